Context: an optimization exercise on an open-source flow, tuned for small area. The choices shown serve that exercise and are no tape-out recipe.
At most, simulation tests tie the RTL to the original design; equivalence was not proved.
Runs are listed by start time; runs that overlapped did not see each other's results, and the first one shown may already differ from the original design.
Some runs may be left out. An edit can pass the tests and still lose a function that they never use.
Only the layout flow was run in run 2; the RTL was not checked for function there.
In runs 3 to 7 the design's own scripts or RTL, not TritonCTS, make the clock network.
The clock port is modelled as an ideal driver, which makes a skipped or thinned clock tree look cheaper than it is; a real chip needs a root buffer or a tree.

File: design/flow/design.v
`timescale 1ns/1ns
module divisor_clock_m 
# (parameter CLK_FPGA = 32767)
(
    input clk, rst_n,
    input logic [7:0] velocidade,
    output logic clk_hz
);
logic [31:0] cont;
logic [31:0] clk_velocidade;
assign clk_velocidade = (60 * (CLK_FPGA + 1) - 1) / velocidade;
always_ff @(posedge clk or negedge rst_n)
begin
    if(~rst_n)
    begin
        cont <= 32'd0;
        clk_hz <= 1'b0;
    end
    else if(cont < clk_velocidade)
    begin
        cont <= cont + 1'b1;
        clk_hz <= 1'b0;
    end
    else
    begin
        cont <= 32'd0;
        clk_hz <= 1'b1;
    end
end
endmodule
module metronomo_m 
# (parameter width = 2)
(
    input clk, rst_n, en,
    output logic [width - 1:0] leds
);
logic [width - 1:0] cont;
always_ff @ (posedge clk or negedge rst_n)
begin
    if(~rst_n)
    begin
       cont <= {{(width - 1){1'b0}}, 1'b1};
    end
    else if(en)
    begin
		cont <= {cont[width - 2:0],cont[width - 1]};
    end
end
assign leds = cont;
endmodule
`timescale 1ns / 1ps
module veloc_atual_m
(
	input clk, 
	input b_decrem, 
	input b_increm, 
	input rst_n,   
	output logic [7:0] veloc       
);
logic clk_1HZ;
divisor_clock_m div(clk, rst_n, 60, clk_1HZ);
always_ff @(posedge clk or negedge rst_n)
begin
	if(!rst_n)
		veloc <= 6'b111100;     
	else if(clk_1HZ && b_decrem && !b_increm && veloc >= 5'b11110)
		veloc <= veloc - 4'b1010;	 
	else if(clk_1HZ && b_increm && !b_decrem && veloc <= 8'b11011100)
		veloc <= veloc + 4'b1010;	 
end
endmodule
`timescale 1ns/1ns
module triple_display_7_segments(value, rst, clk, disp7_dig1, disp7_dig2, disp7_dig3);
	input rst, clk;
	input [8:0] value;
	output logic [6:0] disp7_dig1, disp7_dig2, disp7_dig3;
	logic [8:0] aux_buffer;
	always_ff @(posedge clk)
		begin
			if(value >= 7'b1100100 && value < 8'b11001000) begin
				disp7_dig1 <= 7'b1111001;
				aux_buffer = value - 7'b1100100;
			end else if(value >= 8'b11001000) begin
				disp7_dig1 <= 7'b0100100;
				aux_buffer = value - 8'b11001000;
			end else begin
				disp7_dig1 <= 7'b1000000;
				aux_buffer = value;
			end
			if(aux_buffer >= 4'b1010 && aux_buffer < 5'b10100) begin
				disp7_dig2 <= 7'b1111001;
				aux_buffer = aux_buffer - 4'b1010;
			end else if(aux_buffer >= 5'b10100 && aux_buffer < 5'b11110) begin
				disp7_dig2 <= 7'b0100100;
				aux_buffer = aux_buffer - 5'b10100;
			end else if(aux_buffer >= 5'b11110 && aux_buffer < 6'b101000) begin
				disp7_dig2 <= 7'b0110000;
				aux_buffer = aux_buffer - 5'b11110;
			end else if(aux_buffer >= 6'b101000 && aux_buffer < 6'b110010) begin
				disp7_dig2 <= 7'b0011001;
				aux_buffer = aux_buffer - 6'b101000;
			end else if(aux_buffer >= 6'b110010 && aux_buffer < 6'b111100) begin
				disp7_dig2 <= 7'b0010010;
				aux_buffer = aux_buffer - 6'b110010;
			end else if(aux_buffer >= 6'b111100 && aux_buffer < 7'b1000110) begin
				disp7_dig2 <= 7'b0000010;
				aux_buffer = aux_buffer - 6'b111100;
			end else if(aux_buffer >= 7'b1000110 && aux_buffer < 7'b1010000) begin
				disp7_dig2 <= 7'b1111000;
				aux_buffer = aux_buffer - 7'b1000110;
			end else if(aux_buffer >= 7'b1010000 && aux_buffer < 7'b1011010) begin
				disp7_dig2 <= 7'b0000000;
				aux_buffer = aux_buffer - 7'b1010000;
			end else if(aux_buffer >= 7'b1011010) begin	
				disp7_dig2 <= 7'b0010000;
				aux_buffer = aux_buffer - 7'b1011010;
			end else begin
				disp7_dig2 <= 7'b1000000;
			end
			case (aux_buffer)
				4'd0: disp7_dig3 <= 7'b1000000;
				4'd1: disp7_dig3 <= 7'b1111001;
				4'd2: disp7_dig3 <= 7'b0100100;
				4'd3: disp7_dig3 <= 7'b0110000;
				4'd4: disp7_dig3 <= 7'b0011001;
				4'd5: disp7_dig3 <= 7'b0010010;
				4'd6: disp7_dig3 <= 7'b0000010;
				4'd7: disp7_dig3 <= 7'b1111000;
				4'd8: disp7_dig3 <= 7'b0000000;
				4'd9: disp7_dig3 <= 7'b0010000;
			endcase
		end
endmodule
`timescale 1ns / 1ps
module top_level
# (parameter width = 2)
(
    input clk,
    input rst_n,
    input botao1,  
    input botao2,  
    output logic [width - 1:0] LED,  
    output logic [6:0] digito1, digito2, digito3
);
wire [7:0] veloc;
wire inc, dec;
wire clk_veloc;
veloc_atual_m   vel(clk, botao1, botao2, rst_n, veloc);                   
divisor_clock_m div(clk, rst_n, veloc, clk_veloc);                  
triple_display_7_segments  displays(veloc, rst_n, clk, digito1, digito2, digito3);  
metronomo_m     met(clk, rst_n, clk_veloc, LED);                         
endmodule
File: design/flow/run.sh
#!/bin/bash
# synth_recipe.tcl (not shown) runs the flow's synth.tcl, then flattens the netlist and writes it again
# the make line also repeats each setting of config.mk as NAME=value (left out here)
make -C /OpenROAD-flow-scripts/flow DESIGN_CONFIG=/design/flow/config.mk WORK_HOME=/design/flow/orfs CLKGATE_MAP_FILE= SYNTH_SCRIPT=/design/flow/synth_recipe.tcl finish
File: design/flow/config.mk
export PLATFORM = sky130hd
export DESIGN_NAME = top_level
export DESIGN_NICKNAME = top_level
export VERILOG_FILES = /design/flow/design.v
export SDC_FILE = /design/flow/constraint.sdc
export NUM_CORES = 4
export LEC_CHECK = 0
export CAP_MARGIN = 20
export CORE_MARGIN = 2
export CORE_UTILIZATION = 40
export PLACE_DENSITY = 0.6
export SLEW_MARGIN = 20
File: design/flow/constraint.sdc
create_clock -name core_clock -period 100.0 [get_ports {clk}]
set_input_delay 20.0000 -clock core_clock [delete_from_list [all_inputs] [get_ports {clk}]]
set_output_delay 20.0000 -clock core_clock [all_outputs]
set_load 0.01 [all_outputs]
==> results of run 1 <==
-- area by class of cell --
| cell class | count | area share (%) |
|---|---|---|
| clock buffer | 9 | 0.807 |
| clock inverter | 7 | 0.247 |
| inverter | 83 | 1.13 |
| multi-input combinational | 3410 | 84.3 |
| sequential | 90 | 7.97 |
| tap | 864 | 3.87 |
| timing repair buffer | 55 | 1.70 |
-- synth_stat cells (17+ instances only) --
cell / number / area [µm²]
a211oi_1: 38 / 285
a21o_1: 156 / 1170
a21oi_1: 300 / 1500
a31oi_1: 51 / 319
and2_1: 52 / 325
and3_1: 68 / 425
and4_1: 17 / 149
buf_2: 33 / 165
clkbuf_1: 56 / 210
dfrtp_1: 70 / 1750
ha_1: 227 / 2840
inv_1: 65 / 244
mux2_2: 42 / 473
mux2i_1: 47 / 470
nand2_1: 294 / 1100
nand2b_1: 74 / 463
nand3_1: 124 / 621
nand4_1: 50 / 313
nor2_1: 350 / 1310
nor2b_1: 42 / 263
nor3_1: 151 / 756
nor4_1: 43 / 269
nor4b_1: 17 / 149
o2111ai_1: 20 / 175
o211ai_1: 50 / 375
o21a_1: 72 / 541
o21ai_0: 175 / 876
o21ai_1: 30 / 150
o21bai_1: 20 / 150
o22ai_1: 19 / 119
o31ai_1: 48 / 360
or2_2: 34 / 213
or3_1: 42 / 263
or4_1: 18 / 135
xnor2_1: 160 / 1400
xor2_1: 134 / 1170
-- worst max-delay path by stage --
stage	cells past startpoint	startpoint	end	slack, ns
5_1_grt	329	vel.veloc[2]	div.cont[5]	16.98
3_5_place_dp	323	vel.veloc[2]	div.cont[24]	25.80
2_1_floorplan	360	vel.veloc[2]	div.cont[2]	34.24
6_report	325	vel.veloc[2]	div.cont[24]	24.86
3_3_place_gp	322	vel.veloc[2]	div.cont[24]	27.85
4_1_cts	323	vel.veloc[2]	div.cont[24]	25.48
-- metal layers --
layer	global-route usage [%]	routed length [µm]	up-vias	part of all wire [%]
li1	-	-	14000	-
met2	38.0	36200	758	46
met5	0	0	-	0
met1	31.6	38700	13200	49
met4	4.23	1280	0	1.6
met3	1.07	3170	90	4.0
-- kinds of logic (layout without fill, tap and decap cells) --
kind of cell / count (synthesis) / after routing / share of synthesized area (%)
AO/OA/AOI/OAI: 1279 / 1279 / 33.9
XOR/XNOR: 296 / 296 / 9.84
adder cells (fa/ha/maj): 229 / 229 / 10.8
buffers and inverters: 203 / 154 / 3.44
flip-flops: 90 / 90 / 8.37
multiplexers: 94 / 94 / 3.81
other: 1 / 18 / 0.0141
AND/OR/NAND/NOR: 1494 / 1494 / 29.8
-- through the flow --
stage | cells | hold slack [ns]
after global placement | 4502 | 0.490
after global routing | 4518 | 0.533
after CTS | 4518 | 0.516
after floorplan | 3703 | 0.461
final | 4518 | 0.510
after detailed placement | 4502 | 0.504
==> flow_summary_export.csv, run 1 <==
group,metric,value,unit
worst_hold_path,hold_end,"div.cont[0]",
floorplan,core_area,65700,µm²
floorplan,io_pins,27,
logic_synthesis,ys_ff_latch,90,
logic_synthesis,ys.flop_type,"dfrtp_1",
clock_tree,cts_max_path_buffers,2,
logic_synthesis,ys_seq_area_share,8.37,%
setup_path,path_max_fanout,33,
worst_hold_path,hold_depth,1,
cells_and_area,drive_gt1_share,7.44,%
setup_path,arrival,75.37,ns
clock_tree,htreeDepth,3,
route,wl_per_cell,17.6,µm
setup_path,startpoint_type,"flop",
clock_tree,numCtsBuffers,9,
sta,fin_crit,75.14,ns
sta,hold_viol_final,0,
sta,worst_pin_slew,1.10,ns
route,routed_wl,79.4,mm
global_route,grt_max_degree,55,
cells_and_area,postLayoutCellArea,27900,µm²
sta,final.setup.worst_slack,24.86,ns
sta,setup_tns,0,ns
global_route,grt.total_usage,22.4,%
global_route,grt_pass1_vias,26100,
floorplan,rows,94,
cells_and_area,final_util,42.4,%
clock_tree,clk_latency,0.35,ns
placed_design,dp_worst_setup_slack,25.80,ns
logic_synthesis,avgSynthCellArea,7.21,µm²
sta,relSlewSlack,25.9,%
global_route,grt_overflow,0,
sta,setup_violations,0,
cells_and_area,nNetsFinal,3881,
sta,rsz0062_at_grt,"false",
placed_design,io_buffers,25,
cells_and_area,final_common_cell,"nor2_1",
floorplan,dieArea,68500,µm²
setup_path,r2r_slack,24.86,ns
clock_tree,postCtsSetupBuffers,0,
setup_path,slowest_delay,0.79,ns
floorplan,start_util,40.4,%
setup_path,r2r_cells,325,
setup_path,end_kind,"flop",
worst_hold_path,hold_path.startpoint,"div.cont[0]",
placed_design,globalplace.congestion,0.920,
sta,drv_slew,0,
setup_path,path_common_cell,"a21o_1",
route,viasPerCell,6.22,
clock_tree,tritoncts,"yes",
global_route,antenna_found_initial,0,
route,drtIter0Drc,2246,
status,status,"timing/DRC/antenna clean",
worst_hold_path,holdCritPathClass,"flop to flop",
setup_path,r2r_end,"div.cont[24]",
route,final_antenna_net_count,0,
cells_and_area,mostFrequentLayoutCells,"350 x nor2_1, 300 x a21oi_1, 294 x nand2_1",
sta,skew,0.00678,ns
logic_synthesis,synth_edf_count,4,
setup_path,critPathTopFamily,"compound AO/OA/AOI/OAI gates",
clock_tree,cts.clk_slew.worst_paths,0.08,ns
floorplan,die_h,262,µm
placed_design,placed_cell_area,27600,µm²
logic_synthesis,syn-cell-area,26600,µm²
cells_and_area,multi_input_area,23500,µm²
logic_synthesis,synth_cells,3686,
sta,fin_crit_sh,75.1,%
setup_path,r2r-start,"vel.veloc[2]",
route,drc_errors,0,
setup_path,required,100.22,ns
cells_and_area,area_delta_synth_final,5.02,%
logic_synthesis,synthDistinctLibCells,146,
setup_path,critPathSlowestCell,"dfstp_2",
logic_synthesis,synth_warnings,6,
clock_tree,cts_resized,0,
clock_tree,holdBufCountCts,0,
placed_design,hpwl,61.9,mm
cells_and_area,n_antenna_cell,0,
route,firstDrtPassIters,6,
clock_tree,cts-root-buf,"clkbuf_16",
setup_path,criticalPathCategory,"flop to flop",
cells_and_area,register_area,2220,µm²
logic_synthesis,async_flop_share,83.3,%
sta,max_freq,13.3,MHz
setup_path,cp.buffers_inverters,19,
cells_and_area,fillers,6839,
floorplan,die_x,262,µm
clock_tree,clock_sinks,90,
run,maxCapViolCount,0,
route,vias,28100,
global_route,grt_first_pass_wirelength,132,mm
Power of run 1 is not shown: default switching activity piles up to over one toggle a cycle in this logic, so the estimate is an artifact.
==> run 2, diff against run 1 <==
==> design/flow/design.v (replaced) <==
`timescale 1ns / 1ps
module top_level
# (parameter width = 2)
(
    input clk,
    input rst_n,
    input botao1,
    input botao2,
    output logic [width - 1:0] LED,
    output logic [6:0] digito1, digito2, digito3
);
logic [14:0] s;
logic [1:0] st;
logic [4:0] k;
logic [16:0] b;
logic led;
wire fresh = st == 2'b11;
wire z14 = s[13:0] == 14'd0;
wire sec = z14 & ~s[14] & ~fresh;
wire beat = (b == 17'd0) & ~fresh;
wire dec = sec & botao1 & ~botao2 & (k >= 5'd3);
wire inc = sec & botao2 & ~botao1 & (k <= 5'd22);
logic [16:0] lim;
always_comb
    case (k)
        5'd2:  lim = 17'd98303;
        5'd3:  lim = 17'd65535;
        5'd4:  lim = 17'd49151;
        5'd5:  lim = 17'd39321;
        5'd6:  lim = 17'd32767;
        5'd7:  lim = 17'd28086;
        5'd8:  lim = 17'd24575;
        5'd9:  lim = 17'd21845;
        5'd10: lim = 17'd19660;
        5'd11: lim = 17'd17873;
        5'd12: lim = 17'd16383;
        5'd13: lim = 17'd15123;
        5'd14: lim = 17'd14043;
        5'd15: lim = 17'd13107;
        5'd16: lim = 17'd12287;
        5'd17: lim = 17'd11565;
        5'd18: lim = 17'd10922;
        5'd19: lim = 17'd10347;
        5'd20: lim = 17'd9830;
        5'd21: lim = 17'd9362;
        5'd22: lim = 17'd8936;
        5'd23: lim = 17'd8548;
        default: lim = 17'bx;
    endcase
logic wrap;
logic [16:0] binc;
always_comb begin
    wrap = 1'b1;
    for (int i = 0; i < 17; i++)
        wrap = (b[i] == lim[i]) ? wrap : b[i];
    for (int i = 0; i < 17; i++)
        binc[i] = b[i] ^ (&(b | ~((17'd1 << i) - 17'd1)));
end
always_ff @(posedge clk or negedge rst_n)
begin
    if (~rst_n) begin
        s <= 15'd0;
        st <= 2'b11;
        k <= 5'd6;
        b <= 17'd0;
        led <= 1'b0;
    end else begin
        s <= {s[13:0], s[14] ^ s[13] ^ z14};
        st <= {dec, inc};
        if (dec) k <= k - 5'd1;
        else if (inc) k <= k + 5'd1;
        if (wrap) b <= 17'd0;
        else b <= binc;
        if (beat) led <= ~led;
    end
end
assign LED = {led, ~led};
wire [4:0] kp = st == 2'b10 ? k + 5'd1 : st == 2'b01 ? k - 5'd1 : k;
logic [3:0] t;
always_comb begin
    if (kp >= 5'd20) begin
        digito1 = 7'b0100100;
        t = kp - 5'd20;
    end else if (kp >= 5'd10) begin
        digito1 = 7'b1111001;
        t = kp - 5'd10;
    end else begin
        digito1 = 7'b1000000;
        t = kp[3:0];
    end
    case (t)
        4'd0: digito2 = 7'b1000000;
        4'd1: digito2 = 7'b1111001;
        4'd2: digito2 = 7'b0100100;
        4'd3: digito2 = 7'b0110000;
        4'd4: digito2 = 7'b0011001;
        4'd5: digito2 = 7'b0010010;
        4'd6: digito2 = 7'b0000010;
        4'd7: digito2 = 7'b1111000;
        4'd8: digito2 = 7'b0000000;
        4'd9: digito2 = 7'b0010000;
        default: digito2 = 7'bx;
    endcase
end
assign digito3 = 7'b1000000;
endmodule
--- a/design/flow/config.mk
+++ b/design/flow/config.mk
@@ -6,4 +6,5 @@
 export NUM_CORES = 4
 export LEC_CHECK = 0
+export ABC_AREA = 1
 export CAP_MARGIN = 20
 export CORE_MARGIN = 2
==> run 2 against run 1 <==
Effect of this change: clock skew grew 0.0053 ns; non-clock buffer count fell by 37; register-to-register slack gained 72 ns; count of clock-buffer cells in the layout down 4; highest routed layer unchanged; setup slack improved by 51 ns.
==> flow_summary_export.csv, run 2 <==
group,metric,value,unit
clock_tree,postCtsSetupBuffers,0,
floorplan,rows,31,
clock_tree,holdBufCountCts,0,
placed_design,io_buffers,18,
cells_and_area,nNetsFinal,440,
floorplan,die_h,91.6,µm
worst_hold_path,holdCritPathClass,"flop to flop",
floorplan,start_util,41.9,%
cells_and_area,n_antenna_cell,0,
global_route,gr-usage-met3,2.79,%
floorplan,die_x,91.6,µm
setup_path,end_kind,"output pin",
global_route,grt.total_usage,16.4,%
clock_tree,cts_max_path_buffers,2,
clock_tree,clock_sinks,40,
logic_synthesis,syn-cell-area,3070,µm²
logic_synthesis,synth_edf_count,0,
floorplan,core_area,7330,µm²
sta,relSlewSlack,40.9,%
setup_path,required,80.00,ns
floorplan,dieArea,8390,µm²
global_route,grt_first_pass_wirelength,11.3,mm
global_route,grt_busiest_layer,"met2",
logic_synthesis,ys_seq_area_share,32.8,%
setup_path,criticalPathCategory,"flop to output pin",
logic_synthesis,yosys-top-cells-count,"82 x nand2_1, 57 x inv_1, 36 x dfrtp_1",
sta,setup_violations,0,
cells_and_area,final_common_cell,"nand2_1",
route,routed_wl,6.35,mm
sta,skew,0.0121,ns
global_route,grt_pass1_vias,2411,
sta,hold_viol_final,0,
global_route,grt_max_degree,41,
sta,fin_crit,24.06,ns
sta,rsz0062_at_grt,"false",
route,wl_per_cell,12.3,µm
clock_tree,clk_latency,0.30,ns
global_route,antenna_found_initial,0,
logic_synthesis,ys.flop_type,"dfrtp_1",
cells_and_area,drive_gt1_share,16.5,%
global_route,met1_usage,21.0,%
run,maxCapViolCount,0,
logic_synthesis,synth_warnings,1,
sta,fin_crit_sh,24.1,%
cells_and_area,regMostFlops,"b",
setup_path,critPathSlowestCell,"dfrtp_1",
setup_path,cp_cell_sequence,"inv_2 > ha_1 > inv_1 > o21ai_0 > o21ai_2 > inv_1 > ha_1 > inv_1 > nand2_1 > nand2_1 > a31oi_2 > clkinv_2 > nand2_2 > xor2_2 > inv_1 > ha_1 > nor2_1 > nor2_1 > clkdlybuf4s50_1",
setup_path,startpoint_type,"flop",
route,final_antenna_net_count,0,
setup_path,path_common_cell,"inv_1",
placed_design,globalplace.congestion,0.867,
placed_design,hpwl,4.82,mm
global_route,grt_overflow,0,
logic_synthesis,ys_ff_latch,40,
logic_synthesis,avgSynthCellArea,7.64,µm²
route,vias,2485,
global_route,use_met2,27.9,%
clock_tree,cts_resized,0,
clock_tree,numCtsBuffers,5,
cells_and_area,largest_register_ffs,17,
cells_and_area,mostFrequentLayoutCells,"82 x nand2_1, 57 x inv_1, 36 x dfrtp_1",
sta,max_freq,41.6,MHz
cells_and_area,area_delta_synth_final,9.41,%
logic_synthesis,synth.area.top_cells,"dfrtp_1 29%, nand2_1 10%, ha_1 8.1%, inv_1 7.0%, nor2_1 4.2%",
setup_path,arrival,4.06,ns
logic_synthesis,synthDistinctLibCells,44,
logic_synthesis,synth_top_area_share,29.3,%
clock_tree,cts-root-buf,"clkbuf_8",
clock_tree,tritoncts,"yes",
route,viasPerCell,4.82,
setup_path,slowest_delay,0.60,ns
logic_synthesis,yosysMostFrequentCell,"nand2_1",
logic_synthesis,synth_cells,402,
route,firstDrtPassIters,5,
sta,drv_slew,0,
status,status,"timing/DRC/antenna clean",
sta,worst_pin_slew,0.887,ns
route,drc_errors,0,
logic_synthesis,async_flop_share,100,%
floorplan,io_pins,27,
logic_synthesis,synth_area_leader_cell,"dfrtp_1",
clock_tree,htreeDepth,2,
setup_path,path_max_fanout,10,
clock_tree,cts.clk_slew.worst_paths,0.09,ns
route,drtIter0Drc,101,
sta,setup_tns,0,ns
==> run 2: through the flow <==
step	setup slack, ns	utilization [%]	instance area [µm²]	hold slack (ns)	instances
2_1_floorplan	77.05	-	3090	0.346	408
3_3_place_gp	76.44	44.3	3240	0.358	508
3_5_place_dp	76.29	44.3	3240	0.353	508
4_1_cts	75.94	45.8	3360	0.374	516
5_1_grt	75.56	45.8	3360	0.391	516
6_report	75.94	45.8	3360	0.371	516
==> run 2: area by class of cell <==
| type | instances | area [µm²] |
|---|---|---|
| fillers | 762 | 3970 |
| multi-input cells | 275 | 1650 |
| flip-flops and latches | 40 | 1010 |
| inverters | 76 | 289 |
| repair buffers | 18 | 175 |
| well taps | 99 | 124 |
| clock buffers | 5 | 68.8 |
| clock inverters | 3 | 46.3 |
==> run 2: final timing paths <==
check | startpoint | endpoint | slack [ns] | cells after the start
max | k[0] | digito2[3] | 75.94 | 19
min | s[4] | s[5] | 0.37 | 0
max reg2reg | k[0] | b[11] | 97.08 | 20
min reg2reg | s[4] | s[5] | 0.37 | 0
max in group asynchronous | rst_n | s[14] | 79.63 | 1
min in group asynchronous | rst_n | b[14] | 19.81 | 1
==> run 2: critical path: cells and delay by family (launching register included) <==
family | cells | cell delay [ns]
xor gates and xnor gates | 1 | 0.21
and+or+nand+nor | 5 | 0.38
buffers and inverters | 7 | 1.16
AOI/OAI and AO/OA | 3 | 0.56
adders and majority gates | 3 | 0.85
DFF | 1 | 0.60
==> run 2: per-layer routing <==
layer	vias up	part of all wire, %	wire length, µm
met1	1144	45	2890
li1	1272	-	-
met4	0	1.7	108
met2	56	49	3110
met3	13	3.7	237
met5	-	0	0
==> run 2: logic make-up (layout without fill, tap and decap cells) <==
kind of cell,Yosys count,count (layout),synth area share [%]
AND/OR/NAND/NOR,181,181,29.3
buffers and inverters,93,102,14.2
AO/OA/AOI/OAI,49,49,10.2
flip-flops,40,40,32.8
adder cells (fa/ha/maj),20,20,8.15
XOR/XNOR,17,17,5.09
other,2,8,0.245
Power of run 2 is not shown: the default activity estimate is doubtful for this run.
==> run 3, diff against run 2 <==
--- a/design/flow/design.v
+++ b/design/flow/design.v
@@ -12,16 +12,15 @@
 logic [14:0] s;
 logic [1:0] st;
-logic [4:0] k;
-logic [16:0] b;
+logic [4:0] kd;
+logic [16:0] c;
 logic led;
 wire fresh = st == 2'b11;
 wire z14 = s[13:0] == 14'd0;
 wire sec = z14 & ~s[14] & ~fresh;
-wire beat = (b == 17'd0) & ~fresh;
-wire dec = sec & botao1 & ~botao2 & (k >= 5'd3);
-wire inc = sec & botao2 & ~botao1 & (k <= 5'd22);
+wire dec = sec & botao1 & ~botao2 & (kd >= 5'd3);
+wire inc = sec & botao2 & ~botao1 & (kd <= 5'd22);
 logic [16:0] lim;
 always_comb
-    case (k)
+    case (kd)
         5'd2:  lim = 17'd98303;
         5'd3:  lim = 17'd65535;
@@ -46,15 +45,17 @@
         5'd22: lim = 17'd8936;
         5'd23: lim = 17'd8548;
-        default: lim = 17'bx;
+        default: lim = 17'd0;
     endcase
 logic wrap;
-logic [16:0] binc;
+logic [16:0] cinc;
 always_comb begin
     wrap = 1'b1;
     for (int i = 0; i < 17; i++)
-        wrap = (b[i] == lim[i]) ? wrap : b[i];
+        wrap = (c[i] == lim[i]) ? wrap : c[i];
     for (int i = 0; i < 17; i++)
-        binc[i] = b[i] ^ (&(b | ~((17'd1 << i) - 17'd1)));
+        cinc[i] = c[i] ^ (&(c | ~((17'd1 << i) - 17'd1)));
 end
+always_ff @(posedge clk)
+    c <= (wrap | fresh | ~rst_n) ? 17'd0 : cinc;
 always_ff @(posedge clk or negedge rst_n)
 begin
@@ -62,30 +63,26 @@
         s <= 15'd0;
         st <= 2'b11;
-        k <= 5'd6;
-        b <= 17'd0;
+        kd <= 5'd6;
         led <= 1'b0;
     end else begin
         s <= {s[13:0], s[14] ^ s[13] ^ z14};
         st <= {dec, inc};
-        if (dec) k <= k - 5'd1;
-        else if (inc) k <= k + 5'd1;
-        if (wrap) b <= 17'd0;
-        else b <= binc;
-        if (beat) led <= ~led;
+        if (st == 2'b01) kd <= kd + 5'd1;
+        else if (st == 2'b10) kd <= kd - 5'd1;
+        if (wrap) led <= ~led;
     end
 end
 assign LED = {led, ~led};
-wire [4:0] kp = st == 2'b10 ? k + 5'd1 : st == 2'b01 ? k - 5'd1 : k;
 logic [3:0] t;
 always_comb begin
-    if (kp >= 5'd20) begin
+    if (kd >= 5'd20) begin
         digito1 = 7'b0100100;
-        t = kp - 5'd20;
-    end else if (kp >= 5'd10) begin
+        t = kd - 5'd20;
+    end else if (kd >= 5'd10) begin
         digito1 = 7'b1111001;
-        t = kp - 5'd10;
+        t = kd - 5'd10;
     end else begin
         digito1 = 7'b1000000;
-        t = kp[3:0];
+        t = kd[3:0];
     end
     case (t)
@@ -100,5 +97,5 @@
         4'd8: digito2 = 7'b0000000;
         4'd9: digito2 = 7'b0010000;
-        default: digito2 = 7'bx;
+        default: digito2 = 7'b0000000;
     endcase
 end
==> design/flow/flow/run.sh (new file) <==
#!/bin/bash
# Own layout flow: the standard ORFS flow (standard.sh), with
#  - synthesis: the same script (synth_recipe.tcl), but ABC maps with an
#    area-oriented script (abc_area.script here) and full adders are not
#    extracted first, so ABC sees all of the logic; registers are unchanged;
#  - port buffers: the smallest buffer cell;
#  - tie cells: not duplicated per load;
#  - clock tree: one clock buffer for all registers (own_cts.tcl).
# Each tool's output goes to a log file of its own in this folder.
set -euo pipefail
W=$(pwd)
rm -rf "$W/scripts_own"
cp -r "$FLOW_HOME/scripts" "$W/scripts_own"
cp "$W/flow/abc_area.script" "$W/scripts_own/abc_area.script"
sed -i 's|^log_cmd clock_tree_synthesis .*|source $::env(OWN_CTS_TCL)|' "$W/scripts_own/cts.tcl"
grep -q OWN_CTS_TCL "$W/scripts_own/cts.tcl"
V=(SCRIPTS_DIR="$W/scripts_own" ABC_AREA=1 ADDER_MAP_FILE=
   "BUFFER_PORTS_ARGS=-buffer_cell sky130_fd_sc_hd__buf_1"
   SKIP_REPAIR_TIE_FANOUT=1
   OWN_CTS_TCL="$W/flow/own_cts.tcl" OWN_CLK_BUF=sky130_fd_sc_hd__clkbuf_8 OWN_CLK_NBUF=2)
bash standard.sh "${V[@]}" synth > "$W/log_synth.txt" 2>&1
bash standard.sh "${V[@]}" finish > "$W/log_layout.txt" 2>&1
==> design/flow/flow/abc_area.script (new file) <==
strash
&get -n
&st
&dch
&nf -R 1000
&put
strash
&get -n
&st
&dch
&nf -R 1000
&put
topo
==> design/flow/flow/own_cts.tcl (new file) <==
# Clock tree: OWN_CLK_NBUF clock buffers of type OWN_CLK_BUF, one per group of
# registers (the groups split the registers left to right), each placed at
# the centre of its group; the clock port drives only these buffers.
set block [ord::get_db_block]
set dbu [$block getDbUnitsPerMicron]
set sinks {}
foreach it [[$block findNet clk] getITerms] {
  set bb [[$it getInst] getBBox]
  lappend sinks [list [expr {([$bb xMin] + [$bb xMax]) / 2.0 / $dbu}] \
                      [expr {([$bb yMin] + [$bb yMax]) / 2.0 / $dbu}] \
                      [[$it getInst] getName]/[[$it getMTerm] getName]]
}
set sinks [lsort -real -index 0 $sinks]
set nbuf $::env(OWN_CLK_NBUF)
set n [llength $sinks]
for {set g 0} {$g < $nbuf} {incr g} {
  set part [lrange $sinks [expr {$g * $n / $nbuf}] [expr {($g + 1) * $n / $nbuf - 1}]]
  set sx 0
  set sy 0
  set pins {}
  foreach s $part {
    set sx [expr {$sx + [lindex $s 0]}]
    set sy [expr {$sy + [lindex $s 1]}]
    lappend pins [get_pins [lindex $s 2]]
  }
  set cx [expr {$sx / [llength $part]}]
  set cy [expr {$sy / [llength $part]}]
  puts "own clock buffer $g: $::env(OWN_CLK_BUF) for [llength $part] sinks at ($cx, $cy)"
  insert_buffer -buffer_cell $::env(OWN_CLK_BUF) -net clk -load_pins $pins \
    -location [list $cx $cy] -buffer_name clkbuf_own$g -net_name clknet_own$g
}
set_propagated_clock [all_clocks]
==> design/flow/standard.sh (new file) <==
#!/bin/bash
# synth_recipe.tcl (not shown) runs the flow's synth.tcl, then flattens the netlist and writes it again
# the make line also repeats each setting of config.mk as NAME=value (left out here)
make -C /OpenROAD-flow-scripts/flow DESIGN_CONFIG=/design/flow/config.mk WORK_HOME=/design/flow/orfs CLKGATE_MAP_FILE= SYNTH_SCRIPT=/design/flow/synth_recipe.tcl "${@:-finish}"
--- a/design/flow/config.mk
+++ b/design/flow/config.mk
@@ -6,8 +6,8 @@
 export NUM_CORES = 4
 export LEC_CHECK = 0
-export ABC_AREA = 1
 export CAP_MARGIN = 20
 export CORE_MARGIN = 2
 export CORE_UTILIZATION = 40
+export CTS_BUF_LIST = sky130_fd_sc_hd__clkbuf_4 sky130_fd_sc_hd__clkbuf_8
 export PLACE_DENSITY = 0.6
 export SLEW_MARGIN = 20
removed: design/flow/run.sh
==> run 3 against run 2 <==
Effect of this change: still clean on timing, DRC and antenna; flip-flop and latch count unchanged; sequential share of layout area rose by 12 points; die area fell by 30%; fmax increased by 7.0%; utilization fell by 2.4 points; synthesized cell count decreased by 40%.
==> flow_summary_export.csv, run 3 <==
group,metric,value,unit
cells_and_area,regMostFlops,"c",
sta,skew,0.00576,ns
setup_path,arrival,2.48,ns
sta,fin_crit,22.48,ns
cells_and_area,drive_gt1_share,2.79,%
setup_path,r2r_slack,94.40,ns
sta,fin_crit_sh,22.5,%
setup_path,slowest_delay,0.78,ns
logic_synthesis,syn-cell-area,2110,µm²
setup_path,criticalPathCategory,"flop to output pin",
route,drc_errors,0,
setup_path,path_max_fanout,22,
placed_design,globalplace.congestion,0.902,
sta,setup_violations,0,
sta,setup_tns,0,ns
setup_path,cp_cell_sequence,"nor2_1 > nor2b_1 > clkinv_1 > a21oi_1 > xor2_1 > a21oi_1 > nor3_1 > buf_1",
logic_synthesis,ys_ff_latch,40,
global_route,antenna_found_initial,0,
floorplan,io_pins,27,
cells_and_area,fillers,532,
sta,final.setup.worst_slack,77.52,ns
setup_path,critPathSlowestCell,"dfstp_2",
logic_synthesis,synth_area_leader_cell,"dfrtp_1",
route,wl_per_cell,12.9,µm
setup_path,required,80.00,ns
cells_and_area,area_delta_synth_final,5.10,%
setup_path,end_kind,"output pin",
logic_synthesis,yosys-top-cells-count,"34 x nor2_1, 26 x a21oi_1, 19 x dfrtp_1",
route,dr_wl_met2,1.83,mm
logic_synthesis,synth_edf_count,0,
clock_tree,clk_latency,0.17,ns
route,top_layer,"met4",
clock_tree,cts.clk_slew.worst_paths,0.12,ns
route,m1WireLength,2.09,mm
route,wl_met3,166,µm
logic_synthesis,synth_cells,241,
status,status,"timing/DRC/antenna clean",
setup_path,path_common_cell,"a21oi_1",
logic_synthesis,async_flop_share,57.5,%
logic_synthesis,ys_seq_area_share,43.6,%
global_route,grt_first_pass_wirelength,7.22,mm
setup_path,startpoint_type,"flop",
sta,drv_slew,0,
logic_synthesis,yosysMostFrequentCell,"nor2_1",
logic_synthesis,synth_top_area_share,22.5,%
logic_synthesis,synth.area.top_cells,"dfrtp_1 23%, dfxtp_1 16%, a21oi_1 6.2%, nor2_1 6.0%, xnor2_1 5.8%",
cells_and_area,mostFrequentLayoutCells,"34 x nor2_1, 26 x a21oi_1, 19 x dfrtp_1",
clock_tree,holdBufCountCts,0,
clock_tree,cts_resized,0,
cells_and_area,n_antenna_cell,0,
floorplan,start_util,41.3,%
floorplan,core_area,5110,µm²
route,vias,1719,
floorplan,die_x,76.6,µm
route,routed_wl,4.13,mm
floorplan,dieArea,5870,µm²
global_route,grt.total_usage,14.1,%
global_route,grt_max_degree,26,
floorplan,die_h,76.6,µm
sta,hold_viol_final,0,
cells_and_area,nNetsFinal,257,
cells_and_area,final_common_cell,"nor2_1",
sta,worst_pin_slew,0.783,ns
route,firstDrtPassIters,4,
global_route,grt_pass1_vias,1521,
global_route,grt_overflow,0,
logic_synthesis,synthDistinctLibCells,40,
sta,max_freq,44.5,MHz
logic_synthesis,avgSynthCellArea,8.76,µm²
placed_design,dp_worst_setup_slack,77.73,ns
floorplan,rows,26,
logic_synthesis,synth_warnings,1,
sta,relSlewSlack,47.8,%
clock_tree,postCtsSetupBuffers,0,
route,final_antenna_net_count,0,
cells_and_area,largest_register_ffs,17,
route,viasPerCell,5.36,
run,maxCapViolCount,0,
logic_synthesis,ys.flop_type,"dfrtp_1",
placed_design,io_buffers,18,
placed_design,hpwl,2.95,mm
route,drtIter0Drc,144,
worst_hold_path,holdCritPathClass,"flop to flop",
sta,rsz0062_at_grt,"false",
[run 3: cell count changes after synthesis, moves of 10 or more]
cell	delta
dfrtp_1	-17
dfxtp_1	+17
nor3_1	+10
inv_1	-57
nor2_4	-10
nand3_1	-18
nand2_1	-67
ha_1	-20
a21oi_1	+16
inv_2	-17
[run 3: routing by layer]
| metal | up-vias | global-route usage (%) |
|---|---|---|
| met4 | 0 | 1.45 |
| met2 | 31 | 23.1 |
| met5 | - | 0 |
| met3 | 4 | 1.18 |
| met1 | 807 | 21.0 |
| li1 | 877 | - |
[run 3: layout make-up, clock buffers not listed]
class	count	area (µm²)	share of cell area (%)
multi-input combinational	185	1090	49.1
sequential	40	921	41.5
tap	70	87.6	3.95
timing repair buffer	19	75.1	3.38
inverter	5	18.8	0.846
[run 3: worst paths after layout]
check	from	to	cells after the start
min in group asynchronous	rst_n	s[5]	2
max in group asynchronous	rst_n	st[1]	2
min	s[4]	s[5]	0
max	kd[2]	digito2[0]	8
max reg2reg	kd[4]	c[2]	21
min reg2reg	s[4]	s[5]	0
[run 3: stage by stage]
step | area [µm²] | utilization, % | hold slack (ns) | instances
after floorplan | 2110 | - | 0.346 | 241
after global placement | 2190 | 42.9 | 0.349 | 319
after detailed placement | 2190 | 42.9 | 0.352 | 319
after CTS | 2220 | 43.4 | 0.384 | 321
after global routing | 2220 | 43.4 | 0.396 | 321
final | 2220 | 43.4 | 0.376 | 321
[run 3: cells by family after synthesis]
group                    Yosys count  synth area share (%)
AO/OA/AOI/OAI                     59                  17.5
XOR/XNOR                          19                  7.88
adder cells (fa/ha/maj)            5                  2.37
buffers and inverters             16                  4.80
flip-flops                        40                  43.6
other                              2                 0.356
AND/OR/NAND/NOR                  100                  23.4
[run 3: worst max-delay path, delay by kind of cell (launching register included)]
kind                      cells  cell delay (ns)
AOI/OAI and AO/OA             2             0.30
DFF                           1             0.78
buffers and inverters         2             0.30
and+or+nand+nor               3             0.57
xor gates and xnor gates      1             0.35
Power of run 3 is not shown: the default activity estimate is doubtful for this run.
==> run 4, diff against run 3 <==
--- a/design/flow/design.v
+++ b/design/flow/design.v
@@ -11,6 +11,8 @@
 );
 logic [14:0] s;
-logic [1:0] st;
-logic [4:0] kd;
+logic [1:0] stn;
+wire [1:0] st = ~stn;
+logic [4:0] kq;
+wire [4:0] kd = kq ^ 5'd6;
 logic [16:0] c;
 logic led;
@@ -62,12 +64,12 @@
     if (~rst_n) begin
         s <= 15'd0;
-        st <= 2'b11;
-        kd <= 5'd6;
+        stn <= 2'b00;
+        kq <= 5'd0;
         led <= 1'b0;
     end else begin
         s <= {s[13:0], s[14] ^ s[13] ^ z14};
-        st <= {dec, inc};
-        if (st == 2'b01) kd <= kd + 5'd1;
-        else if (st == 2'b10) kd <= kd - 5'd1;
+        stn <= ~{dec, inc};
+        if (st == 2'b01) kq <= (kd + 5'd1) ^ 5'd6;
+        else if (st == 2'b10) kq <= (kd - 5'd1) ^ 5'd6;
         if (wrap) led <= ~led;
     end
==> design/flow/flow/abc_area.script (replaced) <==
strash
&get -n
&deepsyn -T 90
&put
&get -n
&dch
&nf -R 1000
&put
strash
&get -n
&dch
&nf -R 1000
&put
topo
--- a/design/flow/config.mk
+++ b/design/flow/config.mk
@@ -9,5 +9,4 @@
 export CORE_MARGIN = 2
 export CORE_UTILIZATION = 40
-export CTS_BUF_LIST = sky130_fd_sc_hd__clkbuf_4 sky130_fd_sc_hd__clkbuf_8
 export PLACE_DENSITY = 0.6
 export SLEW_MARGIN = 20
==> run 4 against run 3 <==
Effect of this change: highest routed layer unchanged; worst hold slack improved by 0.0020 ns; cell count decreased by 7.5%; synthesized cell count decreased by 8.7%; synthesized area decreased by 5.6%; flip-flop and latch count unchanged; clock skew decreased by 0.0022 ns; register-to-register slack improved by 0.15 ns; utilization increased by 0.67 points; design area decreased by 5.5%; fmax decreased by 2.5%; routed wire length about the same; still clean on timing, DRC and antenna.
==> flow_summary_export.csv, run 4 <==
group,metric,value,unit
floorplan,core_area,4750,µm²
floorplan,rows,25,
sta,fin_crit,23.06,ns
setup_path,required,80.00,ns
setup_path,critPathTopFamily,"compound AO/OA/AOI/OAI gates",
logic_synthesis,synth_area_leader_cell,"dfrtp_1",
logic_synthesis,synth_edf_count,0,
floorplan,die_h,74.6,µm
global_route,grt.total_usage,15.0,%
setup_path,cp.buffers_inverters,1,
floorplan,dieArea,5560,µm²
cells_and_area,final_common_cell,"dfrtp_1",
cells_and_area,n_antenna_cell,0,
floorplan,io_pins,27,
setup_path,path_common_cell,"nor2b_1",
clock_tree,clk_latency,0.17,ns
logic_synthesis,synth_top_area_share,28.9,%
logic_synthesis,synth.area.top_cells,"dfrtp_1 29%, dfxtp_1 17%, xnor2_1 4.4%, buf_4 4.1%, nor2_1 4.0%",
floorplan,die_x,74.6,µm
setup_path,r2r_cells,23,
logic_synthesis,ys_seq_area_share,46.0,%
run,maxCapViolCount,0,
logic_synthesis,synthDistinctLibCells,40,
sta,setup_violations,0,
route,wl_per_cell,13.9,µm
global_route,antenna_found_initial,0,
route,final_antenna_net_count,0,
global_route,grt_pass1_vias,1377,
cells_and_area,largest_register_ffs,17,
sta,rsz0062_at_grt,"false",
sta,relSlewSlack,54.5,%
logic_synthesis,ys_ff_latch,40,
setup_path,slowest_delay,0.70,ns
route,drtIter0Drc,206,
setup_path,r2r-start,"kq[3]",
setup_path,end_kind,"output pin",
setup_path,critPathSlowestCell,"dfrtp_1",
sta,drv_slew,0,
status,status,"timing/DRC/antenna clean",
setup_path,r2r_end,"c[14]",
cells_and_area,drive_gt1_share,1.30,%
clock_tree,cts.clk_slew.worst_paths,0.12,ns
route,vias,1622,
setup_path,arrival,3.06,ns
worst_hold_path,hold_depth,0,
logic_synthesis,syn-cell-area,1990,µm²
placed_design,hpwl,3.00,mm
floorplan,start_util,41.9,%
logic_synthesis,yosys-top-cells-count,"23 x dfrtp_1, 21 x nor2_1, 17 x dfxtp_1",
sta,fin_crit_sh,23.1,%
cells_and_area,regMostFlops,"c",
sta,worst_pin_slew,0.683,ns
setup_path,startpoint_type,"flop",
setup_path,path_max_fanout,18,
placed_design,io_buffers,18,
sta,skew,0.00359,ns
logic_synthesis,synth_cells,220,
route,viasPerCell,5.46,
setup_path,r2r_slack,94.55,ns
logic_synthesis,async_flop_share,57.5,%
setup_path,cp_cell_sequence,"nor2b_1 > nor2_1 > o32ai_1 > or2_0 > o221a_1 > o21ai_0 > a21boi_0 > nor2b_1 > buf_1",
global_route,grt_first_pass_wirelength,6.73,mm
route,firstDrtPassIters,4,
logic_synthesis,synth_warnings,1,
logic_synthesis,avgSynthCellArea,9.06,µm²
logic_synthesis,ys.flop_type,"dfrtp_1",
clock_tree,postCtsSetupBuffers,0,
global_route,grt_max_degree,25,
sta,max_freq,43.4,MHz
cells_and_area,area_delta_synth_final,5.21,%
route,drc_errors,0,
sta,hold_viol_final,0,
global_route,grt_overflow,0,
setup_path,criticalPathCategory,"flop to output pin",
clock_tree,cts_resized,0,
worst_hold_path,hold_path.startpoint,"s[0]",
cells_and_area,fillers,497,
sta,setup_tns,0,ns
worst_hold_path,holdCritPathClass,"flop to flop",
logic_synthesis,yosysMostFrequentCell,"dfrtp_1",
cells_and_area,nNetsFinal,236,
cells_and_area,mostFrequentLayoutCells,"23 x dfrtp_1, 21 x nor2_1, 18 x buf_1",
route,routed_wl,4.13,mm
worst_hold_path,hold_end,"s[1]",
clock_tree,holdBufCountCts,0,
placed_design,globalplace.congestion,0.870,
run 4: cell types whose count changed after synthesis, moves of 5 or more:
cell	change
a21oi_1	-11
maj3_1	-5
nor2_1	-13
o21ai_0	+5
run 4: per-stage QoR:
stage,hold slack (ns),utilization [%],setup slack [ns],instances,cell area [µm²]
2_1_floorplan,0.346,-,77.41,220,1990
3_3_place_gp,0.354,43.5,77.22,295,2070
3_5_place_dp,0.361,43.5,77.23,295,2070
4_1_cts,0.381,44.1,76.98,297,2100
5_1_grt,0.395,44.1,76.72,297,2100
6_report,0.378,44.1,76.94,297,2100
run 4: cell type report, clock buffers not listed:
class	count	area, µm²	area share (%)
multi-input combinational	166	983	46.9
sequential	40	916	43.7
tap	67	83.8	4.00
timing repair buffer	19	75.1	3.58
inverter	3	11.3	0.537
run 4: how the worst max path moves through the flow:
stage / cells past startpoint / endpoint / start / slack [ns]
final: 9 / digito2[0] / kq[3] / 76.94
after global routing: 9 / digito2[0] / kq[3] / 76.72
after CTS: 9 / digito2[0] / kq[3] / 76.98
after detailed placement: 9 / digito2[0] / kq[3] / 77.23
after global placement: 9 / digito2[0] / kq[3] / 77.22
after floorplan: 8 / digito2[2] / kq[1] / 77.41
run 4: cell families (layout without fill, tap and decap cells):
kind of cell,after synthesis,count (layout),share of synthesized area (%)
xor+xnor,13,13,5.71
flops,40,40,46.0
other cells,2,2,0.377
buf+inv,14,24,4.71
mux,1,1,0.502
simple gates,93,93,24.2
compound gates,57,57,18.6
run 4: routing by layer:
layer | track usage (%) | wire length, µm | vias up
met5 | 0 | 0 | -
met4 | 1.39 | 25 | 0
met3 | 1.63 | 134 | 2
met2 | 21.8 | 1750 | 29
met1 | 24.5 | 2220 | 778
li1 | - | - | 813
run 4: worst reg2reg max path, delay by kind of cell (launching register included):
family | cells | cell delay (ns)
AOI/OAI and AO/OA | 16 | 3.05
and+or+nand+nor | 7 | 1.65
DFF | 1 | 0.70
Power of run 4 is not shown: the default activity estimate is doubtful for this run.
==> run 5, diff against run 4 <==
--- a/design/flow/design.v
+++ b/design/flow/design.v
@@ -10,5 +10,6 @@
     output logic [6:0] digito1, digito2, digito3
 );
-logic [14:0] s;
+logic [14:0] q;
+wire [14:0] s = q ^ 15'h2aaa;
 logic [1:0] stn;
 wire [1:0] st = ~stn;
@@ -60,13 +61,13 @@
 always_ff @(posedge clk)
     c <= (wrap | fresh | ~rst_n) ? 17'd0 : cinc;
+always_ff @(posedge clk)
+    q <= (rst_n ? {s[13:0], s[14] ^ s[13] ^ z14} : 15'd0) ^ 15'h2aaa;
 always_ff @(posedge clk or negedge rst_n)
 begin
     if (~rst_n) begin
-        s <= 15'd0;
         stn <= 2'b00;
         kq <= 5'd0;
         led <= 1'b0;
     end else begin
-        s <= {s[13:0], s[14] ^ s[13] ^ z14};
         stn <= ~{dec, inc};
         if (st == 2'b01) kq <= (kd + 5'd1) ^ 5'd6;
==> design/flow/flow/run.sh (replaced) <==
#!/bin/bash
# Own layout flow: the standard ORFS flow (standard.sh), with
#  - synthesis: the same script (synth_recipe.tcl), but ABC maps with an
#    area-oriented script (abc_area.script here, with deepsyn) and full adders
#    are not extracted first, so ABC sees all of the logic; registers are
#    unchanged. Synthesis runs once per deepsyn seed in SEEDS, and the run with
#    the smallest cell area is laid out;
#  - port buffers: the smallest buffer cell;
#  - tie cells: not duplicated per load;
#  - clock tree: OWN_CLK_NBUF clock buffers, each driving a group of registers
#    (own_cts.tcl).
# Each tool's output goes to a log file of its own in this folder.
set -euo pipefail
W=$(pwd)
SEEDS="0 1 2 3"
V=(ABC_AREA=1 ADDER_MAP_FILE=
   "BUFFER_PORTS_ARGS=-buffer_cell sky130_fd_sc_hd__buf_1"
   SKIP_REPAIR_TIE_FANOUT=1
   OWN_CTS_TCL="$W/flow/own_cts.tcl" OWN_CLK_BUF=sky130_fd_sc_hd__clkbuf_8 OWN_CLK_NBUF=2)
for i in $SEEDS; do
  d="$W/syn_$i"
  rm -rf "$d"
  mkdir -p "$d"
  cp -r "$FLOW_HOME/scripts" "$d/scripts_own"
  sed "s/@SEED@/$i/" "$W/flow/abc_area.script" > "$d/scripts_own/abc_area.script"
  sed -i 's|^log_cmd clock_tree_synthesis .*|source $::env(OWN_CTS_TCL)|' "$d/scripts_own/cts.tcl"
  grep -q OWN_CTS_TCL "$d/scripts_own/cts.tcl"
  sed "s|$W/orfs|$d/orfs|g" "$W/standard.sh" > "$d/standard.sh"
done
for i in $SEEDS; do
  d="$W/syn_$i"
  bash "$d/standard.sh" SCRIPTS_DIR="$d/scripts_own" "${V[@]}" synth > "$W/log_synth_$i.txt" 2>&1 &
done
wait
best=""
best_area=""
for i in $SEEDS; do
  f="$W/syn_$i/orfs/reports/sky130hd/top_level/base/synth_stat.txt"
  [[ -f "$W/syn_$i/orfs/results/sky130hd/top_level/base/1_synth.odb" && -f "$f" ]] || continue
  a=$(awk '/Chip area for module/ {print $NF}' "$f")
  echo "seed $i: synthesis area $a" >> "$W/log_seeds.txt"
  if [[ -z "$best" ]] || awk -v a="$a" -v b="$best_area" 'BEGIN {exit !(a < b)}'; then
    best=$i
    best_area=$a
  fi
done
echo "laid out: seed $best" >> "$W/log_seeds.txt"
rm -rf "$W/orfs"
mv "$W/syn_$best/orfs" "$W/orfs"
bash standard.sh SCRIPTS_DIR="$W/syn_$best/scripts_own" "${V[@]}" finish > "$W/log_layout.txt" 2>&1
==> design/flow/flow/abc_area.script (replaced) <==
strash
&get -n
&deepsyn -T 90 -S @SEED@
&put
&get -n
&dch
&nf -R 1000
&put
strash
&get -n
&dch
&nf -R 1000
&put
topo
==> run 5 against run 4 <==
Effect of this change: still clean; die area down 0.12%; synthesized area down 0.13%; synthesized cell count up 14%; sequential share of layout area down 3.5 points; critical endpoint unchanged.
==> flow_summary_export.csv, run 5 <==
group,metric,value,unit
route,viasPerCell,5.29,
cells_and_area,multi_input_area,1050,µm²
logic_synthesis,synthXorXnorAreaFrac,6.16,%
sta,setup_violations,0,
sta,skew,0.00449,ns
route,drc_errors,0,
setup_path,slowest_delay,0.57,ns
floorplan,io_pins,27,
clock_tree,postCtsSetupBuffers,0,
cells_and_area,regMostFlops,"c",
worst_hold_path,hold_depth,1,
setup_path,r2r-start,"kq[1]",
sta,relSlewSlack,61.3,%
logic_synthesis,synth_warnings,1,
logic_synthesis,yosysMostFrequentCell,"nor2_1",
setup_path,startpoint_type,"flop",
floorplan,die_x,74.5,µm
setup_path,required,80.00,ns
cells_and_area,area_delta_synth_final,5.22,%
logic_synthesis,synth_top_family_by_area,"simple AND/OR/NAND/NOR gates",
worst_hold_path,holdCritPathClass,"flop to flop",
route,firstDrtPassIters,7,
clock_tree,holdBufCountCts,0,
logic_synthesis,synth_adder_area_share,1.01,%
sta,final.setup.worst_slack,77.49,ns
route,drtIter0Drc,172,
placed_design,dp_worst_setup_slack,77.77,ns
logic_synthesis,ys_seq_area_share,42.2,%
floorplan,die_h,74.5,µm
logic_synthesis,avgSynthCellArea,7.96,µm²
global_route,antenna_found_initial,0,
cells_and_area,final_common_cell,"nor2_1",
placed_design,hpwl,2.96,mm
setup_path,criticalPathCategory,"flop to output pin",
logic_synthesis,synth_area_leader_cell,"dfxtp_1",
logic_synthesis,ys.flop_type,"dfxtp_1",
global_route,grt_pass1_vias,1435,
floorplan,core_area,4750,µm²
cells_and_area,register_area,841,µm²
status,status,"timing/DRC/antenna clean",
global_route,grt_max_degree,25,
sta,worst_pin_slew,0.581,ns
logic_synthesis,synth_compound_area_share,16.5,%
sta,drv_slew,0,
global_route,grt_first_pass_wirelength,6.84,mm
clock_tree,cts.clk_slew.worst_paths,0.12,ns
run,maxCapViolCount,0,
logic_synthesis,yosys-top-cells-count,"40 x nor2_1, 34 x nand2_1, 32 x dfxtp_1",
setup_path,critPathTopFamily,"simple AND/OR/NAND/NOR gates",
setup_path,cp_num_cells,10,
route,vias,1731,
setup_path,arrival,2.51,ns
sta,fin_crit_sh,22.5,%
logic_synthesis,synth_cells,250,
worst_hold_path,hold_path.startpoint,"q[12]",
floorplan,start_util,41.9,%
cells_and_area,n_antenna_cell,0,
logic_synthesis,yosys-mux-area-fraction,0,%
setup_path,r2r_end,"c[5]",
setup_path,cp_cell_sequence,"clkinv_1 > nor2_1 > nand2_1 > nand2_1 > o21a_1 > nand3b_1 > o21ai_0 > nand2_1 > o21ai_0 > buf_1",
logic_synthesis,syn-cell-area,1990,µm²
logic_synthesis,async_flop_share,20.0,%
clock_tree,cts_resized,0,
setup_path,r2r_cells,24,
sta,rsz0062_at_grt,"false",
cells_and_area,mostFrequentLayoutCells,"40 x nor2_1, 34 x nand2_1, 32 x dfxtp_1",
worst_hold_path,hold_end,"q[13]",
floorplan,dieArea,5560,µm²
setup_path,path_common_cell,"nand2_1",
setup_path,cp.buffers_inverters,2,
cells_and_area,nNetsFinal,266,
sta,fin_crit,22.51,ns
setup_path,end_kind,"output pin",
route,final_antenna_net_count,0,
global_route,grt.total_usage,14.9,%
logic_synthesis,ys_ff_latch,40,
clock_tree,clk_latency,0.17,ns
cells_and_area,fillers,495,
logic_synthesis,synth_top_area_share,32.2,%
route,wl_per_cell,12.6,µm
sta,hold_viol_final,0,
setup_path,critPathSlowestCell,"dfrtp_1",
cells_and_area,largest_register_ffs,17,
placed_design,io_buffers,18,
sta,max_freq,44.4,MHz
setup_path,r2r_slack,95.22,ns
route,routed_wl,4.11,mm
logic_synthesis,synthDistinctLibCells,37,
floorplan,rows,25,
cells_and_area,drive_gt1_share,1.15,%
logic_synthesis,synth_edf_count,0,
sta,setup_tns,0,ns
logic_synthesis,yosys.area_share.simple,28.6,%
setup_path,path_max_fanout,10,
global_route,grt_overflow,0,
placed_design,globalplace.congestion,0.867,
logic_synthesis,synth.area.top_cells,"dfxtp_1 32%, dfrtp_1 10%, nor2_1 7.5%, nand2_1 6.4%, a21oi_1 4.8%",
[run 5: cell count changes in the layout (fill, tap and decap cells not counted), sizes merged, moves of 3 or more]
| cell | previous run | this run |
|---|---|---|
| nand2b | 7 | 4 |
| nor2 | 21 | 40 |
| nand2 | 15 | 34 |
| nand3b | 4 | 1 |
| dfrtp | 23 | 8 |
| dfxtp | 17 | 32 |
| nand3 | 6 | 3 |
| a221oi | 4 | 1 |
| a21oi | 15 | 19 |
[run 5: worst max path at each step]
stage	slack (ns)	startpoint	to
after global routing	77.25	kq[4]	digito2[0]
after detailed placement	77.77	kq[4]	digito2[0]
final	77.49	kq[4]	digito2[0]
after global placement	77.93	kq[4]	digito2[0]
after floorplan	78.03	kq[1]	digito2[1]
after CTS	77.53	kq[4]	digito2[0]
[run 5: through the flow]
| stage | cells | hold WS, ns | area, µm² | util [%] |
|---|---|---|---|---|
| 5_1_grt | 327 | 0.424 | 2090 | 44.1 |
| 3_3_place_gp | 325 | 0.373 | 2070 | 43.5 |
| 6_report | 327 | 0.405 | 2090 | 44.1 |
| 3_5_place_dp | 325 | 0.378 | 2070 | 43.5 |
| 4_1_cts | 327 | 0.407 | 2090 | 44.1 |
| 2_1_floorplan | 250 | 0.359 | 1990 | - |
[run 5: layout make-up, clock buffers not listed]
type                    count  area share [%]
multi-input cells         194            50.1
well taps                  67            4.00
inverters                   5           0.896
flip-flops and latches     40            40.1
repair buffers             19            3.58
[run 5: cell families (layout without fill, tap and decap cells)]
| logic type | Yosys count | count (layout) |
|---|---|---|
| flops | 40 | 40 |
| other cells | 2 | 2 |
| simple gates | 122 | 122 |
| xor+xnor | 14 | 14 |
| compound gates | 54 | 54 |
| buf+inv | 16 | 26 |
| fa+ha+maj | 2 | 2 |
[run 5: routing by layer]
| layer | up-vias | share of wire [%] | GRT usage, % |
|---|---|---|---|
| met2 | 58 | 37 | 21.6 |
| met5 | - | 0 | 0 |
| met3 | 3 | 7.1 | 1.49 |
| met1 | 775 | 55 | 24.8 |
| met4 | 0 | 0.71 | 0.794 |
| li1 | 895 | - | - |
Power of run 5 is not shown: the default activity estimate is doubtful for this run.
==> run 6, diff against run 5 <==
==> design/flow/design.v (replaced) <==
module top_level #(parameter width = 2) (clk, rst_n, botao1, botao2, LED, digito1, digito2, digito3);
  input clk;
  wire clk;
  input rst_n;
  wire rst_n;
  input botao1;
  wire botao1;
  input botao2;
  wire botao2;
  output [1:0] LED;
  wire [1:0] LED;
  output [6:0] digito1;
  wire [6:0] digito1;
  output [6:0] digito2;
  wire [6:0] digito2;
  output [6:0] digito3;
  wire [6:0] digito3;
  wire [13:0] _0000_;
  wire _0001_;
  wire _0002_;
  wire _0003_;
  wire _0004_;
  wire _0005_;
  wire _0006_;
  wire _0007_;
  wire _0008_;
  wire _0009_;
  wire _0010_;
  wire _0011_;
  wire _0012_;
  wire _0013_;
  wire _0014_;
  wire _0015_;
  wire _0016_;
  wire _0017_;
  wire _0018_;
  wire _0019_;
  wire _0020_;
  wire _0021_;
  wire _0022_;
  wire _0023_;
  wire _0024_;
  wire _0025_;
  wire _0026_;
  wire _0027_;
  wire _0028_;
  wire _0029_;
  wire _0030_;
  wire _0031_;
  wire _0032_;
  wire _0033_;
  wire _0034_;
  wire _0035_;
  wire _0036_;
  wire _0037_;
  wire _0038_;
  wire _0039_;
  wire _0040_;
  wire _0041_;
  wire _0042_;
  wire _0043_;
  wire _0044_;
  wire _0045_;
  wire _0046_;
  wire _0047_;
  wire _0048_;
  wire _0049_;
  wire _0050_;
  wire _0051_;
  wire _0052_;
  wire _0053_;
  wire _0054_;
  wire _0055_;
  wire _0056_;
  wire _0057_;
  wire _0058_;
  wire _0059_;
  wire _0060_;
  wire _0061_;
  wire _0062_;
  wire _0063_;
  wire _0064_;
  wire _0065_;
  wire _0066_;
  wire _0067_;
  wire _0068_;
  wire _0069_;
  wire _0070_;
  wire _0071_;
  wire _0072_;
  wire _0073_;
  wire _0074_;
  wire _0075_;
  wire _0076_;
  wire _0077_;
  wire _0078_;
  wire _0079_;
  wire _0080_;
  wire _0081_;
  wire _0082_;
  wire _0083_;
  wire _0084_;
  wire _0085_;
  wire _0086_;
  wire _0087_;
  wire _0088_;
  wire _0089_;
  wire _0090_;
  wire _0091_;
  wire _0092_;
  wire _0093_;
  wire _0094_;
  wire _0095_;
  wire _0096_;
  wire _0097_;
  wire _0098_;
  wire _0099_;
  wire _0100_;
  wire _0101_;
  wire _0102_;
  wire _0103_;
  wire _0104_;
  wire _0105_;
  wire _0106_;
  wire _0107_;
  wire _0108_;
  wire _0109_;
  wire _0110_;
  wire _0111_;
  wire _0112_;
  wire _0113_;
  wire _0114_;
  wire _0115_;
  wire _0116_;
  wire _0117_;
  wire _0118_;
  wire _0119_;
  wire _0120_;
  wire _0121_;
  wire _0122_;
  wire _0123_;
  wire _0124_;
  wire _0125_;
  wire _0126_;
  wire _0127_;
  wire _0128_;
  wire _0129_;
  wire _0130_;
  wire _0131_;
  wire _0132_;
  wire _0133_;
  wire _0134_;
  wire _0135_;
  wire _0136_;
  wire _0137_;
  wire _0138_;
  wire _0139_;
  wire _0140_;
  wire _0141_;
  wire _0142_;
  wire _0143_;
  wire _0144_;
  wire _0145_;
  wire _0146_;
  wire _0147_;
  wire _0148_;
  wire _0149_;
  wire _0150_;
  wire _0151_;
  wire _0152_;
  wire _0153_;
  wire _0154_;
  wire _0155_;
  wire _0156_;
  wire _0157_;
  wire _0158_;
  wire _0159_;
  wire _0160_;
  wire _0161_;
  wire _0162_;
  wire _0163_;
  wire _0164_;
  wire _0165_;
  wire _0166_;
  wire _0167_;
  wire _0168_;
  wire _0169_;
  wire _0170_;
  wire _0171_;
  wire _0172_;
  wire _0173_;
  wire _0174_;
  wire _0175_;
  wire _0176_;
  wire _0177_;
  wire _0178_;
  wire _0179_;
  wire _0180_;
  wire _0181_;
  wire _0182_;
  wire _0183_;
  wire _0184_;
  wire _0185_;
  wire _0186_;
  wire _0187_;
  wire _0188_;
  wire _0189_;
  wire _0190_;
  wire _0191_;
  wire _0192_;
  wire _0193_;
  wire _0194_;
  wire _0195_;
  wire _0196_;
  wire _0197_;
  wire _0198_;
  wire _0199_;
  wire _0200_;
  wire _0201_;
  wire _0202_;
  wire _0203_;
  wire _0204_;
  wire _0205_;
  wire _0206_;
  wire _0207_;
  wire _0208_;
  wire _0209_;
  wire _0210_;
  wire _0211_;
  wire _0212_;
  wire _0213_;
  wire _0214_;
  wire _0215_;
  wire _0216_;
  wire _0217_;
  wire _0218_;
  wire _0219_;
  wire _0220_;
  wire _0221_;
  wire _0222_;
  wire _0223_;
  wire _0224_;
  wire _0225_;
  wire _0226_;
  wire _0227_;
  wire _0228_;
  wire _0229_;
  wire _0230_;
  wire _0231_;
  wire _0232_;
  wire _0233_;
  wire _0234_;
  wire _0235_;
  wire _0236_;
  wire _0237_;
  wire _0238_;
  wire _0239_;
  wire _0240_;
  wire _0241_;
  wire _0242_;
  wire _0243_;
  wire _0244_;
  wire _0245_;
  wire _0246_;
  wire _0247_;
  wire _0248_;
  wire _0249_;
  wire _0250_;
  wire _0251_;
  wire _0252_;
  wire _0253_;
  wire _0254_;
  wire _0255_;
  wire _0256_;
  wire _0257_;
  wire _0258_;
  wire _0259_;
  wire _0260_;
  wire _0261_;
  wire _0262_;
  wire _0263_;
  wire _0264_;
  wire _0265_;
  wire _0266_;
  wire _0267_;
  wire _0268_;
  wire _0269_;
  wire _0270_;
  wire _0271_;
  wire _0272_;
  wire _0273_;
  wire _0274_;
  wire _0275_;
  wire _0276_;
  wire _0277_;
  wire _0278_;
  wire _0279_;
  wire _0280_;
  wire _0281_;
  wire _0282_;
  wire _0283_;
  wire _0284_;
  wire _0285_;
  wire _0286_;
  wire _0287_;
  wire _0288_;
  wire _0289_;
  wire _0290_;
  wire _0291_;
  wire _0292_;
  wire _0293_;
  wire _0294_;
  wire _0295_;
  wire _0296_;
  wire _0297_;
  wire _0298_;
  wire _0299_;
  wire _0300_;
  wire _0301_;
  wire _0302_;
  wire _0303_;
  wire _0304_;
  wire _0305_;
  wire _0306_;
  wire _0307_;
  wire _0308_;
  wire _0309_;
  wire _0310_;
  wire _0311_;
  wire _0312_;
  wire _0313_;
  wire _0314_;
  wire _0315_;
  wire _0316_;
  wire _0317_;
  wire _0318_;
  wire _0319_;
  wire _0320_;
  wire _0321_;
  wire _0322_;
  wire _0323_;
  wire _0324_;
  wire _0325_;
  wire _0326_;
  wire _0327_;
  wire _0328_;
  wire _0329_;
  wire _0330_;
  wire _0331_;
  wire _0332_;
  wire _0333_;
  wire _0334_;
  wire _0335_;
  wire _0336_;
  wire _0337_;
  wire _0338_;
  wire _0339_;
  wire _0340_;
  wire _0341_;
  wire _0342_;
  wire _0343_;
  wire _0344_;
  wire _0345_;
  wire _0346_;
  wire _0347_;
  wire _0348_;
  wire _0349_;
  wire _0350_;
  wire _0351_;
  wire _0352_;
  wire _0353_;
  wire _0354_;
  wire _0355_;
  wire _0356_;
  wire _0357_;
  wire _0358_;
  wire _0359_;
  wire _0360_;
  wire _0361_;
  wire _0362_;
  wire _0363_;
  wire _0364_;
  wire _0365_;
  wire _0366_;
  wire _0367_;
  wire _0368_;
  wire _0369_;
  wire _0370_;
  wire _0371_;
  wire _0372_;
  wire _0373_;
  wire _0374_;
  wire _0375_;
  wire _0376_;
  wire _0377_;
  wire _0378_;
  wire _0379_;
  wire _0380_;
  wire _0381_;
  wire _0382_;
  wire _0383_;
  wire _0384_;
  wire _0385_;
  wire _0386_;
  wire _0387_;
  wire _0388_;
  wire _0389_;
  wire _0390_;
  wire _0391_;
  wire _0392_;
  wire _0393_;
  wire _0394_;
  wire _0395_;
  wire _0396_;
  wire _0397_;
  wire _0398_;
  wire _0399_;
  wire _0400_;
  wire _0401_;
  wire _0402_;
  wire _0403_;
  wire _0404_;
  wire _0405_;
  wire _0406_;
  wire _0407_;
  wire _0408_;
  wire _0409_;
  wire _0410_;
  wire _0411_;
  wire _0412_;
  wire _0413_;
  wire _0414_;
  wire _0415_;
  wire _0416_;
  wire _0417_;
  wire _0418_;
  wire _0419_;
  wire _0420_;
  wire _0421_;
  wire _0422_;
  wire _0423_;
  wire _0424_;
  wire _0425_;
  wire _0426_;
  wire _0427_;
  wire _0428_;
  wire _0429_;
  wire _0430_;
  wire _0431_;
  wire _0432_;
  wire _0433_;
  wire _0434_;
  wire _0435_;
  wire _0436_;
  wire _0437_;
  wire _0438_;
  wire _0439_;
  wire _0440_;
  wire _0441_;
  wire _0442_;
  wire _0443_;
  wire _0444_;
  wire _0445_;
  wire _0446_;
  wire _0447_;
  wire _0448_;
  wire _0449_;
  wire _0450_;
  wire _0451_;
  wire _0452_;
  wire _0453_;
  wire _0454_;
  wire _0455_;
  wire _0456_;
  wire _0457_;
  wire _0458_;
  wire _0459_;
  wire _0460_;
  wire _0461_;
  wire _0462_;
  wire _0463_;
  wire _0464_;
  wire _0465_;
  wire _0466_;
  wire _0467_;
  wire _0468_;
  wire _0469_;
  wire _0470_;
  wire _0471_;
  wire _0472_;
  wire _0473_;
  wire _0474_;
  wire _0475_;
  wire _0476_;
  wire _0477_;
  wire _0478_;
  wire _0479_;
  wire _0480_;
  wire _0481_;
  wire _0482_;
  wire _0483_;
  wire _0484_;
  wire _0485_;
  wire _0486_;
  wire _0487_;
  wire _0488_;
  wire _0489_;
  wire _0490_;
  wire _0491_;
  wire _0492_;
  wire _0493_;
  wire _0494_;
  wire _0495_;
  wire _0496_;
  wire _0497_;
  wire _0498_;
  wire _0499_;
  wire _0500_;
  wire _0501_;
  wire _0502_;
  wire _0503_;
  wire _0504_;
  wire _0505_;
  wire _0506_;
  wire _0507_;
  wire _0508_;
  wire _0509_;
  wire _0510_;
  wire _0511_;
  wire _0512_;
  wire _0513_;
  wire _0514_;
  wire _0515_;
  wire _0516_;
  wire _0517_;
  wire _0518_;
  wire _0519_;
  wire _0520_;
  wire _0521_;
  wire _0522_;
  wire _0523_;
  wire _0524_;
  wire _0525_;
  wire _0526_;
  wire _0527_;
  wire _0528_;
  wire _0529_;
  wire _0530_;
  wire _0531_;
  wire _0532_;
  wire _0533_;
  wire _0534_;
  wire _0535_;
  wire _0536_;
  wire _0537_;
  wire _0538_;
  wire _0539_;
  wire _0540_;
  wire _0541_;
  wire _0542_;
  wire _0543_;
  wire _0544_;
  wire _0545_;
  wire _0546_;
  wire _0547_;
  wire _0548_;
  wire _0549_;
  wire _0550_;
  wire _0551_;
  wire _0552_;
  wire _0553_;
  wire _0554_;
  wire _0555_;
  wire _0556_;
  wire _0557_;
  wire _0558_;
  wire _0559_;
  wire _0560_;
  wire _0561_;
  wire _0562_;
  wire _0563_;
  wire _0564_;
  wire _0565_;
  wire _0566_;
  wire _0567_;
  wire _0568_;
  wire _0569_;
  wire _0570_;
  wire _0571_;
  wire _0572_;
  wire _0573_;
  wire _0574_;
  wire _0575_;
  wire _0576_;
  wire _0577_;
  wire _0578_;
  wire _0579_;
  wire _0580_;
  wire _0581_;
  wire _0582_;
  wire _0583_;
  wire _0584_;
  wire _0585_;
  wire _0586_;
  wire _0587_;
  wire _0588_;
  wire _0589_;
  wire _0590_;
  wire _0591_;
  wire _0592_;
  wire _0593_;
  wire _0594_;
  wire _0595_;
  wire _0596_;
  wire _0597_;
  wire _0598_;
  wire _0599_;
  wire _0600_;
  wire _0601_;
  wire _0602_;
  wire _0603_;
  wire _0604_;
  wire _0605_;
  wire _0606_;
  wire _0607_;
  wire _0608_;
  wire _0609_;
  wire _0610_;
  wire _0611_;
  wire _0612_;
  wire _0613_;
  wire _0614_;
  wire _0615_;
  wire _0616_;
  wire _0617_;
  wire _0618_;
  wire _0619_;
  wire _0620_;
  wire _0621_;
  wire _0622_;
  wire _0623_;
  wire _0624_;
  wire _0625_;
  wire _0626_;
  wire _0627_;
  wire _0628_;
  wire _0629_;
  wire _0630_;
  wire _0631_;
  wire _0632_;
  wire _0633_;
  wire _0634_;
  wire _0635_;
  wire _0636_;
  wire _0637_;
  wire _0638_;
  wire _0639_;
  wire _0640_;
  wire _0641_;
  wire _0642_;
  wire _0643_;
  wire _0644_;
  wire _0645_;
  wire _0646_;
  wire _0647_;
  wire _0648_;
  wire _0649_;
  wire _0650_;
  wire _0651_;
  wire _0652_;
  wire _0653_;
  wire _0654_;
  wire _0655_;
  wire _0656_;
  wire _0657_;
  wire _0658_;
  wire _0659_;
  wire _0660_;
  wire _0661_;
  wire _0662_;
  wire _0663_;
  wire _0664_;
  wire _0665_;
  wire _0666_;
  wire _0667_;
  wire _0668_;
  wire _0669_;
  wire _0670_;
  wire _0671_;
  wire _0672_;
  wire _0673_;
  wire _0674_;
  wire _0675_;
  wire _0676_;
  wire _0677_;
  wire _0678_;
  wire _0679_;
  wire _0680_;
  wire _0681_;
  wire _0682_;
  wire _0683_;
  wire _0684_;
  wire _0685_;
  wire _0686_;
  wire _0687_;
  wire _0688_;
  wire _0689_;
  wire _0690_;
  wire _0691_;
  wire _0692_;
  wire _0693_;
  wire _0694_;
  wire _0695_;
  wire _0696_;
  wire _0697_;
  wire _0698_;
  wire _0699_;
  wire _0700_;
  wire _0701_;
  wire _0702_;
  wire _0703_;
  wire _0704_;
  wire _0705_;
  wire _0706_;
  wire _0707_;
  wire _0708_;
  wire _0709_;
  wire _0710_;
  wire _0711_;
  wire _0712_;
  wire _0713_;
  wire _0714_;
  wire _0715_;
  wire _0716_;
  wire _0717_;
  wire _0718_;
  wire _0719_;
  wire _0720_;
  wire _0721_;
  wire _0722_;
  wire _0723_;
  wire _0724_;
  wire _0725_;
  wire _0726_;
  wire _0727_;
  wire _0728_;
  wire _0729_;
  wire _0730_;
  wire _0731_;
  wire _0732_;
  wire _0733_;
  wire _0734_;
  wire _0735_;
  wire _0736_;
  wire _0737_;
  wire _0738_;
  wire _0739_;
  wire _0740_;
  wire _0741_;
  wire _0742_;
  wire _0743_;
  wire _0744_;
  wire _0745_;
  wire _0746_;
  wire _0747_;
  wire _0748_;
  wire _0749_;
  wire _0750_;
  wire _0751_;
  wire _0752_;
  wire _0753_;
  wire _0754_;
  wire _0755_;
  wire _0756_;
  wire _0757_;
  wire _0758_;
  wire _0759_;
  wire _0760_;
  wire _0761_;
  wire _0762_;
  wire _0763_;
  wire _0764_;
  wire _0765_;
  wire _0766_;
  wire _0767_;
  wire _0768_;
  wire _0769_;
  wire _0770_;
  wire _0771_;
  wire _0772_;
  wire _0773_;
  wire _0774_;
  wire _0775_;
  wire _0776_;
  wire _0777_;
  wire _0778_;
  wire _0779_;
  wire _0780_;
  wire _0781_;
  wire _0782_;
  wire _0783_;
  wire _0784_;
  wire _0785_;
  wire _0786_;
  wire _0787_;
  wire _0788_;
  wire _0789_;
  wire _0790_;
  wire _0791_;
  wire _0792_;
  wire _0793_;
  wire _0794_;
  wire _0795_;
  wire _0796_;
  wire _0797_;
  wire _0798_;
  wire _0799_;
  wire _0800_;
  wire _0801_;
  wire _0802_;
  wire _0803_;
  wire _0804_;
  wire _0805_;
  wire _0806_;
  wire _0807_;
  wire _0808_;
  wire _0809_;
  wire _0810_;
  wire _0811_;
  wire _0812_;
  wire _0813_;
  wire _0814_;
  wire _0815_;
  wire _0816_;
  wire _0817_;
  wire _0818_;
  wire _0819_;
  wire _0820_;
  wire _0821_;
  wire _0822_;
  wire _0823_;
  wire _0824_;
  wire _0825_;
  wire _0826_;
  wire _0827_;
  wire _0828_;
  wire _0829_;
  wire _0830_;
  wire _0831_;
  wire _0832_;
  wire _0833_;
  wire _0834_;
  wire _0835_;
  wire _0836_;
  wire _0837_;
  wire _0838_;
  wire _0839_;
  wire _0840_;
  wire _0841_;
  wire _0842_;
  wire _0843_;
  wire _0844_;
  wire _0845_;
  wire _0846_;
  wire _0847_;
  wire _0848_;
  wire _0849_;
  wire _0850_;
  wire _0851_;
  reg [16:0] c;
  wire [4:0] kd;
  wire [4:0] kq;
  reg led;
  reg [14:0] q;
  reg [1:0] stn;
  always @(posedge clk)
    c[0] <= _0145_;
  always @(posedge clk)
    c[1] <= _0144_;
  always @(posedge clk)
    c[2] <= _0142_;
  always @(posedge clk)
    c[3] <= _0140_;
  always @(posedge clk)
    c[4] <= _0138_;
  always @(posedge clk)
    c[5] <= _0136_;
  always @(posedge clk)
    c[6] <= _0134_;
  always @(posedge clk)
    c[7] <= _0124_;
  always @(posedge clk)
    c[8] <= _0121_;
  always @(posedge clk)
    c[9] <= _0119_;
  always @(posedge clk)
    c[10] <= _0116_;
  always @(posedge clk)
    c[11] <= _0114_;
  always @(posedge clk)
    c[12] <= _0112_;
  always @(posedge clk)
    c[13] <= _0109_;
  always @(posedge clk)
    c[14] <= _0097_;
  always @(posedge clk)
    c[15] <= _0169_;
  always @(posedge clk)
    c[16] <= _0167_;
  always @(posedge clk)
    q[1] <= _0000_[1];
  always @(posedge clk)
    q[3] <= _0000_[3];
  always @(posedge clk)
    q[5] <= _0000_[5];
  always @(posedge clk)
    q[7] <= _0000_[7];
  always @(posedge clk)
    q[9] <= _0000_[9];
  always @(posedge clk)
    q[11] <= _0000_[11];
  always @(posedge clk)
    q[13] <= _0000_[13];
  always @(posedge clk)
    q[0] <= _0165_;
  always @(posedge clk)
    q[2] <= _0162_;
  always @(posedge clk)
    q[4] <= _0161_;
  always @(posedge clk)
    q[6] <= _0160_;
  always @(posedge clk)
    q[8] <= _0159_;
  always @(posedge clk)
    q[10] <= _0158_;
  always @(posedge clk)
    q[12] <= _0157_;
  always @(posedge clk)
    q[14] <= _0166_;
  always @(posedge clk, negedge rst_n)
    if (!rst_n) led <= 1'h0;
    else led <= _0098_;
  always @(posedge clk)
    stn[0] <= _0156_;
  always @(posedge clk)
    stn[1] <= _0107_;
  reg \kd_reg[0] ;
  always @(posedge clk)
    \kd_reg[0]  <= _0153_;
  assign kd[0] = \kd_reg[0] ;
  reg \kq_reg[1] ;
  always @(posedge clk)
    \kq_reg[1]  <= _0151_;
  assign kq[1] = \kq_reg[1] ;
  reg \kq_reg[2] ;
  always @(posedge clk)
    \kq_reg[2]  <= _0149_;
  assign kq[2] = \kq_reg[2] ;
  reg \kd_reg[3] ;
  always @(posedge clk)
    \kd_reg[3]  <= _0147_;
  assign kd[3] = \kd_reg[3] ;
  reg \kd_reg[4] ;
  always @(posedge clk)
    \kd_reg[4]  <= _0132_;
  assign kd[4] = \kd_reg[4] ;
  assign _0003_ = _0170_ & _0171_;
  assign _0170_ = ~kq[2];
  assign _0171_ = ~kd[4];
  assign _0007_ = kd[3] & kd[4];
  assign _0001_ = _0172_ | _0173_;
  assign _0172_ = ~kq[1];
  assign _0173_ = ~kq[2];
  assign _0177_ = _0174_ & _0175_;
  assign _0008_ = _0177_ | _0176_;
  assign _0174_ = ~kq[1];
  assign _0175_ = ~kd[3];
  assign _0176_ = ~_0001_;
  assign _0002_ = ~kd[4];
  assign _0004_ = _0178_ & _0179_;
  assign _0178_ = ~kd[3];
  assign _0179_ = ~_0002_;
  assign _0183_ = _0180_ & _0181_;
  assign _0009_ = _0183_ | _0182_;
  assign _0180_ = ~_0003_;
  assign _0181_ = ~_0004_;
  assign _0182_ = ~kd[0];
  assign _0005_ = _0184_ & _0185_;
  assign _0184_ = ~kq[1];
  assign _0185_ = ~kd[3];
  assign _0006_ = _0186_ | _0187_;
  assign _0186_ = ~kd[0];
  assign _0187_ = ~_0003_;
  assign _0192_ = _0188_ & _0189_;
  assign _0193_ = _0190_ & _0191_;
  assign _0010_ = _0192_ | _0193_;
  assign _0188_ = ~_0005_;
  assign _0189_ = ~_0006_;
  assign _0190_ = ~kq[1];
  assign _0191_ = ~_0002_;
  assign _0199_ = _0194_ & _0195_;
  assign _0200_ = _0199_ & _0196_;
  assign _0201_ = _0197_ & _0198_;
  assign digito2[6] = _0200_ | _0201_;
  assign _0194_ = ~_0003_;
  assign _0195_ = ~_0007_;
  assign _0196_ = ~_0008_;
  assign _0197_ = ~_0009_;
  assign _0198_ = ~_0010_;
  assign _0018_ = _0202_ | _0203_;
  assign _0202_ = ~kd[0];
  assign _0203_ = ~digito2[6];
  assign _0013_ = _0204_ & _0205_;
  assign _0204_ = ~kd[3];
  assign _0205_ = ~kd[4];
  assign _0011_ = _0206_ & _0207_;
  assign _0206_ = ~kq[1];
  assign _0207_ = ~kq[2];
  assign _0014_ = _0001_ & _0208_;
  assign _0208_ = ~_0011_;
  assign _0012_ = kq[2] | _0209_;
  assign _0209_ = ~kd[4];
  assign digito1[2] = _0210_ & _0211_;
  assign _0210_ = ~kd[3];
  assign _0211_ = ~_0012_;
  assign _0212_ = kq[2] & _0013_;
  assign _0213_ = _0212_ | _0014_;
  assign _0015_ = _0213_ | digito1[2];
  assign _0216_ = _0214_ & _0215_;
  assign _0217_ = kq[1] & kd[3];
  assign _0016_ = _0216_ | _0217_;
  assign _0214_ = ~kq[1];
  assign _0215_ = ~kd[3];
  assign _0221_ = _0218_ & _0219_;
  assign _0017_ = _0221_ | _0220_;
  assign _0218_ = ~kq[1];
  assign _0219_ = ~kq[2];
  assign _0220_ = ~kd[4];
  assign _0225_ = _0222_ | _0223_;
  assign _0019_ = _0225_ | _0224_;
  assign _0222_ = ~_0015_;
  assign _0223_ = ~_0016_;
  assign _0224_ = ~_0017_;
  assign digito2[5] = _0226_ | _0227_;
  assign _0226_ = ~_0018_;
  assign _0227_ = ~_0019_;
  assign _0232_ = _0228_ & _0229_;
  assign _0233_ = _0230_ & _0231_;
  assign _0020_ = _0232_ | _0233_;
  assign _0228_ = ~kq[1];
  assign _0229_ = ~_0007_;
  assign _0230_ = ~_0013_;
  assign _0231_ = ~_0007_;
  assign _0022_ = _0234_ | _0235_;
  assign _0234_ = ~kd[0];
  assign _0235_ = ~_0020_;
  assign _0238_ = kq[1] & _0236_;
  assign _0239_ = _0237_ & kd[3];
  assign _0021_ = _0238_ | _0239_;
  assign _0236_ = ~kd[3];
  assign _0237_ = ~kq[1];
  assign _0023_ = _0240_ | _0241_;
  assign _0240_ = ~_0003_;
  assign _0241_ = ~_0021_;
  assign digito2[4] = _0242_ | _0243_;
  assign _0242_ = ~_0022_;
  assign _0243_ = ~_0023_;
  assign _0247_ = _0244_ & _0245_;
  assign digito2[3] = _0247_ | _0246_;
  assign _0244_ = ~kd[0];
  assign _0245_ = ~_0023_;
  assign _0246_ = ~_0018_;
  assign digito2[2] = _0248_ & _0249_;
  assign _0248_ = ~kd[0];
  assign _0249_ = ~_0019_;
  assign _0255_ = _0250_ & _0251_;
  assign _0256_ = _0255_ & _0252_;
  assign _0257_ = _0253_ & _0254_;
  assign digito2[1] = _0256_ | _0257_;
  assign _0250_ = ~kd[0];
  assign _0251_ = ~kd[3];
  assign _0252_ = ~_0015_;
  assign _0253_ = ~_0016_;
  assign _0254_ = ~_0006_;
  assign digito2[0] = digito2[3] & _0258_;
  assign _0258_ = ~_0008_;
  assign _0027_ = _0259_ & _0260_;
  assign _0259_ = ~_0003_;
  assign _0260_ = ~_0004_;
  assign _0028_ = _0261_ & _0262_;
  assign _0261_ = ~kq[2];
  assign _0262_ = ~_0002_;
  assign _0024_ = kd[3] | _0263_;
  assign _0263_ = ~kq[1];
  assign _0025_ = _0264_ | _0265_;
  assign _0264_ = ~_0002_;
  assign _0265_ = ~_0024_;
  assign _0026_ = kd[3] & _0266_;
  assign _0266_ = ~kq[2];
  assign _0029_ = _0025_ | _0026_;
  assign _0270_ = _0267_ & _0268_;
  assign digito1[6] = _0270_ | _0269_;
  assign _0267_ = ~_0027_;
  assign _0268_ = ~_0028_;
  assign _0269_ = ~_0029_;
  assign _0275_ = _0271_ & _0272_;
  assign _0276_ = _0273_ & _0274_;
  assign digito1[5] = _0275_ | _0276_;
  assign _0271_ = ~_0008_;
  assign _0272_ = ~_0025_;
  assign _0273_ = ~kd[3];
  assign _0274_ = ~_0002_;
  assign digito1[0] = _0012_ & digito1[5];
  assign _0000_[11] = _0277_ | _0278_;
  assign _0277_ = ~q[10];
  assign _0278_ = ~rst_n;
  assign _0000_[9] = _0279_ | _0280_;
  assign _0279_ = ~q[8];
  assign _0280_ = ~rst_n;
  assign _0000_[7] = _0281_ | _0282_;
  assign _0281_ = ~q[6];
  assign _0282_ = ~rst_n;
  assign _0000_[5] = _0283_ | _0284_;
  assign _0283_ = ~q[4];
  assign _0284_ = ~rst_n;
  assign _0000_[3] = _0285_ | _0286_;
  assign _0285_ = ~q[2];
  assign _0286_ = ~rst_n;
  assign _0000_[1] = _0287_ | _0288_;
  assign _0287_ = ~q[0];
  assign _0288_ = ~rst_n;
  assign LED[0] = ~led;
  assign _0000_[13] = _0289_ | _0290_;
  assign _0289_ = ~q[12];
  assign _0290_ = ~rst_n;
  assign _0086_ = ~rst_n;
  assign _0072_ = kd[4] | digito2[6];
  assign _0030_ = _0291_ | _0292_;
  assign _0291_ = ~kq[2];
  assign _0292_ = ~kd[3];
  assign _0296_ = _0293_ & _0294_;
  assign _0074_ = _0296_ | _0295_;
  assign _0293_ = ~_0006_;
  assign _0294_ = ~_0024_;
  assign _0295_ = ~_0030_;
  assign _0031_ = _0297_ & _0298_;
  assign _0297_ = ~_0028_;
  assign _0298_ = ~_0011_;
  assign _0302_ = _0299_ | _0300_;
  assign _0032_ = _0302_ | _0301_;
  assign _0299_ = ~kd[0];
  assign _0300_ = ~kq[2];
  assign _0301_ = ~kd[3];
  assign _0306_ = _0303_ & _0304_;
  assign _0068_ = _0306_ | _0305_;
  assign _0303_ = ~_0013_;
  assign _0304_ = ~_0031_;
  assign _0305_ = ~_0032_;
  assign _0035_ = _0307_ | _0308_;
  assign _0307_ = ~kq[1];
  assign _0308_ = ~_0028_;
  assign _0313_ = _0309_ & _0310_;
  assign _0314_ = _0313_ & _0311_;
  assign _0033_ = _0314_ | _0312_;
  assign _0309_ = ~kd[3];
  assign _0310_ = ~_0028_;
  assign _0311_ = ~_0011_;
  assign _0312_ = ~kd[0];
  assign _0034_ = _0315_ & _0316_;
  assign _0315_ = ~kq[1];
  assign _0316_ = ~_0013_;
  assign _0036_ = _0317_ | _0318_;
  assign _0317_ = ~_0033_;
  assign _0318_ = ~_0034_;
  assign _0044_ = _0319_ | _0320_;
  assign _0319_ = ~_0035_;
  assign _0320_ = ~_0036_;
  assign _0323_ = kd[0] & _0321_;
  assign _0324_ = _0322_ & kq[1];
  assign _0037_ = _0323_ | _0324_;
  assign _0321_ = ~kq[1];
  assign _0322_ = ~kd[0];
  assign _0328_ = _0325_ & _0326_;
  assign _0038_ = _0328_ | _0327_;
  assign _0325_ = ~_0008_;
  assign _0326_ = ~_0037_;
  assign _0327_ = ~_0032_;
  assign _0039_ = ~_0038_;
  assign _0333_ = _0329_ & _0330_;
  assign _0334_ = _0331_ & _0332_;
  assign _0050_ = _0333_ | _0334_;
  assign _0329_ = ~_0009_;
  assign _0330_ = ~_0026_;
  assign _0331_ = ~_0039_;
  assign _0332_ = ~_0026_;
  assign _0338_ = _0335_ & _0336_;
  assign _0059_ = _0338_ | _0337_;
  assign _0335_ = ~_0017_;
  assign _0336_ = ~_0037_;
  assign _0337_ = ~_0006_;
  assign _0054_ = _0339_ | _0340_;
  assign _0339_ = ~_0035_;
  assign _0340_ = ~_0033_;
  assign _0040_ = _0341_ & _0342_;
  assign _0341_ = ~_0008_;
  assign _0342_ = ~_0037_;
  assign _0046_ = _0343_ & _0344_;
  assign _0343_ = ~_0034_;
  assign _0344_ = ~_0040_;
  assign _0041_ = _0345_ | _0346_;
  assign _0345_ = ~kq[2];
  assign _0346_ = ~c[0];
  assign _0042_ = _0347_ | _0348_;
  assign _0347_ = ~kd[0];
  assign _0348_ = ~_0041_;
  assign _0043_ = c[1] | _0349_;
  assign _0349_ = ~kq[2];
  assign _0356_ = _0350_ & _0351_;
  assign _0357_ = _0352_ & _0353_;
  assign _0358_ = _0354_ & _0355_;
  assign _0359_ = _0356_ | _0357_;
  assign _0051_ = _0359_ | _0358_;
  assign _0350_ = ~kd[4];
  assign _0351_ = ~c[2];
  assign _0352_ = ~_0042_;
  assign _0353_ = ~c[2];
  assign _0354_ = ~_0043_;
  assign _0355_ = ~c[2];
  assign _0364_ = _0360_ & _0361_;
  assign _0365_ = _0362_ & _0363_;
  assign _0052_ = _0364_ | _0365_;
  assign _0360_ = ~c[0];
  assign _0361_ = ~c[1];
  assign _0362_ = ~_0031_;
  assign _0363_ = ~c[1];
  assign _0370_ = _0366_ & _0367_;
  assign _0371_ = _0368_ & _0369_;
  assign _0045_ = _0370_ | _0371_;
  assign _0366_ = ~kd[0];
  assign _0367_ = ~_0044_;
  assign _0368_ = ~kd[4];
  assign _0369_ = ~_0044_;
  assign _0047_ = _0372_ & _0373_;
  assign _0372_ = ~digito2[0];
  assign _0373_ = ~_0045_;
  assign _0048_ = _0374_ & _0375_;
  assign _0374_ = ~_0046_;
  assign _0375_ = ~_0047_;
  assign _0376_ = c[0] & c[1];
  assign _0377_ = _0028_ & c[1];
  assign _0049_ = _0376_ | _0377_;
  assign _0382_ = _0378_ & _0379_;
  assign _0383_ = _0380_ & _0381_;
  assign _0053_ = _0382_ | _0383_;
  assign _0378_ = ~_0049_;
  assign _0379_ = ~_0050_;
  assign _0380_ = ~c[2];
  assign _0381_ = ~_0048_;
  assign _0388_ = _0384_ & _0385_;
  assign _0389_ = _0386_ & _0387_;
  assign _0055_ = _0388_ | _0389_;
  assign _0384_ = ~_0052_;
  assign _0385_ = ~_0053_;
  assign _0386_ = ~_0046_;
  assign _0387_ = ~_0051_;
  assign _0393_ = _0390_ & _0391_;
  assign _0056_ = _0393_ | _0392_;
  assign _0390_ = ~c[3];
  assign _0391_ = ~_0054_;
  assign _0392_ = ~_0055_;
  assign _0402_ = _0394_ & _0395_;
  assign _0403_ = _0396_ & _0397_;
  assign _0404_ = _0398_ & _0399_;
  assign _0405_ = _0400_ & _0401_;
  assign _0406_ = _0402_ | _0403_;
  assign _0407_ = _0406_ | _0404_;
  assign _0057_ = _0407_ | _0405_;
  assign _0394_ = ~c[3];
  assign _0395_ = ~_0047_;
  assign _0396_ = ~c[3];
  assign _0397_ = ~c[4];
  assign _0398_ = ~_0054_;
  assign _0399_ = ~_0047_;
  assign _0400_ = ~_0054_;
  assign _0401_ = ~c[4];
  assign _0412_ = _0408_ & _0409_;
  assign _0413_ = _0410_ & _0411_;
  assign _0058_ = _0412_ | _0413_;
  assign _0408_ = ~_0038_;
  assign _0409_ = ~c[5];
  assign _0410_ = ~c[4];
  assign _0411_ = ~_0047_;
  assign _0418_ = _0414_ & _0415_;
  assign _0419_ = _0416_ & _0417_;
  assign _0060_ = _0418_ | _0419_;
  assign _0414_ = ~_0056_;
  assign _0415_ = ~_0058_;
  assign _0416_ = ~_0057_;
  assign _0417_ = ~_0058_;
  assign _0432_ = _0420_ & _0421_;
  assign _0433_ = _0432_ & _0422_;
  assign _0434_ = _0423_ & _0424_;
  assign _0435_ = _0434_ & _0425_;
  assign _0436_ = _0426_ & _0427_;
  assign _0437_ = _0436_ & _0428_;
  assign _0438_ = _0429_ & _0430_;
  assign _0439_ = _0438_ & _0431_;
  assign _0440_ = _0433_ | _0435_;
  assign _0441_ = _0440_ | _0437_;
  assign _0064_ = _0441_ | _0439_;
  assign _0420_ = ~c[5];
  assign _0421_ = ~_0059_;
  assign _0422_ = ~_0060_;
  assign _0423_ = ~c[5];
  assign _0424_ = ~c[6];
  assign _0425_ = ~_0060_;
  assign _0426_ = ~_0038_;
  assign _0427_ = ~_0059_;
  assign _0428_ = ~_0060_;
  assign _0429_ = ~_0038_;
  assign _0430_ = ~c[6];
  assign _0431_ = ~_0060_;
  assign _0445_ = _0442_ & _0443_;
  assign _0061_ = _0445_ | _0444_;
  assign _0442_ = ~kq[1];
  assign _0443_ = ~_0002_;
  assign _0444_ = ~_0001_;
  assign _0449_ = _0446_ & _0447_;
  assign _0062_ = _0449_ | _0448_;
  assign _0446_ = ~_0026_;
  assign _0447_ = ~_0061_;
  assign _0448_ = ~kd[0];
  assign _0453_ = _0450_ & _0451_;
  assign _0063_ = _0453_ | _0452_;
  assign _0450_ = ~kd[0];
  assign _0451_ = ~_0035_;
  assign _0452_ = ~_0062_;
  assign _0458_ = _0454_ & _0455_;
  assign _0459_ = _0456_ & _0457_;
  assign _0065_ = _0458_ | _0459_;
  assign _0454_ = ~_0063_;
  assign _0455_ = ~c[7];
  assign _0456_ = ~c[6];
  assign _0457_ = ~_0059_;
  assign _0468_ = _0460_ & _0461_;
  assign _0469_ = _0462_ & _0463_;
  assign _0470_ = _0464_ & _0465_;
  assign _0471_ = _0466_ & _0467_;
  assign _0472_ = _0468_ | _0469_;
  assign _0473_ = _0472_ | _0470_;
  assign _0066_ = _0473_ | _0471_;
  assign _0460_ = ~c[8];
  assign _0461_ = ~_0063_;
  assign _0462_ = ~c[8];
  assign _0463_ = ~c[7];
  assign _0464_ = ~_0044_;
  assign _0465_ = ~_0063_;
  assign _0466_ = ~_0044_;
  assign _0467_ = ~c[7];
  assign _0477_ = _0474_ & _0475_;
  assign _0067_ = _0477_ | _0476_;
  assign _0474_ = ~_0064_;
  assign _0475_ = ~_0065_;
  assign _0476_ = ~_0066_;
  assign _0483_ = _0478_ & _0479_;
  assign _0484_ = _0480_ & _0481_;
  assign _0485_ = _0483_ | _0484_;
  assign _0069_ = _0485_ | _0482_;
  assign _0478_ = ~_0050_;
  assign _0479_ = ~c[9];
  assign _0480_ = ~c[8];
  assign _0481_ = ~_0044_;
  assign _0482_ = ~_0067_;
  assign _0494_ = _0486_ & _0487_;
  assign _0495_ = _0488_ & _0489_;
  assign _0496_ = _0490_ & _0491_;
  assign _0497_ = _0492_ & _0493_;
  assign _0498_ = _0494_ | _0495_;
  assign _0499_ = _0498_ | _0496_;
  assign _0070_ = _0499_ | _0497_;
  assign _0486_ = ~c[10];
  assign _0487_ = ~_0050_;
  assign _0488_ = ~c[10];
  assign _0489_ = ~c[9];
  assign _0490_ = ~_0010_;
  assign _0491_ = ~_0050_;
  assign _0492_ = ~_0010_;
  assign _0493_ = ~c[9];
  assign _0504_ = _0500_ & _0501_;
  assign _0505_ = _0502_ & _0503_;
  assign _0071_ = _0504_ | _0505_;
  assign _0500_ = ~_0068_;
  assign _0501_ = ~c[11];
  assign _0502_ = ~c[10];
  assign _0503_ = ~_0010_;
  assign _0510_ = _0506_ & _0507_;
  assign _0511_ = _0508_ & _0509_;
  assign _0073_ = _0510_ | _0511_;
  assign _0506_ = ~_0069_;
  assign _0507_ = ~_0071_;
  assign _0508_ = ~_0070_;
  assign _0509_ = ~_0071_;
  assign _0512_ = _0072_ & c[12];
  assign _0513_ = c[11] & _0068_;
  assign _0514_ = _0512_ | _0513_;
  assign _0075_ = _0514_ | _0073_;
  assign _0520_ = _0515_ & _0516_;
  assign _0521_ = _0517_ & _0518_;
  assign _0522_ = _0520_ | _0521_;
  assign _0076_ = _0522_ | _0519_;
  assign _0515_ = ~_0074_;
  assign _0516_ = ~c[13];
  assign _0517_ = ~c[12];
  assign _0518_ = ~_0072_;
  assign _0519_ = ~_0075_;
  assign _0077_ = _0523_ | _0524_;
  assign _0523_ = ~c[13];
  assign _0524_ = ~_0074_;
  assign _0528_ = _0525_ & _0526_;
  assign _0078_ = _0528_ | _0527_;
  assign _0525_ = ~c[14];
  assign _0526_ = ~_0027_;
  assign _0527_ = ~_0029_;
  assign _0079_ = _0529_ & _0530_;
  assign _0529_ = ~c[14];
  assign _0530_ = ~_0029_;
  assign _0537_ = _0531_ & _0532_;
  assign _0538_ = _0533_ & _0534_;
  assign _0539_ = _0535_ & _0536_;
  assign _0540_ = _0537_ | _0538_;
  assign _0080_ = _0540_ | _0539_;
  assign _0531_ = ~_0076_;
  assign _0532_ = ~_0079_;
  assign _0533_ = ~_0077_;
  assign _0534_ = ~_0079_;
  assign _0535_ = ~_0078_;
  assign _0536_ = ~_0079_;
  assign _0545_ = _0541_ & _0542_;
  assign _0546_ = _0543_ & _0544_;
  assign _0083_ = _0545_ | _0546_;
  assign _0541_ = ~c[15];
  assign _0542_ = ~c[16];
  assign _0543_ = ~_0080_;
  assign _0544_ = ~c[16];
  assign _0081_ = ~kd[0];
  assign _0547_ = _0081_ & kq[2];
  assign _0548_ = _0547_ & _0013_;
  assign _0549_ = kq[1] & kq[2];
  assign _0550_ = _0549_ & _0013_;
  assign _0084_ = _0548_ | _0550_;
  assign _0082_ = _0551_ | _0552_;
  assign _0551_ = ~_0014_;
  assign _0552_ = ~_0013_;
  assign _0557_ = _0553_ & _0554_;
  assign _0558_ = _0555_ & _0556_;
  assign _0085_ = _0557_ | _0558_;
  assign _0553_ = ~_0082_;
  assign _0554_ = ~c[16];
  assign _0555_ = ~c[15];
  assign _0556_ = ~_0080_;
  assign _0562_ = _0559_ & _0560_;
  assign _0087_ = _0562_ | _0561_;
  assign _0559_ = ~_0083_;
  assign _0560_ = ~_0084_;
  assign _0561_ = ~_0085_;
  assign _0088_ = _0563_ & _0564_;
  assign _0563_ = ~stn[1];
  assign _0564_ = ~stn[0];
  assign _0565_ = _0086_ | _0087_;
  assign _0094_ = _0565_ | _0088_;
  assign _0566_ = c[2] & c[0];
  assign _0089_ = _0566_ & c[1];
  assign _0567_ = c[4] & c[3];
  assign _0090_ = _0567_ & _0089_;
  assign _0568_ = c[7] & c[6];
  assign _0569_ = _0568_ & c[5];
  assign _0091_ = _0569_ & _0090_;
  assign _0570_ = c[10] & c[9];
  assign _0571_ = _0570_ & c[8];
  assign _0092_ = _0571_ & _0091_;
  assign _0572_ = c[11] & c[12];
  assign _0573_ = _0572_ & c[13];
  assign _0093_ = _0573_ & _0092_;
  assign _0095_ = _0574_ & _0575_;
  assign _0574_ = ~c[14];
  assign _0575_ = ~_0093_;
  assign _0096_ = _0576_ | _0577_;
  assign _0576_ = ~c[14];
  assign _0577_ = ~_0093_;
  assign _0580_ = _0578_ & _0579_;
  assign _0097_ = _0580_ & _0096_;
  assign _0578_ = ~_0094_;
  assign _0579_ = ~_0095_;
  assign _0583_ = _0581_ & _0582_;
  assign _0584_ = LED[0] & _0087_;
  assign _0098_ = _0583_ | _0584_;
  assign _0581_ = ~LED[0];
  assign _0582_ = ~_0087_;
  assign _0105_ = _0585_ & _0586_;
  assign _0585_ = ~botao2;
  assign _0586_ = ~_0084_;
  assign _0099_ = _0587_ | _0588_;
  assign _0587_ = ~q[11];
  assign _0588_ = ~q[13];
  assign _0592_ = _0589_ & _0590_;
  assign _0102_ = _0592_ & _0591_;
  assign _0589_ = ~q[10];
  assign _0590_ = ~q[12];
  assign _0591_ = ~_0099_;
  assign _0596_ = q[0] | _0593_;
  assign _0597_ = _0596_ | _0594_;
  assign _0100_ = _0597_ | _0595_;
  assign _0593_ = ~q[1];
  assign _0594_ = ~q[3];
  assign _0595_ = ~q[5];
  assign _0598_ = q[2] | q[4];
  assign _0599_ = _0598_ | q[6];
  assign _0101_ = _0599_ | q[8];
  assign _0103_ = _0600_ & _0601_;
  assign _0600_ = ~_0100_;
  assign _0601_ = ~_0101_;
  assign _0606_ = _0602_ | _0603_;
  assign _0607_ = _0606_ | _0604_;
  assign _0104_ = _0607_ | _0605_;
  assign _0602_ = ~q[7];
  assign _0603_ = ~q[9];
  assign _0604_ = ~_0102_;
  assign _0605_ = ~_0103_;
  assign _0611_ = _0608_ & _0609_;
  assign _0106_ = _0611_ & _0610_;
  assign _0608_ = ~q[14];
  assign _0609_ = ~_0088_;
  assign _0610_ = ~_0104_;
  assign _0618_ = _0612_ & _0613_;
  assign _0619_ = _0614_ & _0615_;
  assign _0620_ = _0616_ & _0617_;
  assign _0621_ = _0618_ | _0619_;
  assign _0107_ = _0621_ | _0620_;
  assign _0612_ = ~botao1;
  assign _0613_ = ~_0086_;
  assign _0614_ = ~_0105_;
  assign _0615_ = ~_0086_;
  assign _0616_ = ~_0106_;
  assign _0617_ = ~_0086_;
  assign _0628_ = _0622_ & _0623_;
  assign _0629_ = _0624_ & _0625_;
  assign _0630_ = _0626_ & _0627_;
  assign _0631_ = _0628_ | _0629_;
  assign _0108_ = _0631_ | _0630_;
  assign _0622_ = ~c[11];
  assign _0623_ = ~c[13];
  assign _0624_ = ~c[12];
  assign _0625_ = ~c[13];
  assign _0626_ = ~_0092_;
  assign _0627_ = ~c[13];
  assign _0635_ = _0632_ & _0633_;
  assign _0109_ = _0635_ & _0634_;
  assign _0632_ = ~_0094_;
  assign _0633_ = ~_0093_;
  assign _0634_ = ~_0108_;
  assign _0110_ = _0636_ | _0637_;
  assign _0636_ = ~c[11];
  assign _0637_ = ~_0092_;
  assign _0640_ = c[12] & _0638_;
  assign _0641_ = _0639_ & _0110_;
  assign _0111_ = _0640_ | _0641_;
  assign _0638_ = ~_0110_;
  assign _0639_ = ~c[12];
  assign _0112_ = _0642_ & _0643_;
  assign _0642_ = ~_0094_;
  assign _0643_ = ~_0111_;
  assign _0113_ = _0644_ & _0645_;
  assign _0644_ = ~c[11];
  assign _0645_ = ~_0092_;
  assign _0648_ = _0646_ & _0647_;
  assign _0114_ = _0648_ & _0110_;
  assign _0646_ = ~_0113_;
  assign _0647_ = ~_0094_;
  assign _0655_ = _0649_ & _0650_;
  assign _0656_ = _0651_ & _0652_;
  assign _0657_ = _0653_ & _0654_;
  assign _0658_ = _0655_ | _0656_;
  assign _0115_ = _0658_ | _0657_;
  assign _0649_ = ~c[9];
  assign _0650_ = ~c[10];
  assign _0651_ = ~c[8];
  assign _0652_ = ~c[10];
  assign _0653_ = ~_0091_;
  assign _0654_ = ~c[10];
  assign _0662_ = _0659_ & _0660_;
  assign _0116_ = _0662_ & _0661_;
  assign _0659_ = ~_0094_;
  assign _0660_ = ~_0092_;
  assign _0661_ = ~_0115_;
  assign _0117_ = _0663_ | _0664_;
  assign _0663_ = ~c[8];
  assign _0664_ = ~_0091_;
  assign _0667_ = c[9] & _0665_;
  assign _0668_ = _0666_ & _0117_;
  assign _0118_ = _0667_ | _0668_;
  assign _0665_ = ~_0117_;
  assign _0666_ = ~c[9];
  assign _0119_ = _0669_ & _0670_;
  assign _0669_ = ~_0094_;
  assign _0670_ = ~_0118_;
  assign _0120_ = _0671_ & _0672_;
  assign _0671_ = ~c[8];
  assign _0672_ = ~_0091_;
  assign _0675_ = _0673_ & _0674_;
  assign _0121_ = _0675_ & _0117_;
  assign _0673_ = ~_0120_;
  assign _0674_ = ~_0094_;
  assign _0122_ = c[5] & _0090_;
  assign _0680_ = _0676_ & _0677_;
  assign _0681_ = _0678_ & _0679_;
  assign _0123_ = _0680_ | _0681_;
  assign _0676_ = ~c[6];
  assign _0677_ = ~c[7];
  assign _0678_ = ~_0122_;
  assign _0679_ = ~c[7];
  assign _0685_ = _0682_ & _0683_;
  assign _0124_ = _0685_ & _0684_;
  assign _0682_ = ~_0094_;
  assign _0683_ = ~_0091_;
  assign _0684_ = ~_0123_;
  assign _0688_ = kd[0] & _0686_;
  assign _0689_ = _0687_ & stn[0];
  assign _0125_ = _0688_ | _0689_;
  assign _0686_ = ~stn[0];
  assign _0687_ = ~kd[0];
  assign _0693_ = _0690_ & _0691_;
  assign _0126_ = _0693_ | _0692_;
  assign _0690_ = ~stn[1];
  assign _0691_ = ~stn[0];
  assign _0692_ = ~_0125_;
  assign _0698_ = _0694_ & _0695_;
  assign _0699_ = _0696_ & _0697_;
  assign _0127_ = _0698_ | _0699_;
  assign _0694_ = ~_0081_;
  assign _0695_ = ~_0126_;
  assign _0696_ = ~stn[1];
  assign _0697_ = ~_0126_;
  assign _0128_ = _0037_ & _0127_;
  assign _0129_ = _0128_ & _0700_;
  assign _0700_ = ~_0014_;
  assign _0701_ = kd[4] & _0021_;
  assign _0130_ = _0701_ & _0129_;
  assign _0706_ = _0702_ & _0703_;
  assign _0707_ = _0704_ & _0705_;
  assign _0131_ = _0706_ | _0707_;
  assign _0702_ = ~_0021_;
  assign _0703_ = ~kd[4];
  assign _0704_ = ~_0129_;
  assign _0705_ = ~kd[4];
  assign _0711_ = _0708_ & _0709_;
  assign _0132_ = _0711_ & _0710_;
  assign _0708_ = ~_0086_;
  assign _0709_ = ~_0130_;
  assign _0710_ = ~_0131_;
  assign _0714_ = _0712_ & _0713_;
  assign _0715_ = c[6] & _0122_;
  assign _0133_ = _0714_ | _0715_;
  assign _0712_ = ~c[6];
  assign _0713_ = ~_0122_;
  assign _0134_ = _0716_ & _0717_;
  assign _0716_ = ~_0094_;
  assign _0717_ = ~_0133_;
  assign _0135_ = _0718_ & _0719_;
  assign _0718_ = ~c[5];
  assign _0719_ = ~_0090_;
  assign _0723_ = _0720_ & _0721_;
  assign _0136_ = _0723_ & _0722_;
  assign _0720_ = ~_0094_;
  assign _0721_ = ~_0122_;
  assign _0722_ = ~_0135_;
  assign _0728_ = _0724_ & _0725_;
  assign _0729_ = _0726_ & _0727_;
  assign _0137_ = _0728_ | _0729_;
  assign _0724_ = ~c[3];
  assign _0725_ = ~c[4];
  assign _0726_ = ~_0089_;
  assign _0727_ = ~c[4];
  assign _0733_ = _0730_ & _0731_;
  assign _0138_ = _0733_ & _0732_;
  assign _0730_ = ~_0094_;
  assign _0731_ = ~_0090_;
  assign _0732_ = ~_0137_;
  assign _0736_ = _0734_ & _0735_;
  assign _0737_ = c[3] & _0089_;
  assign _0139_ = _0736_ | _0737_;
  assign _0734_ = ~c[3];
  assign _0735_ = ~_0089_;
  assign _0140_ = _0738_ & _0739_;
  assign _0738_ = ~_0094_;
  assign _0739_ = ~_0139_;
  assign _0744_ = _0740_ & _0741_;
  assign _0745_ = _0742_ & _0743_;
  assign _0141_ = _0744_ | _0745_;
  assign _0740_ = ~c[0];
  assign _0741_ = ~c[2];
  assign _0742_ = ~c[1];
  assign _0743_ = ~c[2];
  assign _0749_ = _0746_ & _0747_;
  assign _0142_ = _0749_ & _0748_;
  assign _0746_ = ~_0094_;
  assign _0747_ = ~_0089_;
  assign _0748_ = ~_0141_;
  assign _0752_ = _0750_ & _0751_;
  assign _0753_ = c[0] & c[1];
  assign _0143_ = _0752_ | _0753_;
  assign _0750_ = ~c[0];
  assign _0751_ = ~c[1];
  assign _0144_ = _0754_ & _0755_;
  assign _0754_ = ~_0094_;
  assign _0755_ = ~_0143_;
  assign _0145_ = _0756_ & _0757_;
  assign _0756_ = ~c[0];
  assign _0757_ = ~_0094_;
  assign _0761_ = _0758_ & _0759_;
  assign _0146_ = _0761_ | _0760_;
  assign _0758_ = ~kd[3];
  assign _0759_ = ~_0129_;
  assign _0760_ = ~rst_n;
  assign _0766_ = _0762_ & _0763_;
  assign _0767_ = _0764_ & _0765_;
  assign _0147_ = _0766_ | _0767_;
  assign _0762_ = ~kd[3];
  assign _0763_ = ~_0146_;
  assign _0764_ = ~_0129_;
  assign _0765_ = ~_0146_;
  assign _0771_ = _0768_ & _0769_;
  assign _0148_ = _0771_ | _0770_;
  assign _0768_ = ~kq[2];
  assign _0769_ = ~_0128_;
  assign _0770_ = ~rst_n;
  assign _0776_ = _0772_ & _0773_;
  assign _0777_ = _0774_ & _0775_;
  assign _0149_ = _0776_ | _0777_;
  assign _0772_ = ~kq[2];
  assign _0773_ = ~_0148_;
  assign _0774_ = ~_0128_;
  assign _0775_ = ~_0148_;
  assign _0781_ = _0778_ & _0779_;
  assign _0150_ = _0781_ | _0780_;
  assign _0778_ = ~kq[1];
  assign _0779_ = ~_0127_;
  assign _0780_ = ~rst_n;
  assign _0786_ = _0782_ & _0783_;
  assign _0787_ = _0784_ & _0785_;
  assign _0151_ = _0786_ | _0787_;
  assign _0782_ = ~kq[1];
  assign _0783_ = ~_0150_;
  assign _0784_ = ~_0127_;
  assign _0785_ = ~_0150_;
  assign _0791_ = _0788_ & _0789_;
  assign _0152_ = _0791_ | _0790_;
  assign _0788_ = ~stn[1];
  assign _0789_ = ~_0125_;
  assign _0790_ = ~rst_n;
  assign _0796_ = _0792_ & _0793_;
  assign _0797_ = _0794_ & _0795_;
  assign _0153_ = _0796_ | _0797_;
  assign _0792_ = ~stn[1];
  assign _0793_ = ~_0152_;
  assign _0794_ = ~_0125_;
  assign _0795_ = ~_0152_;
  assign _0801_ = _0798_ | _0799_;
  assign _0154_ = _0801_ | _0800_;
  assign _0798_ = ~kd[0];
  assign _0799_ = ~kd[4];
  assign _0800_ = ~_0011_;
  assign _0155_ = _0802_ & _0803_;
  assign _0802_ = ~botao1;
  assign _0803_ = ~_0007_;
  assign _0812_ = _0804_ & _0805_;
  assign _0813_ = _0806_ & _0807_;
  assign _0814_ = _0808_ & _0809_;
  assign _0815_ = _0810_ & _0811_;
  assign _0816_ = _0812_ | _0813_;
  assign _0817_ = _0816_ | _0814_;
  assign _0156_ = _0817_ | _0815_;
  assign _0804_ = ~botao2;
  assign _0805_ = ~_0086_;
  assign _0806_ = ~_0106_;
  assign _0807_ = ~_0086_;
  assign _0808_ = ~_0154_;
  assign _0809_ = ~_0086_;
  assign _0810_ = ~_0155_;
  assign _0811_ = ~_0086_;
  assign _0157_ = _0818_ & _0819_;
  assign _0818_ = ~q[11];
  assign _0819_ = ~_0086_;
  assign _0158_ = _0820_ & _0821_;
  assign _0820_ = ~q[9];
  assign _0821_ = ~_0086_;
  assign _0159_ = _0822_ & _0823_;
  assign _0822_ = ~q[7];
  assign _0823_ = ~_0086_;
  assign _0160_ = _0824_ & _0825_;
  assign _0824_ = ~q[5];
  assign _0825_ = ~_0086_;
  assign _0161_ = _0826_ & _0827_;
  assign _0826_ = ~q[3];
  assign _0827_ = ~_0086_;
  assign _0162_ = _0828_ & _0829_;
  assign _0828_ = ~q[1];
  assign _0829_ = ~_0086_;
  assign _0163_ = _0830_ | _0831_;
  assign _0830_ = ~q[13];
  assign _0831_ = ~_0104_;
  assign _0835_ = _0832_ & _0833_;
  assign _0164_ = _0835_ | _0834_;
  assign _0832_ = ~q[14];
  assign _0833_ = ~_0163_;
  assign _0834_ = ~rst_n;
  assign _0840_ = _0836_ & _0837_;
  assign _0841_ = _0838_ & _0839_;
  assign _0165_ = _0840_ | _0841_;
  assign _0836_ = ~q[14];
  assign _0837_ = ~_0164_;
  assign _0838_ = ~_0163_;
  assign _0839_ = ~_0164_;
  assign _0166_ = _0842_ & _0843_;
  assign _0842_ = ~q[13];
  assign _0843_ = ~_0086_;
  assign _0167_ = _0844_ & _0845_;
  assign _0844_ = ~_0083_;
  assign _0845_ = ~_0094_;
  assign _0848_ = c[15] & _0846_;
  assign _0849_ = _0847_ & _0096_;
  assign _0168_ = _0848_ | _0849_;
  assign _0846_ = ~_0096_;
  assign _0847_ = ~c[15];
  assign _0169_ = _0850_ & _0851_;
  assign _0850_ = ~_0094_;
  assign _0851_ = ~_0168_;
  assign { kq[4:3], kq[0] } = { kd[4:3], kd[0] };
  assign digito3 = 7'h40;
  assign { digito1[4:3], digito1[1] } = { digito1[0], digito1[0], 1'h0 };
  assign LED[1] = led;
endmodule
--- a/design/flow/flow/run.sh
+++ b/design/flow/flow/run.sh
@@ -4,8 +4,11 @@
 #    area-oriented script (abc_area.script here, with deepsyn) and full adders
 #    are not extracted first, so ABC sees all of the logic; registers are
-#    unchanged. Synthesis runs once per deepsyn seed in SEEDS, and the run with
-#    the smallest cell area is laid out;
+#    unchanged. Synthesis runs once per entry of SEEDS: "x" maps with
+#    abc_light.script (no restructuring, which keeps the structure the RTL
+#    already has), a number is a deepsyn seed for abc_area.script; the run
+#    with the smallest cell area is laid out;
 #  - port buffers: the smallest buffer cell;
-#  - tie cells: not duplicated per load;
+#  - tie cells: not duplicated per load, and one conb_1 gives both the
+#    high and the low constant (merge_ties.tcl);
 #  - clock tree: OWN_CLK_NBUF clock buffers, each driving a group of registers
 #    (own_cts.tcl).
@@ -13,9 +16,9 @@
 set -euo pipefail
 W=$(pwd)
-SEEDS="0 1 2 3"
+SEEDS="${OWN_SEEDS:-x 0 1 2}"
 V=(ABC_AREA=1 ADDER_MAP_FILE=
    "BUFFER_PORTS_ARGS=-buffer_cell sky130_fd_sc_hd__buf_1"
-   SKIP_REPAIR_TIE_FANOUT=1
-   OWN_CTS_TCL="$W/flow/own_cts.tcl" OWN_CLK_BUF=sky130_fd_sc_hd__clkbuf_8 OWN_CLK_NBUF=2)
+   SKIP_REPAIR_TIE_FANOUT=1 PRE_FLOORPLAN_TCL="$W/flow/merge_ties.tcl"
+   OWN_CTS_TCL="$W/flow/own_cts.tcl" OWN_CLK_BUF=sky130_fd_sc_hd__clkbuf_4 OWN_CLK_NBUF=4)
 for i in $SEEDS; do
   d="$W/syn_$i"
@@ -23,5 +26,9 @@
   mkdir -p "$d"
   cp -r "$FLOW_HOME/scripts" "$d/scripts_own"
-  sed "s/@SEED@/$i/" "$W/flow/abc_area.script" > "$d/scripts_own/abc_area.script"
+  if [[ "$i" == x ]]; then
+    cp "$W/flow/abc_light.script" "$d/scripts_own/abc_area.script"
+  else
+    sed "s/@SEED@/$i/" "$W/flow/abc_area.script" > "$d/scripts_own/abc_area.script"
+  fi
   sed -i 's|^log_cmd clock_tree_synthesis .*|source $::env(OWN_CTS_TCL)|' "$d/scripts_own/cts.tcl"
   grep -q OWN_CTS_TCL "$d/scripts_own/cts.tcl"
==> design/flow/flow/abc_light.script (new file) <==
strash
&get -n
&st
&dch
&nf -R 1000
&put
topo
==> design/flow/flow/merge_ties.tcl (new file) <==
# Synthesis leaves one tie-high and one tie-low cell; a conb_1 has both
# outputs, so let the tie-low cell drive the tie-high net as well.
set block [ord::get_db_block]
set hi {}
set lo {}
foreach inst [$block getInsts] {
  if {[[$inst getMaster] getName] ne "sky130_fd_sc_hd__conb_1"} { continue }
  set hn [[$inst findITerm HI] getNet]
  set ln [[$inst findITerm LO] getNet]
  if {$hn ne "NULL" && $ln eq "NULL"} { lappend hi $inst }
  if {$ln ne "NULL" && $hn eq "NULL"} { lappend lo $inst }
}
if {[llength $hi] == 1 && [llength $lo] == 1} {
  set h [lindex $hi 0]
  set l [lindex $lo 0]
  set net [[$h findITerm HI] getNet]
  [$h findITerm HI] disconnect
  [$l findITerm HI] connect $net
  odb::dbInst_destroy $h
  puts "merged tie cells: [$l getName] drives [$net getName]"
}
==> design/flow/flow/own_cts.tcl (replaced) <==
# Clock tree: OWN_CLK_NBUF clock buffers of type OWN_CLK_BUF. The registers
# are split into that many compact groups (recursive bisection across the
# longer side of each group), and each group gets one buffer at its centre; the clock port drives only the
# buffers.
set block [ord::get_db_block]
set dbu [$block getDbUnitsPerMicron]
set sinks {}
foreach it [[$block findNet clk] getITerms] {
  set bb [[$it getInst] getBBox]
  lappend sinks [list [expr {([$bb xMin] + [$bb xMax]) / 2.0 / $dbu}] \
                      [expr {([$bb yMin] + [$bb yMax]) / 2.0 / $dbu}] \
                      [[$it getInst] getName]/[[$it getMTerm] getName]]
}
set sinks [lsort -real -index 0 $sinks]
set nbuf $::env(OWN_CLK_NBUF)
set n [llength $sinks]
# recursive bisection: split a group across its longer side, in proportion
# to the number of buffers each half gets
proc bisect {part nb} {
  if {$nb <= 1} { return [list $part] }
  set xs {}
  set ys {}
  foreach s $part { lappend xs [lindex $s 0]; lappend ys [lindex $s 1] }
  set xs [lsort -real $xs]
  set ys [lsort -real $ys]
  set idx [expr {[lindex $xs end] - [lindex $xs 0] >= [lindex $ys end] - [lindex $ys 0] ? 0 : 1}]
  set part [lsort -real -index $idx $part]
  set na [expr {$nb / 2}]
  set cut [expr {int(round(double([llength $part]) * $na / $nb))}]
  return [concat [bisect [lrange $part 0 [expr {$cut - 1}]] $na] \
                 [bisect [lrange $part $cut end] [expr {$nb - $na}]]]
}
set groups [bisect $sinks $nbuf]
set centres {}
foreach part $groups {
  set sx 0
  set sy 0
  foreach s $part {
    set sx [expr {$sx + [lindex $s 0]}]
    set sy [expr {$sy + [lindex $s 1]}]
  }
  lappend centres [list [expr {$sx / [llength $part]}] [expr {$sy / [llength $part]}]]
}
for {set g 0} {$g < $nbuf} {incr g} {
  set part [lindex $groups $g]
  if {[llength $part] == 0} { continue }
  set pins {}
  foreach s $part { lappend pins [get_pins [lindex $s 2]] }
  set c [lindex $centres $g]
  puts "own clock buffer $g: $::env(OWN_CLK_BUF) for [llength $part] sinks at ($c)"
  insert_buffer -buffer_cell $::env(OWN_CLK_BUF) -net clk -load_pins $pins \
    -location $c -buffer_name clkbuf_own$g -net_name clknet_own$g
}
set_propagated_clock [all_clocks]
==> run 6 against run 5 <==
Effect of this change: still clean; register-to-register slack about the same; flip-flop and latch count unchanged; fmax increased by 0.81%; die area decreased by 3.9%; worst hold slack got worse by 0.0087 ns; synthesized cell count decreased by 3.6%; critical path type unchanged; synthesized area decreased by 4.1%.
==> flow_summary_export.csv, run 6 <==
group,metric,value,unit
status,status,"timing/DRC/antenna clean",
cells_and_area,drive_gt1_share,1.98,%
setup_path,required,80.00,ns
global_route,grt_pass1_vias,1414,
clock_tree,cts.clk_slew.worst_paths,0.12,ns
cells_and_area,mostFrequentLayoutCells,"39 x dfxtp_1, 33 x nand2_1, 30 x nor2_1",
route,viasPerCell,5.41,
logic_synthesis,syn-cell-area,1910,µm²
global_route,met1_usage,20.4,%
global_route,grt.total_usage,14.1,%
placed_design,dp_worst_setup_slack,77.97,ns
global_route,grt_max_degree,25,
run,maxCapViolCount,0,
cells_and_area,nNetsFinal,260,
global_route,grt_first_pass_wirelength,6.38,mm
route,routed_wl,3.81,mm
sta,final.setup.worst_slack,77.67,ns
global_route,antenna_found_initial,0,
clock_tree,postCtsSetupBuffers,0,
floorplan,dieArea,5340,µm²
cells_and_area,fin_cells,307,
sta,hold_viol_final,0,
clock_tree,cts_resized,0,
logic_synthesis,avgSynthCellArea,7.92,µm²
route,drc_errors,0,
setup_path,criticalPathCategory,"flop to output pin",
global_route,grt_overflow,0,
sta,max_freq,44.8,MHz
clock_tree,holdBufCountCts,0,
setup_path,end_kind,"output pin",
sta,drv_slew,0,
logic_synthesis,synth_warnings,1,
floorplan,io_pins,27,
floorplan,die_x,73.1,µm
global_route,use_met2,23.3,%
placed_design,dp.cells,303,
sta,fin_crit,22.33,ns
clock_tree,clk_latency,0.17,ns
sta,worst_pin_slew,0.599,ns
placed_design,io_buffers,18,
global_route,grt_busiest_layer,"met2",
cells_and_area,final_common_cell,"dfxtp_1",
cells_and_area,area_delta_synth_final,4.72,%
logic_synthesis,synth_cells,241,
route,drtIter0Drc,193,
route,vias,1660,
cells_and_area,largest_register_ffs,17,
sta,fin_crit_sh,22.3,%
route,final_antenna_net_count,0,
global_route,gr-usage-met3,0.967,%
cells_and_area,n_antenna_cell,0,
placed_design,hpwl,2.80,mm
setup_path,arrival,2.33,ns
sta,setup_tns,0,ns
cells_and_area,fillers,477,
route,wl_per_cell,12.4,µm
floorplan,core_area,4660,µm²
worst_hold_path,holdCritPathClass,"flop to flop",
floorplan,rows,25,
placed_design,globalplace.congestion,0.927,
floorplan,die_h,73.1,µm
sta,skew,0.0164,ns
sta,rsz0062_at_grt,"false",
sta,relSlewSlack,60.0,%
setup_path,path_max_fanout,12,
route,firstDrtPassIters,4,
sta,setup_violations,0,
setup_path,startpoint_type,"flop",
floorplan,start_util,41.0,%
## run 6: changes by cell type in the layout (fill, tap and decap cells not counted), sizes merged, moves of 4 or more
| cell | before | now |
|---|---|---|
| dfxtp | 32 | 39 |
| nor2 | 40 | 30 |
| o21ai | 11 | 21 |
| dfrtp | 8 | 1 |
| xnor2 | 10 | 6 |
## run 6: final cells by class, clock buffers not listed
type                    count  area, µm²  share of cell area (%)
inverters                   8       30.0                    1.50
multi-input cells         182        991                    49.6
flip-flops and latches     40        806                    40.3
well taps                  54       67.6                    3.38
repair buffers             19       75.1                    3.75
## run 6: stage by stage
step,cell area [µm²],utilization (%),hold WS (ns)
2_1_floorplan,1910,-,0.361
3_3_place_gp,1970,42.3,0.375
3_5_place_dp,1970,42.3,0.376
4_1_cts,2000,42.9,0.400
5_1_grt,2000,42.9,0.415
6_report,2000,42.9,0.396
## run 6: metal layers
metal  vias to the layer above  routed length (µm)
li1                        872                   -
met1                       740                1920
met2                        44                1660
met3                         4                 171
met4                         0                  60
met5                         -                   0
## run 6: worst paths after layout
kind	from	endpoint	slack (ns)	depth (start not counted)
min in group asynchronous	rst_n	led	19.74	2
min	q[2]	q[3]	0.40	1
max in group asynchronous	rst_n	led	80.09	2
min reg2reg	q[2]	q[3]	0.40	1
max	kq_reg[2]	digito2[0]	77.67	8
max reg2reg	kq_reg[2]	c[12]	95.23	22
## run 6: critical path, stage by stage (launching register included)
cell and delay, ns:
dfxtp_1 0.58, nand2_1 0.15, o21ai_0 0.23, o21ai_0 0.26
o22ai_1 0.32, nand2_1 0.12, o21ai_0 0.17, nor2b_1 0.17
buf_1 0.16
Power of run 6 is not shown: the default activity estimate is doubtful for this run.
==> run 7, diff against run 6 <==
--- a/design/flow/flow/run.sh
+++ b/design/flow/flow/run.sh
@@ -5,6 +5,7 @@
 #    are not extracted first, so ABC sees all of the logic; registers are
 #    unchanged. Synthesis runs once per entry of SEEDS: "x" maps with
-#    abc_light.script (no restructuring, which keeps the structure the RTL
-#    already has), a number is a deepsyn seed for abc_area.script; the run
+#    abc_light.script and "y" with abc_map.script (little or no
+#    restructuring, which keeps the structure the RTL already has), a number
+#    is a deepsyn seed for abc_area.script; the run
 #    with the smallest cell area is laid out;
 #  - port buffers: the smallest buffer cell;
@@ -16,5 +17,5 @@
 set -euo pipefail
 W=$(pwd)
-SEEDS="${OWN_SEEDS:-x 0 1 2}"
+SEEDS="${OWN_SEEDS:-x y 0 1 2}"
 V=(ABC_AREA=1 ADDER_MAP_FILE=
    "BUFFER_PORTS_ARGS=-buffer_cell sky130_fd_sc_hd__buf_1"
@@ -28,4 +29,6 @@
   if [[ "$i" == x ]]; then
     cp "$W/flow/abc_light.script" "$d/scripts_own/abc_area.script"
+  elif [[ "$i" == y ]]; then
+    cp "$W/flow/abc_map.script" "$d/scripts_own/abc_area.script"
   else
     sed "s/@SEED@/$i/" "$W/flow/abc_area.script" > "$d/scripts_own/abc_area.script"
==> design/flow/flow/abc_map.script (new file) <==
strash
&get -n
&nf -R 1000
&put
topo
--- a/design/flow/config.mk
+++ b/design/flow/config.mk
@@ -6,7 +6,7 @@
 export NUM_CORES = 4
 export LEC_CHECK = 0
-export CAP_MARGIN = 20
+export CAP_MARGIN = 10
 export CORE_MARGIN = 2
 export CORE_UTILIZATION = 40
 export PLACE_DENSITY = 0.6
-export SLEW_MARGIN = 20
+export SLEW_MARGIN = 10
==> run 7 against run 6 <==
Effect of this change: still clean; routed wire length is the same; flip-flop and latch count is the same; worst hold slack is the same; fmax is the same; cell count is the same.
==> flow_summary_export.csv, run 7 <==
group,metric,value,unit
sta,fin_worst_hold_slack,0.396,ns
setup_path,r2r-start,"kq_reg[2]",
setup_path,required,80.00,ns
sta,worst_pin_slew,0.599,ns
clock_tree,holdBufCountCts,0,
sta,hold_viol_final,0,
route,firstDrtPassIters,4,
setup_path,slowest_delay,0.58,ns
cells_and_area,nNetsFinal,260,
sta,fin_crit_sh,22.3,%
global_route,grt_max_degree,25,
floorplan,core_area,4660,µm²
global_route,antenna_found_initial,0,
floorplan,rows,25,
setup_path,criticalPathCategory,"flop to output pin",
setup_path,cp_cell_sequence,"nand2_1 > o21ai_0 > o21ai_0 > o22ai_1 > nand2_1 > o21ai_0 > nor2b_1 > buf_1",
clock_tree,postCtsSetupBuffers,0,
worst_hold_path,holdCritPathClass,"flop to flop",
cells_and_area,area_delta_synth_final,4.72,%
worst_hold_path,hold_path.startpoint,"q[2]",
placed_design,io_buffers,18,
setup_path,critPathSlowestCell,"dfxtp_1",
route,drc_errors,0,
floorplan,die_x,73.1,µm
sta,setup_tns,0,ns
clock_tree,clk_latency,0.17,ns
clock_tree,cts.clk_slew.worst_paths,0.12,ns
placed_design,globalplace.congestion,0.927,
placed_design,dp.cells,303,
global_route,grt_pass1_vias,1414,
setup_path,critPathTopFamily,"compound AO/OA/AOI/OAI gates",
setup_path,end_kind,"output pin",
sta,max_freq,44.8,MHz
setup_path,path_max_fanout,12,
sta,rsz0062_at_grt,"false",
route,wl_per_cell,12.4,µm
clock_tree,cts_resized,0,
placed_design,placed_cell_area,1970,µm²
floorplan,start_util,41.0,%
cells_and_area,n_antenna_cell,0,
global_route,grt_overflow,0,
cells_and_area,postLayoutCellArea,2000,µm²
route,drtIter0Drc,193,
sta,relSlewSlack,60.0,%
cells_and_area,largest_register_ffs,17,
setup_path,cp.buffers_inverters,1,
floorplan,dieArea,5340,µm²
cells_and_area,mostFrequentLayoutCells,"39 x dfxtp_1, 33 x nand2_1, 30 x nor2_1",
global_route,grt_first_pass_wirelength,6.38,mm
run,maxCapViolCount,0,
route,viasPerCell,5.41,
route,routed_wl,3.81,mm
logic_synthesis,synth_warnings,1,
sta,fin_crit,22.33,ns
logic_synthesis,syn-cell-area,1910,µm²
status,status,"timing/DRC/antenna clean",
setup_path,startpoint_type,"flop",
global_route,grt.total_usage,14.1,%
route,final_antenna_net_count,0,
cells_and_area,drive_gt1_share,1.98,%
route,vias,1660,
sta,skew,0.0164,ns
placed_design,hpwl,2.80,mm
floorplan,die_h,73.1,µm
floorplan,io_pins,27,
cells_and_area,final_common_cell,"dfxtp_1",
logic_synthesis,avgSynthCellArea,7.92,µm²
setup_path,arrival,2.33,ns
sta,setup_violations,0,
cells_and_area,fin_cells,307,
setup_path,startpoint,"kq_reg[2]",
logic_synthesis,synth_cells,241,
sta,drv_slew,0,
setup_path,path_common_cell,"o21ai_0",
## run 7: cell counts in the layout (fill, tap and decap cells not counted)
Identical to the previous run, type by type.
## run 7: final cells by class, clock buffers not listed
class,instances,area (µm²)
fill,477,2660
inverter,8,30.0
multi-input combinational,182,991
sequential,40,806
tap,54,67.6
timing repair buffer,19,75.1
## run 7: stage by stage
| stage | setup slack [ns] | util (%) |
|---|---|---|
| 2_1_floorplan | 78.14 | - |
| 3_3_place_gp | 78.04 | 42.3 |
| 3_5_place_dp | 77.97 | 42.3 |
| 4_1_cts | 77.74 | 42.9 |
| 5_1_grt | 77.48 | 42.9 |
| 6_report | 77.67 | 42.9 |
## run 7: final timing paths
| check | cells past startpoint | to | slack (ns) |
|---|---|---|---|
| worst max-delay path | 8 | digito2[0] | 77.67 |
| worst min-delay path | 1 | q[3] | 0.40 |
| worst max register to register | 22 | c[12] | 95.23 |
| worst min register to register | 1 | q[3] | 0.40 |
| max in group asynchronous | 2 | led | 80.09 |
| min in group asynchronous | 2 | led | 19.74 |
## run 7: metal layers
metal  part of all wire, %  GRT usage [%]  routed length, µm  vias to the layer above
met3                   4.5          0.967                171                        4
met4                   1.6           2.26                 60                        0
met5                     0              0                  0                        -
li1                      -              -                  -                      872
met1                    50           20.4               1920                      740
met2                    43           23.3               1660                       44
## run 7: worst register-to-register path, cell delays in order (launching register included)
cell and delay [ns]:
dfxtp_1 0.58, nand2_1 0.15, o21ai_0 0.23, o21ai_0 0.26, o22ai_1 0.32, or2_0 0.23
a21boi_0 0.35, nor2_1 0.08, o22ai_1 0.16, o2bb2ai_1 0.13, a21oi_1 0.08, a221oi_1 0.20
o21ai_0 0.14, o221ai_1 0.09, a21oi_1 0.09, a221o_1 0.26, o221ai_1 0.07, a31oi_1 0.12
a21oi_1 0.20, o22ai_1 0.16, nor2_1 0.12, nand2_1 0.34, a311oi_1 0.32
Power of run 7 is not shown: the default activity estimate is doubtful for this run.

-- separate check: timing with driven ports --
No port has a modelled driver above. Below, the same layouts with a new extraction and two added sets of constraints.
Step 1 sets driving cells, clkbuf_16 on the clock port and buf_2 on the other inputs (assumed; they add their load-dependent delay and slew).
Step 2 moves the port delays by t, midway between the first and last clock arrival at a register: inputs arrive t later, outputs are due t later. That takes back most of the time a late clock gives input paths.
Three values: no drivers, after step 1, after step 2; two values: the first two.
run | t, ns | slack for setup (ns) | worst hold slack (ns) | clock arrival spread, ns | slew at the worst register clock pin (ns)
run 1 | 0.398 | 24.858 / 24.858 / 24.858 | 0.510 / 0.510 / 0.510 | 0.011 / 0.011 | 0.08 / 0.08
run 2 | 0.328 | 75.940 / 75.911 / 76.238 | 0.371 / 0.371 / 0.371 | 0.012 / 0.013 | 0.09 / 0.09
run 3 | 0.212 | 77.519 / 77.478 / 77.690 | 0.376 / 0.376 / 0.376 | 0.006 / 0.006 | 0.12 / 0.12
run 4 | 0.208 | 76.937 / 76.897 / 77.105 | 0.378 / 0.378 / 0.378 | 0.004 / 0.004 | 0.12 / 0.12
run 5 | 0.206 | 77.489 / 77.451 / 77.658 | 0.405 / 0.405 / 0.405 | 0.004 / 0.005 | 0.12 / 0.12
run 6 | 0.213 | 77.670 / 77.622 / 77.835 | 0.396 / 0.396 / 0.396 | 0.016 / 0.016 | 0.12 / 0.12
run 7 | 0.213 | 77.670 / 77.622 / 77.835 | 0.396 / 0.396 / 0.396 | 0.016 / 0.016 | 0.12 / 0.12
After both steps setup and hold are still met in every run listed.
